This is an optimization exercise on Yosys and OpenROAD, whose aim is small area and a short achievable clock period, not a production implementation. The RTL was checked by simulation tests, not by an equivalence proof against the original design. The runs stand in the order in which they began. Some may have run side by side, so a run need not build on the results above it, and the first need not be the original design. The series may have gaps, and a smaller design here may also do less where the tests do not look. No activity file was given, so power comes from the tool's default toggle rates.

==> flow/design.v <==
`timescale 1ns/1ns
module ceff #(
	parameter SIZE = 1
)
(
	input clk,
	input reset,
	input valid_i,
	input logic [SIZE-1:0] data_i,
	output logic [SIZE- 1:0] data_o,
	output logic valid_o
);
reg [SIZE-1:0] data;
logic valid;
assign data_o = data;
assign valid_o = valid;
always_ff @(posedge clk) begin
	if(reset) begin
		data <= 'b0;
		valid <= 'b0;
	end
	else begin
		if (valid_i) begin
			data <= data_i;
			valid <= 'b1;
		end
	end
end
endmodule
`timescale 1ns/1ns
module register_ #(
	parameter SIZE = 32
)
(
	input clk,
	input reset,
	input valid_i,
	input logic [SIZE - 1: 0] data_i,
	output logic [SIZE - 1: 0] data_o,
	output logic valid_o
);
ceff #(.SIZE(SIZE)) ff_inst(
	clk,
	reset,
	valid_i,
	data_i,
	data_o,
	valid_o
);
endmodule
`timescale 1ns/1ns
module decoder #(
	parameter SIZE = 5
)
(
	input logic [SIZE-1:0] inp_i,
	input logic valid_i,
	output logic [2**SIZE-1:0] out_o
);
always_comb begin
	if (~valid_i) begin
		out_o = 32'h0000_0000;
	end else begin
		out_o = 32'h0000_0000;
		case (inp_i)
			5'h00: out_o = 32'h0000_0001;
			5'h01: out_o = 32'h0000_0002;
			5'h02: out_o = 32'h0000_0004;
			5'h03: out_o = 32'h0000_0008;
			5'h04: out_o = 32'h0000_0010;
			5'h05: out_o = 32'h0000_0020;
			5'h06: out_o = 32'h0000_0040;
			5'h07: out_o = 32'h0000_0080;
			5'h08: out_o = 32'h0000_0100;
			5'h09: out_o = 32'h0000_0200;
			5'h0A: out_o = 32'h0000_0400;
			5'h0B: out_o = 32'h0000_0800;
			5'h0C: out_o = 32'h0000_1000;
			5'h0D: out_o = 32'h0000_2000;
			5'h0E: out_o = 32'h0000_4000;
			5'h0F: out_o = 32'h0000_8000;
			5'h10: out_o = 32'h0001_0000;
			5'h11: out_o = 32'h0002_0000;
			5'h12: out_o = 32'h0004_0000;
			5'h13: out_o = 32'h0008_0000;
			5'h14: out_o = 32'h0010_0000;
			5'h15: out_o = 32'h0020_0000;
			5'h16: out_o = 32'h0040_0000;
			5'h17: out_o = 32'h0080_0000;
			5'h18: out_o = 32'h0100_0000;
			5'h19: out_o = 32'h0200_0000;
			5'h1A: out_o = 32'h0400_0000;
			5'h1B: out_o = 32'h0800_0000;
			5'h1C: out_o = 32'h1000_0000;
			5'h1D: out_o = 32'h2000_0000;
			5'h1E: out_o = 32'h4000_0000;
			5'h1F: out_o = 32'h8000_0000;
		endcase
	end
end
endmodule
`timescale 1ns/1ns
module mux #(
	parameter SELECT_WIDTH = 5,
	parameter DATA_WIDTH = 5
)
(
	input logic [2**SELECT_WIDTH*2**DATA_WIDTH-1:0] inp_i,
	input [SELECT_WIDTH-1:0] selector_i,
	output [2**DATA_WIDTH-1:0] out_o
);
localparam W = 2**DATA_WIDTH;
logic [2**DATA_WIDTH-1:0] out;
assign out_o = out;
always_comb begin
	out = '0;
	case (selector_i)
		5'd00: out = inp_i[0*W +: W];
		5'd01: out = inp_i[1*W +: W];
		5'd02: out = inp_i[2*W +: W];
		5'd03: out = inp_i[3*W +: W];
		5'd04: out = inp_i[4*W +: W];
		5'd05: out = inp_i[5*W +: W];
		5'd06: out = inp_i[6*W +: W];
		5'd07: out = inp_i[7*W +: W];
		5'd08: out = inp_i[8*W +: W];
		5'd09: out = inp_i[9*W +: W];
		5'd10: out = inp_i[10*W +: W];
		5'd11: out = inp_i[11*W +: W];
		5'd12: out = inp_i[12*W +: W];
		5'd13: out = inp_i[13*W +: W];
		5'd14: out = inp_i[14*W +: W];
		5'd15: out = inp_i[15*W +: W];
		5'd16: out = inp_i[16*W +: W];
		5'd17: out = inp_i[17*W +: W];
		5'd18: out = inp_i[18*W +: W];
		5'd19: out = inp_i[19*W +: W];
		5'd20: out = inp_i[20*W +: W];
		5'd21: out = inp_i[21*W +: W];
		5'd22: out = inp_i[22*W +: W];
		5'd23: out = inp_i[23*W +: W];
		5'd24: out = inp_i[24*W +: W];
		5'd25: out = inp_i[25*W +: W];
		5'd26: out = inp_i[26*W +: W];
		5'd27: out = inp_i[27*W +: W];
		5'd28: out = inp_i[28*W +: W];
		5'd29: out = inp_i[29*W +: W];
		5'd30: out = inp_i[30*W +: W];
		5'd31: out = inp_i[31*W +: W];
	endcase
end
endmodule
`timescale 1ns/1ns
module equality_checker #(
	parameter DATA_WIDTH = 5,
	parameter NUM_COMP = 32
)
(
	input logic [NUM_COMP*2**DATA_WIDTH-1:0] inp_i,
	input logic [NUM_COMP-1:0] valid_i,
	input logic [2**DATA_WIDTH-1:0] data_i,
	output logic [NUM_COMP-1:0] out_o
);
logic [NUM_COMP-1:0] out;
assign out_o = out;
always_comb begin
	for (int iter = 0; iter < NUM_COMP; ++iter) begin
		out[iter] = ((inp_i[iter*2**DATA_WIDTH +: 2**DATA_WIDTH] == data_i) & valid_i[iter]);
	end
end
endmodule
`timescale 1ns/1ns
module priorityencoder #(parameter SIZE = 5) (
	input logic [2**SIZE-1:0] inp_i,
	output logic [SIZE-1:0] out_o,
	output logic valid_o
);
always_comb begin
	out_o = '0;
	for (int k = 0; k < 2**SIZE; ++k) begin
		if (inp_i[k]) begin
			out_o = k[SIZE-1:0];
		end
	end
	if (inp_i == 32'd0) begin
		valid_o = 1'b0;
	end
	else begin
		valid_o = 1'b1;
	end
end
endmodule
`timescale 1ns/1ns
module cam #(
  parameter ARRAY_WIDTH_LOG2 = 5,
  parameter ARRAY_SIZE_LOG2 = 5
)
(
  input logic clk,
  input logic reset,
  input logic read_i,
  input logic [ARRAY_WIDTH_LOG2 - 1:0] read_index_i,
  input logic write_i,
  input logic [ARRAY_WIDTH_LOG2 - 1:0] write_index_i,
  input logic [2**ARRAY_WIDTH_LOG2 - 1:0] write_data_i,
  input logic search_i,
  input logic [2**ARRAY_WIDTH_LOG2 - 1:0] search_data_i,
  output logic read_valid_o,
  output logic [2**ARRAY_WIDTH_LOG2 - 1:0] read_value_o,
  output logic search_valid_o,
  output logic [ARRAY_WIDTH_LOG2 - 1:0] search_index_o
);
localparam W = 2**ARRAY_WIDTH_LOG2;
localparam N = 2**ARRAY_SIZE_LOG2;
logic [2**ARRAY_WIDTH_LOG2 - 1:0] out_value;  
logic [ARRAY_WIDTH_LOG2 - 1:0] out_index;  
logic found;
logic written;
logic [N*W - 1:0] cam_i;
wire [N*W - 1:0] cam_o;
wire [N - 1:0] cam_v_o;
logic [2**ARRAY_SIZE_LOG2-1:0] cam_found;  
logic [N-1:0] write_reg_enable;
decoder write_dec(
  .inp_i(write_index_i),
  .valid_i(write_i),
  .out_o(write_reg_enable)
);
always_comb begin
  for (int iter = 0; iter < 2**ARRAY_SIZE_LOG2; ++iter) begin
    cam_i[iter*W +: W] = write_data_i;
  end
end
mux #(
  .SELECT_WIDTH(ARRAY_SIZE_LOG2),
  .DATA_WIDTH(ARRAY_WIDTH_LOG2)
) read_data_mux(
  .inp_i(cam_o),
  .selector_i(read_index_i),
  .out_o(out_value)
);
mux #(
  .SELECT_WIDTH(ARRAY_SIZE_LOG2),
  .DATA_WIDTH(0)
) read_valid_mux(
  .inp_i(cam_v_o),
  .selector_i(read_index_i),
  .out_o(written)
);
equality_checker #(
  .DATA_WIDTH(ARRAY_WIDTH_LOG2),
  .NUM_COMP(2**ARRAY_SIZE_LOG2)
) eq_check_search (
  .inp_i(cam_o),
  .valid_i(cam_v_o),
  .data_i(search_data_i),
  .out_o(cam_found)
);
priorityencoder #(
  .SIZE(ARRAY_WIDTH_LOG2)
) search_priorityenc (
  .inp_i(cam_found),
  .out_o(out_index),
  .valid_o(found)
);
assign read_valid_o = read_i && written && !reset;  
assign search_valid_o = search_i && found && !reset;  
assign read_value_o = out_value;  
assign search_index_o = out_index;  
generate
  for(genvar iter = 0; iter < 2**ARRAY_SIZE_LOG2; iter++) begin : g_entry
    register_ #(
      .SIZE(2**ARRAY_SIZE_LOG2)
    ) ar_inst(
      .clk(clk),
      .reset(reset),
      .data_i(cam_i[iter*W +: W]),
      .data_o(cam_o[iter*W +: W]),
      .valid_i(write_reg_enable[iter]),
      .valid_o(cam_v_o[iter])
    );
  end
endgenerate
endmodule
==> flow/run.sh <==
#!/bin/bash
# synth_recipe.tcl (not shown) runs the flow's synth.tcl, then flattens the netlist and writes it again
# the make line also repeats each setting of config.mk as NAME=value (left out here)
make -C /OpenROAD-flow-scripts/flow DESIGN_CONFIG=/design/flow/config.mk WORK_HOME=/design/flow/orfs CLKGATE_MAP_FILE= SYNTH_SCRIPT=/design/flow/synth_recipe.tcl finish
==> flow/config.mk <==
export PLATFORM = sky130hd
export DESIGN_NAME = cam
export DESIGN_NICKNAME = cam
export VERILOG_FILES = /design/flow/design.v
export SDC_FILE = /design/flow/constraint.sdc
export NUM_CORES = 4
export LEC_CHECK = 0
export CAP_MARGIN = 30
export CORE_MARGIN = 2
export CORE_UTILIZATION = 25
export SETUP_SLACK_MARGIN = 0.6
export SLEW_MARGIN = 40
==> flow/constraint.sdc <==
create_clock -name core_clock -period 7.0 [get_ports {clk}]
set_input_delay 1.4000 -clock core_clock [delete_from_list [all_inputs] [get_ports {clk}]]
set_output_delay 1.4000 -clock core_clock [all_outputs]
set_load 0.01 [all_outputs]
==> flow_metrics.env, run 1 <==
export IMPL_drt_pass1_iterations=8
export IMPL_ys_types=49
export IMPL_syn_num_nets=7161
export IMPL_ir_worst_vdd_mv=0.235
export IMPL_final_cell_mix="2088 x nand2_1, 1060 x a21oi_1, 1056 x dfxtp_1"
export IMPL_hp_start="g_entry[27].ar_inst.ff_inst.data[23]"
export IMPL_required_ns=5.60
export IMPL_core_rowCount=171
export IMPL_critPathKind="in -> out"
export IMPL_track_usage=0.491
export IMPL_final_net_count=7597
export IMPL_hpwl_um=428000
export IMPL_rsz0062_at_grt="yes"
export IMPL_syn_area_per_cell_um2=7.72
export IMPL_reg2reg_from="g_entry[20].ar_inst.ff_inst.data[29]"
export IMPL_die_height_um=472
export IMPL_synthesis_instances=7082
export IMPL_clk_pin_slew_worst_paths_ns=0.05
export IMPL_yosysSeqAreaShare=0.387
export IMPL_die_width_um=472
export IMPL_relSlewSlack=0.283
export IMPL_synth_edff_count=0
export IMPL_whs_ns=0.482
export IMPL_ys_warnings_count=7
export IMPL_async_reset_ff_frac=0
export IMPL_final_common_cell="nand2_1"
export IMPL_synthFlopType="dfxtp_1"
export IMPL_viasPerCell=6.21
export IMPL_timing_final_crit_share=0.937
export IMPL_grt_pass1_vias=57000
export IMPL_initial_core_util=0.252
export IMPL_place_congestion=1.10
export IMPL_ctsHoldBuffers=0
export IMPL_cp_end_kind="output pin"
export IMPL_cts_tree="built"
export IMPL_timing_final_ws_setup_ns=0.444
export IMPL_finClkSkew_ns=0
export IMPL_dieArea_mm2=0.222
export IMPL_htree_levels=4
export IMPL_fmax_mhz=153
export IMPL_finalWirelength_um=567000
export IMPL_first_iter_violations=12800
export IMPL_worstSkewPairLatency_ns=0.85
export IMPL_min_period_ns=6.56
export IMPL_detail_route_antenna_nets=0
export IMPL_root_buffer="clkbuf_16"
export IMPL_r2r_end="g_entry[20].ar_inst.ff_inst.data[29]"
export IMPL_finalHoldViolCount=0
export IMPL_grt_pass1_wl_um=696000
export IMPL_num_io_pins=118
export IMPL_clkSinkCount=1056
export IMPL_port_buffers=117
export IMPL_ys_seq_elements=1056
export IMPL_ff2ff_setup_slack_ns=5.37
export IMPL_syn_area_mm2=0.0547
export IMPL_tightestPinTransition_ns=1.08
export IMPL_gr_total_overflow=0
export IMPL_drc=0
export IMPL_setup_violations_final=0
export IMPL_cp_max_fo=8
export IMPL_place_inst=10200
export IMPL_clockBufferDepth=3
export IMPL_fill_cells=23200
export IMPL_vias=65300
export IMPL_hold_class="reg -> reg"
export IMPL_core_area_mm2=0.217
export IMPL_powerDensity_mw_per_mm2=231
export IMPL_stdcell_count=10500
export IMPL_crit_arrival_ns=5.16
export IMPL_p_leak_nw=23.1
export IMPL_cp_start_kind="input pin"
export IMPL_syn2layout_area_growth_pct=28.9
export IMPL_worst_hold_path_endpoint="g_entry[27].ar_inst.ff_inst.data[23]"
export IMPL_drv_cap=0
export IMPL_wl_per_cell_um=53.9
export IMPL_status="complete, no violations"
export IMPL_place_ws_ns=-0.226
export IMPL_maxSlewViolCount=0
export IMPL_drive_gt1_frac=0.173
export IMPL_hold_depth=2
export IMPL_grt_max_degree=164
export IMPL_antenna_found_initial=78
export IMPL_cts_inserted_buffers=143
export IMPL_r2r_cells=3
==> cell families after synthesis <==
kind of cell | share of synthesized area
simple gates | 0.211
compound gates | 0.182
xor+xnor | 0.164
buf+inv | 0.0566
flops | 0.387
==> state kept, by name, summed over array words and instances (netlist names) <==
name	flops
g_entry.ar_inst.ff_inst.valid	32
g_entry.ar_inst.ff_inst.data	1024
==> repair_timing <==
action,4_1_cts,5_1_grt
setup endpoints to repair,29,10
gates cloned,0,1
setup buffers,12,24
gates resized for setup,87,64
pin swaps,17,24
endpoints found under the hold margin,0,0
==> worst max-delay path, cell delays in order <==
cell and delay (ns):
buf_2 0.14, buf_12 0.16, xnor2_2 0.50, nand4_1 0.28, buf_4 0.26, nor4_2 0.23
buf_4 0.20, nand3_1 0.07, buf_4 0.16, o211ai_1 0.12, a311oi_2 0.14, or3_4 0.36
a31oi_1 0.23, o211ai_1 0.14, a31oi_1 0.24, o211ai_2 0.24, buf_4 0.22
==> final cells by class <==
type	instances	area, um2	area share
repair buffers	932	8700	0.124
inverters	7	26.3	0.000373
well taps	2854	3570	0.0507
diodes	33	82.6	0.00117
flip-flops and latches	1056	21100	0.300
multi-input cells	5378	32000	0.454
clock inverters	54	788	0.0112
clock buffers	207	4180	0.0594
==> routing by layer <==
metal,part of all wire,vias up,global-route usage
met1,0.39,33300,0.622
met3,0.11,1371,0.136
met2,0.40,5600,0.705
met4,0.094,20,0.369
met5,0.00022,-,0
li1,-,25000,-
==> stage by stage <==
| stage | instance area (um2) | utilization | setup TNS (ns) | total power, mW |
|---|---|---|---|---|
| 2_1_floorplan | 54700 | - | 0 | 6.97 |
| 3_3_place_gp | 63500 | 0.292 | -2.44 | 8.18 |
| 3_5_place_dp | 64100 | 0.295 | -0.428 | 8.18 |
| 4_1_cts | 69700 | 0.321 | 0 | 16.1 |
| 5_1_grt | 70400 | 0.324 | 0 | 16.4 |
| 6_report | 70500 | 0.324 | 0 | 16.3 |
==> synthesized netlist by cell type, types with 3 or more instances <==
master / count / area [um2]
buf_6: 73 / 822
o2111ai_1: 3 / 26.3
or4_4: 4 / 45.0
or4_1: 18 / 135
nand3b_1: 3 / 22.5
a221oi_1: 166 / 1450
xnor2_1: 845 / 7400
xor2_1: 174 / 1520
clkbuf_1: 505 / 1900
nor3_1: 20 / 100
nor2b_1: 5 / 31.3
a22o_1: 165 / 1450
nand2b_1: 8 / 50.1
nand2_1: 2096 / 7870
o21ai_0: 4 / 20.0
o21ai_1: 3 / 15.0
nand4_1: 276 / 1730
buf_2: 41 / 205
inv_1: 6 / 22.5
a21oi_1: 1061 / 5310
buf_1: 9 / 33.8
nand3_1: 87 / 435
buf_4: 11 / 82.6
nor2_1: 135 / 507
and3_1: 7 / 43.8
nor4_1: 74 / 463
a22oi_1: 165 / 1240
dfxtp_1: 1056 / 21100
xnor2_2: 4 / 65.1
o32a_1: 32 / 320
==> worst max path at each step <==
stage,from,end
final,search_data_i[27],search_index_o[1]
after global routing,search_data_i[0],search_index_o[1]
after CTS,search_data_i[14],search_index_o[0]
after detailed placement,search_data_i[18],search_index_o[0]
after global placement,search_data_i[15],search_index_o[0]
after floorplan,search_data_i[21],search_valid_o
==> power by group <==
part	internal [mW]	switching, mW	total [mW]
Sequential	6.06	0.109	6.16
Clock	4.63	3.42	8.05
Combinational	0.559	1.48	2.04
Total	11.2	5.01	16.3
==> inputs of run 2 (changes only) <==
==> flow/design.v (replaced) <==
`timescale 1ns/1ns
module cam_row #(parameter W = 32) (
  input  logic         clk,
  input  logic         we,
  input  logic         we_n,
  input  logic [W-1:0] wdata,
  input  logic [W-1:0] sdata,
  output logic [W-1:0] q,
  output logic         eq
);
  always_ff @(posedge clk) q <= (wdata & {W{we}}) | (q & {W{we_n}});
  assign eq = (q == sdata);
endmodule
module cam_read #(parameter N = 32, parameter W = 32) (
  input  logic [N-1:0]   sel,
  input  logic [N*W-1:0] d,
  output logic [W-1:0]   q
);
  always_comb begin
    q = '0;
    for (int k = 0; k < N; k++) q = q | (d[k*W +: W] & {W{sel[k]}});
  end
endmodule
module cam #(
  parameter ARRAY_WIDTH_LOG2 = 5,
  parameter ARRAY_SIZE_LOG2 = 5
)
(
  input logic clk,
  input logic reset,
  input logic read_i,
  input logic [ARRAY_WIDTH_LOG2 - 1:0] read_index_i,
  input logic write_i,
  input logic [ARRAY_WIDTH_LOG2 - 1:0] write_index_i,
  input logic [2**ARRAY_WIDTH_LOG2 - 1:0] write_data_i,
  input logic search_i,
  input logic [2**ARRAY_WIDTH_LOG2 - 1:0] search_data_i,
  output logic read_valid_o,
  output logic [2**ARRAY_WIDTH_LOG2 - 1:0] read_value_o,
  output logic search_valid_o,
  output logic [ARRAY_WIDTH_LOG2 - 1:0] search_index_o
);
localparam W = 2**ARRAY_WIDTH_LOG2;
localparam N = 2**ARRAY_SIZE_LOG2;
logic [N*W-1:0] data;
logic [N-1:0]   valid;
logic [N-1:0]   eq;
logic [N-1:0]   we;
logic [N-1:0]   rsel;
always_comb begin
  for (int k = 0; k < N; k++) begin
    we[k]   = write_i && !reset && (write_index_i == k[ARRAY_SIZE_LOG2-1:0]);
    rsel[k] = (read_index_i == k[ARRAY_SIZE_LOG2-1:0]);
  end
end
for (genvar k = 0; k < N; k++) begin : g_entry
  cam_row #(.W(W)) row (
    .clk(clk), .we(we[k]), .we_n(!we[k]),
    .wdata(write_data_i), .sdata(search_data_i),
    .q(data[k*W +: W]), .eq(eq[k])
  );
end
always_ff @(posedge clk) begin
  if (reset) valid <= '0;
  else valid <= valid | we;
end
cam_read #(.N(N), .W(W)) rd (.sel(rsel), .d(data), .q(read_value_o));
assign read_valid_o = read_i && !reset && (|(rsel & valid));
logic [N-1:0] match;
assign match = eq & valid;
always_comb begin
  search_index_o = '0;
  for (int k = 0; k < N; k++) if (match[k]) search_index_o = k[ARRAY_SIZE_LOG2-1:0];
end
assign search_valid_o = search_i && !reset && (|match);
endmodule
==> flow/config.mk (replaced) <==
export PLATFORM = sky130hd
export DESIGN_NAME = cam
export DESIGN_NICKNAME = cam
export VERILOG_FILES = /design/flow/design.v
export SDC_FILE = /design/flow/constraint.sdc
export NUM_CORES = 4
export LEC_CHECK = 0
export CAP_MARGIN = 20
export CORE_MARGIN = 2
export CORE_UTILIZATION = 55
export SETUP_SLACK_MARGIN = 2.0
export SLEW_MARGIN = 20
export SYNTH_HIERARCHICAL = 1
==> run 2 against run 1 <==
Still clean; flip-flop and latch count is the same; worst setup slack gained 1.0 ns; register-to-register slack gained 0.81 ns; wire length shrank 64%; utilization grew 35 points.
==> flow_metrics.env, run 2 <==
export IMPL_status="complete, no violations"
export IMPL_synth_commonest_cells="1056 x dfxtp_1, 1024 x xor2_1, 995 x a22o_1, 525 x a22oi_1, 256 x nor4_1"
export IMPL_wl_per_cell_um=32.8
export IMPL_antenna_found_initial=27
export IMPL_finClkSkew_ns=0
export IMPL_cts_inserted_buffers=114
export IMPL_synthesis_instances=4758
export IMPL_cts_tree="built"
export IMPL_min_period_ns=5.53
export IMPL_yosys_area_top_type="dfxtp_1"
export IMPL_port_buffers=117
export IMPL_num_io_pins=118
export IMPL_final_common_cell="dfxtp_1"
export IMPL_setup_tns_ns=0
export IMPL_busiest_layer="met2"
export IMPL_syn_area_mm2=0.0493
export IMPL_use_met3=0.107
export IMPL_worst_path_most_repeated_cell="nand2_1"
export IMPL_required_ns=5.60
export IMPL_grt_pass1_vias=41200
export IMPL_vias=44400
export IMPL_detail_route_antenna_nets=0
export IMPL_syn_num_nets=4837
export IMPL_ctsHoldBuffers=0
export IMPL_ff2ff_setup_slack_ns=6.18
export IMPL_syn_area_per_cell_um2=10.4
export IMPL_relSlewSlack=0.287
export IMPL_timing_final_crit_share=0.790
export IMPL_dieArea_mm2=0.0920
export IMPL_cp_max_fo=16
export IMPL_grt_pass1_wl_um=292000
export IMPL_regMostFlops="g_entry.row.q"
export IMPL_die_width_um=303
export IMPL_ys_warnings_count=9
export IMPL_p_leak_nw=25.4
export IMPL_cpMaxStageDelayCell="nand4_1"
export IMPL_clk_pin_slew_worst_paths_ns=0.06
export IMPL_final_net_count=5085
export IMPL_ir_worst_vdd_mv=0.268
export IMPL_largestRegisters="g_entry.row.q (1024), valid (32)"
export IMPL_fmax_mhz=181
export IMPL_async_reset_ff_frac=0
export IMPL_yosysMostFrequentCell="dfxtp_1"
export IMPL_yosys_area_top_type_share=0.429
export IMPL_yosys_top_cells_area="dfxtp_1 43%, xor2_1 18%, a22o_1 18%"
export IMPL_hpwl_um=140000
export IMPL_ys_types=50
export IMPL_track_usage=0.431
export IMPL_largest_reg_flops=1024
export IMPL_place_congestion=1.04
export IMPL_initial_core_util=0.557
export IMPL_powerDensity_mw_per_mm2=280
export IMPL_cp_start_kind="input pin"
export IMPL_core_area_mm2=0.0885
export IMPL_grt_met2_usage=0.622
export IMPL_critPathKind="in -> out"
export IMPL_cp_end_kind="output pin"
export IMPL_root_buffer="clkbuf_16"
export IMPL_finalWirelength_um=206000
export IMPL_slowest_delay_ns=0.40
export IMPL_clkSinkCount=1056
export IMPL_setup_violations_final=0
export IMPL_synthFlopType="dfxtp_1"
export IMPL_synth_edff_count=0
export IMPL_maxSlewViolCount=0
export IMPL_rsz0062_at_grt="yes"
export IMPL_tightestPinTransition_ns=1.07
export IMPL_die_height_um=303
export IMPL_syn2layout_area_growth_pct=20.5
export IMPL_hold_class="reg -> reg"
export IMPL_crit_chain="buf_4 > bufbuf_16 > xor2_1 > nor4_1 > nand4_1 > nor2_2 > nand2_1 > a32o_1 > nand2_1 > nand3_1 > o21ai_2 > buf_2"
export IMPL_gr_total_overflow=0
export IMPL_grt_max_degree=35
export IMPL_p_total_mw=16.6
export IMPL_first_iter_violations=5978
export IMPL_drv_cap=0
export IMPL_grt_met1_usage=0.597
export IMPL_yosysSeqAreaShare=0.429
export IMPL_htree_levels=3
export IMPL_finalHoldViolCount=0
export IMPL_core_rowCount=109
export IMPL_worstSkewPairLatency_ns=0.70
export IMPL_viasPerCell=7.07
export IMPL_clockBufferDepth=3
export IMPL_final_cell_mix="1056 x dfxtp_1, 1012 x xor2_1, 995 x a22o_1"
export IMPL_fill_cells=7006
export IMPL_ys_seq_elements=1056
export IMPL_drive_gt1_frac=0.187
export IMPL_crit_arrival_ns=4.13
export IMPL_drc=0
export IMPL_drt_pass1_iterations=6
run 2: worst paths after layout:
path,start,end,depth (start not counted)
worst min-delay path,g_entry[6].row.q[5],g_entry[6].row.q[5],1
worst min register to register,g_entry[6].row.q[5],g_entry[6].row.q[5],1
worst max-delay path,search_data_i[9],search_index_o[0],12
worst max register to register,g_entry[15].row.q[30],g_entry[15].row.q[30],1
run 2: kinds of logic after synthesis:
kind of cell / count (synthesis) / share of synthesized area
compound gates: 1597 / 0.270
flops: 1056 / 0.429
xor+xnor: 1024 / 0.182
simple gates: 729 / 0.0840
buf+inv: 346 / 0.0334
mux: 6 / 0.00122
run 2: area by class of cell:
type	instances	area, um2	share of cell area
multi-input combinational	3357	28200	0.475
tap	1165	1460	0.0246
clock buffer	169	3420	0.0577
clock inverter	41	477	0.00803
timing repair buffer	437	4470	0.0753
sequential	1056	21100	0.356
antenna	12	30.0	0.000506
inverter	40	150	0.00253
run 2: per-layer routing:
metal  share of wire  wire length [um]
met5         0.00089               183
met4           0.058             12000
met3            0.12             24600
met2            0.42             85900
met1            0.41             83500
run 2: timing repair:
| item | 4_1_cts | 5_1_grt |
|---|---|---|
| cloned | 13 | 6 |
| endpoints found under the setup margin | 39 | 38 |
| resized for setup | 532 | 97 |
| setup buffers | 67 | 17 |
| pin swaps | 171 | 90 |
run 2: worst max-delay path: cells and delay by family:
| family | cells | cell delay (ns) |
|---|---|---|
| AO/OA/AOI/OAI | 2 | 0.54 |
| XOR/XNOR | 1 | 0.15 |
| buffers and inverters | 3 | 0.68 |
| AND/OR/NAND/NOR | 6 | 1.33 |
run 2: metrics by stage:
stage          worst slack, ns  cell area, um2  utilization  std cells  hold WS, ns
6_report                  1.47           59400        0.671       6277        0.519
3_5_place_dp             0.459           52100        0.588       5951        0.498
5_1_grt                   1.46           59300        0.670       6266        0.530
2_1_floorplan             2.44           49300            -       4758        0.454
3_3_place_gp             0.409           52100        0.588       5950        0.496
4_1_cts                   1.58           58700        0.663       6241        0.518
run 2: where the power goes:
part | switching (mW) | leakage [nW] | internal [mW]
registers | 0.877 | 8.70 | 6.83
clock network | 2.57 | 1.93 | 3.73
logic | 1.31 | 14.8 | 1.29
total | 4.75 | 25.4 | 11.9
==> inputs of run 3 (changes only) <==
--- a/flow/config.mk
+++ b/flow/config.mk
@@ -7,7 +7,7 @@
 export LEC_CHECK = 0
 export CAP_MARGIN = 20
 export CORE_MARGIN = 2
-export CORE_UTILIZATION = 55
-export SETUP_SLACK_MARGIN = 2.0
+export CORE_UTILIZATION = 70
+export SETUP_SLACK_MARGIN = 3.0
 export SLEW_MARGIN = 20
 export SYNTH_HIERARCHICAL = 1
==> run 3 against run 2 <==
The run now fails in global routing (5_1_grt); synthesized cell count unchanged; synthesized area unchanged.
==> flow_metrics.env, run 3 <==
export IMPL_port_buffers=117
export IMPL_synth_commonest_cells="1056 x dfxtp_1, 1024 x xor2_1, 995 x a22o_1, 525 x a22oi_1, 256 x nor4_1"
export IMPL_die_width_um=269
export IMPL_grt_max_degree=35
export IMPL_status="stopped before the end"
export IMPL_synthFlopType="dfxtp_1"
export IMPL_syn_area_per_cell_um2=10.4
export IMPL_htree_levels=3
export IMPL_hpwl_um=129000
export IMPL_yosys_area_top_type="dfxtp_1"
export IMPL_core_rowCount=97
export IMPL_stop_stage="global routing (5_1_grt)"
export IMPL_yosys_top_cells_area="dfxtp_1 43%, xor2_1 18%, a22o_1 18%"
export IMPL_yosysSeqAreaShare=0.429
export IMPL_antenna_found_initial=30
export IMPL_place_ws_ns=0.538
export IMPL_num_io_pins=118
export IMPL_ys_warnings_count=9
export IMPL_worst_endpoint="search_index_o[2]"
export IMPL_syn_num_nets=4837
export IMPL_yosys_area_top_type_share=0.429
export IMPL_track_usage=0.801
export IMPL_synth_edff_count=0
export IMPL_ctsHoldBuffers=0
export IMPL_syn_area_mm2=0.0493
export IMPL_gr_total_overflow=23
export IMPL_ys_seq_elements=1056
export IMPL_cts_inserted_buffers=104
export IMPL_root_buffer="clkbuf_16"
export IMPL_place_congestion=1.05
export IMPL_ys_types=50
export IMPL_error="[ERROR GRT-0232] Routing congestion too high. Check the congestion heatmap in the GUI."
export IMPL_die_height_um=269
export IMPL_initial_core_util=0.705
export IMPL_clkSinkCount=1056
export IMPL_worst_path_end_type="output port"
export IMPL_yosysMostFrequentCell="dfxtp_1"
export IMPL_async_reset_ff_frac=0
export IMPL_synthesis_instances=4758
export IMPL_place_inst=5739
export IMPL_clockBufferDepth=3
[run 3: metal layers]
metal / GRT overflow / track usage
met2: 9 / 0.920
met1: 1 / 0.833
met3: 5 / 0.680
met4: 8 / 0.727
met5: 0 / 0.514
[run 3: power groups by stage]
stage / sequential, mW / combinational (mW) / clock (mW)
after floorplan: 7.54 / 1.51 / 0
after global placement: 7.72 / 2.20 / 0
after detailed placement: 7.75 / 2.29 / 0
after CTS: 7.67 / 2.57 / 6.05
[run 3: worst max-delay path by stage]
stage / endpoint / slack [ns] / cells past startpoint
3_3_place_gp: search_index_o[2] / 0.49 / 12
3_5_place_dp: search_index_o[1] / 0.54 / 12
4_1_cts: search_index_o[0] / 1.76 / 13
2_1_floorplan: read_value_o[30] / 2.71 / 9
[run 3: repair_timing]
item                       CTS
setup endpoints to repair   39
buffers inserted           107
pin swaps                  235
gates resized for setup    763
cloned                      20
[run 3: through the flow]
stage	hold WS [ns]	area, um2	total power [mW]	util
4_1_cts	0.517	59700	16.3	0.854
3_3_place_gp	0.487	52000	9.93	0.744
2_1_floorplan	0.454	49500	9.05	-
3_5_place_dp	0.489	52000	10.0	0.744
[run 3: kinds of logic after synthesis]
logic type                after synthesis  share of synthesized area
AOI/OAI and AO/OA                    1597                      0.270
xor gates and xnor gates             1024                      0.182
buffers and inverters                 346                     0.0334
DFF                                  1056                      0.429
muxes                                   6                    0.00122
and+or+nand+nor                       729                     0.0840
==> inputs of run 4 (changes only) <==
--- a/flow/config.mk
+++ b/flow/config.mk
@@ -7,7 +7,8 @@
 export LEC_CHECK = 0
 export CAP_MARGIN = 20
 export CORE_MARGIN = 2
-export CORE_UTILIZATION = 70
-export SETUP_SLACK_MARGIN = 3.0
+export CORE_UTILIZATION = 55
+export CTS_BUF_LIST = sky130_fd_sc_hd__clkbuf_8
+export SETUP_SLACK_MARGIN = 3.5
 export SLEW_MARGIN = 20
 export SYNTH_HIERARCHICAL = 1
==> run 4 against run 3 <==
Now clean on timing, DRC and antenna; synthesized cell count unchanged; synthesized area is the same.
==> flow_metrics.env, run 4 <==
export IMPL_status="complete, no violations"
export IMPL_r2r_end="g_entry[10].row.q[30]"
export IMPL_grt_max_degree=36
export IMPL_clk_pin_slew_worst_paths_ns=0.05
export IMPL_syn_area_per_cell_um2=10.4
export IMPL_reg2reg_from="g_entry[10].row.q[30]"
export IMPL_slowest_delay_ns=0.38
export IMPL_synthesis_instances=4758
export IMPL_finClkSkew_ns=0
export IMPL_num_io_pins=118
export IMPL_stdcell_count=6583
export IMPL_syn_area_mm2=0.0493
export IMPL_p_seq_frac=0.477
export IMPL_rsz0062_at_grt="yes"
export IMPL_hold_class="reg -> reg"
export IMPL_antenna_found_initial=20
export IMPL_wl_per_cell_um=36.8
export IMPL_relSlewSlack=0.153
export IMPL_grt_met1_usage=0.655
export IMPL_cp_start_kind="input pin"
export IMPL_die_width_um=303
export IMPL_drt_pass1_iterations=9
export IMPL_cpMaxStageDelayCell="nor4_2"
export IMPL_cts_tree="built"
export IMPL_largest_reg_flops=1024
export IMPL_worstSkewPairLatency_ns=0.87
export IMPL_final_cell_mix="1056 x dfxtp_1, 1022 x xor2_1, 995 x a22o_1"
export IMPL_critPathKind="in -> out"
export IMPL_syn2layout_area_growth_pct=26.1
export IMPL_vias=48000
export IMPL_cts_inserted_buffers=175
export IMPL_port_buffers=117
export IMPL_seq_area_mm2=0.0211
export IMPL_fill_cells=6784
export IMPL_async_reset_ff_frac=0
export IMPL_drc=0
export IMPL_ys_warnings_count=9
export IMPL_p_clk_frac=0.348
export IMPL_cp_max_fo=16
export IMPL_yosysSeqAreaShare=0.429
export IMPL_hpwl_um=156000
export IMPL_p_total_mw=16.3
export IMPL_p_sw_mw=5.06
export IMPL_core_rowCount=109
export IMPL_htree_levels=4
export IMPL_gr_total_overflow=0
export IMPL_ff2ff_setup_slack_ns=6.06
export IMPL_tightestPinTransition_ns=1.27
export IMPL_hold_depth=1
export IMPL_p_sw_frac=0.310
export IMPL_grt_pass1_wl_um=334000
export IMPL_first_iter_violations=7592
export IMPL_cp_end_kind="output pin"
export IMPL_initial_core_util=0.557
export IMPL_setup_violations_final=0
export IMPL_yosys_area_top_type="dfxtp_1"
export IMPL_grt_pass1_vias=44000
export IMPL_clkSinkCount=1056
export IMPL_yosys_top_cells_area="dfxtp_1 43%, xor2_1 18%, a22o_1 18%"
export IMPL_detail_route_antenna_nets=0
export IMPL_hp_start="g_entry[12].row.q[7]"
export IMPL_synth_commonest_cells="1056 x dfxtp_1, 1024 x xor2_1, 995 x a22o_1, 525 x a22oi_1, 256 x nor4_1"
export IMPL_worst_hold_path_endpoint="g_entry[12].row.q[7]"
export IMPL_synthFlopType="dfxtp_1"
export IMPL_yosysMostFrequentCell="dfxtp_1"
export IMPL_regMostFlops="g_entry.row.q"
export IMPL_die_height_um=303
export IMPL_dieArea_mm2=0.0920
export IMPL_use_met3=0.200
export IMPL_place_congestion=1.08
export IMPL_busiest_layer="met2"
export IMPL_syn_num_nets=4837
export IMPL_viasPerCell=7.29
export IMPL_multi_input_area_mm2=0.0287
export IMPL_drv_cap=0
export IMPL_maxSlewViolCount=0
export IMPL_core_area_mm2=0.0885
export IMPL_yosys_area_top_type_share=0.429
export IMPL_ys_types=50
export IMPL_drive_gt1_frac=0.247
export IMPL_ys_seq_elements=1056
export IMPL_setup_tns_ns=0
export IMPL_root_buffer="clkbuf_8"
export IMPL_largestRegisters="g_entry.row.q (1024), valid (32)"
export IMPL_place_area_mm2=0.0525
export IMPL_cp_buffers_inverters=5
export IMPL_fmax_mhz=180
export IMPL_ir_worst_vdd_mv=0.253
export IMPL_fin_area_mm2=0.0621
export IMPL_ctsHoldBuffers=0
export IMPL_r2r_cells=1
export IMPL_pwr_share_comb=0.175
export IMPL_path_delay_family="simple AND/OR/NAND/NOR gates"
export IMPL_final_net_count=5360
export IMPL_fin_util=0.702
export IMPL_track_usage=0.509
export IMPL_p_leak_nw=26.9
export IMPL_crit_arrival_ns=4.15
export IMPL_final_common_cell="dfxtp_1"
export IMPL_p_int_mw=11.3
export IMPL_finalWirelength_um=242000
export IMPL_min_period_ns=5.55
export IMPL_timing_final_crit_share=0.793
export IMPL_powerDensity_mw_per_mm2=263
export IMPL_finalHoldViolCount=0
export IMPL_crit_chain="buf_6 > buf_12 > xor2_1 > nor4_2 > nand4_1 > nor2_4 > buf_4 > a22o_1 > a31oi_1 > o211ai_1 > a31oi_1 > o21ai_1 > buf_4 > buf_6"
export IMPL_place_inst=5981
export IMPL_clockBufferDepth=3
export IMPL_required_ns=5.60
export IMPL_synth_edff_count=0
export IMPL_grt_met2_usage=0.682
==> run 4: cell counts after synthesis <==
Identical to the previous run, type by type.
==> run 4: worst max-delay path by stage <==
stage / from / endpoint / slack (ns) / depth (start not counted)
2_1_floorplan: read_index_i[2] / read_value_o[30] / 2.71 / 9
3_3_place_gp: read_index_i[2] / read_value_o[20] / 0.29 / 11
3_5_place_dp: read_index_i[2] / read_value_o[3] / 0.26 / 9
4_1_cts: search_data_i[2] / search_index_o[0] / 1.64 / 13
5_1_grt: search_data_i[28] / search_index_o[0] / 1.48 / 14
6_report: search_data_i[28] / search_index_o[0] / 1.45 / 14
==> run 4: layout make-up <==
cell class,count,share of cell area
clock inverters,79,0.00755
well taps,1165,0.0235
diodes,9,0.000363
inverters,40,0.00326
repair buffers,644,0.112
multi-input cells,3362,0.462
repair inverters,2,0.000242
flip-flops and latches,1056,0.340
clock buffers,226,0.0501
==> run 4: power groups by stage <==
stage                     logic, mW  clock network [mW]  registers [mW]
after CTS                      2.68                5.65            7.73
after detailed placement       2.40                   0            7.82
final                          2.85                5.69            7.80
after floorplan                1.51                   0            7.54
after global placement         2.34                   0            7.84
after global routing           2.98                5.91            7.86
==> run 4: through the flow <==
| stage | hold WS (ns) | worst slack [ns] |
|---|---|---|
| floorplan | 0.454 | 2.71 |
| global placement | 0.493 | 0.286 |
| detailed placement | 0.500 | 0.263 |
| CTS | 0.516 | 1.64 |
| global route | 0.535 | 1.48 |
| finish | 0.512 | 1.45 |
==> run 4: cells by family after synthesis <==
| kind of cell | after synthesis | synth area share |
|---|---|---|
| flip-flops | 1056 | 0.429 |
| multiplexers | 6 | 0.00122 |
| XOR/XNOR | 1024 | 0.182 |
| buffers and inverters | 346 | 0.0334 |
| AO/OA/AOI/OAI | 1597 | 0.270 |
| AND/OR/NAND/NOR | 729 | 0.0840 |
==> run 4: timing repair <==
action / in CTS / in global routing
resized for setup: 770 / 122
cloned: 28 / 4
pin swaps: 246 / 132
endpoints found under the setup margin: 186 / 582
setup buffers: 182 / 73
==> run 4: layer usage <==
layer,routed length (um),part of all wire,vias to the layer above
met4,21100,0.087,24
met2,94100,0.39,4038
met5,160,0.00066,-
met1,89700,0.37,23500
li1,-,-,19500
met3,37100,0.15,980
==> inputs of run 5 (changes only) <==
==> flow/design.v (replaced) <==
`timescale 1ns/1ns
module cg_xnor2 (input logic a, b, output logic y); assign y = ~(a ^ b); endmodule
module cg_nand4 (input logic a, b, c, d, output logic y); assign y = ~(a & b & c & d); endmodule
module cg_nand2 (input logic a, b, output logic y); assign y = ~(a & b); endmodule
module cg_nor2  (input logic a, b, output logic y); assign y = ~(a | b); endmodule
module cg_nor3  (input logic a, b, c, output logic y); assign y = ~(a | b | c); endmodule
module cg_a21oi (input logic a1, a2, b1, output logic y); assign y = ~((a1 & a2) | b1); endmodule
module cg_o21ai (input logic a1, a2, b1, output logic y); assign y = ~((a1 | a2) & b1); endmodule
module cg_inv   (input logic a, output logic y); assign y = ~a; endmodule
module cam_row #(parameter W = 32) (
  input  logic         clk,
  input  logic         we,
  input  logic         we_n,
  input  logic [W-1:0] wdata,
  output logic [W-1:0] q
);
  always_ff @(posedge clk) q <= (wdata & {W{we}}) | (q & {W{we_n}});
endmodule
module cam_match (
  input  logic [31:0] q,
  input  logic [31:0] s,
  input  logic        invalid,
  output logic        m
);
  logic [31:0] x;
  logic [7:0]  a_n;
  logic [3:0]  b;
  logic [1:0]  c_n;
  for (genvar i = 0; i < 32; i++) begin : g_x
    cg_xnor2 u (.a(q[i]), .b(s[i]), .y(x[i]));
  end
  for (genvar i = 0; i < 8; i++) begin : g_a
    cg_nand4 u (.a(x[4*i]), .b(x[4*i+1]), .c(x[4*i+2]), .d(x[4*i+3]), .y(a_n[i]));
  end
  for (genvar i = 0; i < 4; i++) begin : g_b
    cg_nor2 u (.a(a_n[2*i]), .b(a_n[2*i+1]), .y(b[i]));
  end
  for (genvar i = 0; i < 2; i++) begin : g_c
    cg_nand2 u (.a(b[2*i]), .b(b[2*i+1]), .y(c_n[i]));
  end
  cg_nor3 u_m (.a(c_n[0]), .b(c_n[1]), .c(invalid), .y(m));
endmodule
module cam_or8 (
  input  logic [7:0] sel,
  input  logic [7:0] d,
  output logic       y
);
  assign y = |(sel & d);
endmodule
module cam_rdec (
  input  logic [4:0]  a,
  output logic [31:0] y
);
  always_comb for (int k = 0; k < 32; k++) y[k] = (a == k[4:0]);
endmodule
module cam_read_bit (
  input  logic [31:0] sel,
  input  logic [31:0] d,
  output logic        y
);
  logic [3:0] o;
  logic [1:0] r_n;
  for (genvar i = 0; i < 4; i++) begin : g_o
    cam_or8 u (.sel(sel[8*i +: 8]), .d(d[8*i +: 8]), .y(o[i]));
  end
  for (genvar i = 0; i < 2; i++) begin : g_r
    cg_nor2 u (.a(o[2*i]), .b(o[2*i+1]), .y(r_n[i]));
  end
  cg_nand2 u_y (.a(r_n[0]), .b(r_n[1]), .y(y));
endmodule
module cam_prio (
  input  logic [31:0] m,       
  output logic [4:0]  idx,     
  output logic        any_n    
);
  logic [15:0] a1_n;
  for (genvar p = 0; p < 16; p++) begin : g_l1
    cg_nor2 u_a (.a(m[2*p+1]), .b(m[2*p]), .y(a1_n[p]));
  end
  logic [7:0] a2;
  logic [7:0] i2_0_n;
  for (genvar q = 0; q < 8; q++) begin : g_l2
    cg_nand2 u_a (.a(a1_n[2*q+1]), .b(a1_n[2*q]), .y(a2[q]));
    cg_a21oi u_0 (.a1(a1_n[2*q+1]), .a2(m[4*q+1]), .b1(m[4*q+3]), .y(i2_0_n[q]));
  end
  logic [3:0] a3_n;
  logic [3:0] i3_0, i3_1;
  for (genvar o = 0; o < 4; o++) begin : g_l3
    cg_nor2  u_a (.a(a2[2*o+1]), .b(a2[2*o]), .y(a3_n[o]));
    cg_o21ai u_0 (.a1(a2[2*o+1]), .a2(i2_0_n[2*o]), .b1(i2_0_n[2*o+1]), .y(i3_0[o]));
    cg_o21ai u_1 (.a1(a2[2*o+1]), .a2(a1_n[4*o+1]), .b1(a1_n[4*o+3]), .y(i3_1[o]));
  end
  logic [1:0] a4;
  logic [1:0] i4_0_n, i4_1_n, i4_2_n;
  for (genvar h = 0; h < 2; h++) begin : g_l4
    cg_nand2 u_a (.a(a3_n[2*h+1]), .b(a3_n[2*h]), .y(a4[h]));
    cg_a21oi u_0 (.a1(a3_n[2*h+1]), .a2(i3_0[2*h]), .b1(i3_0[2*h+1]), .y(i4_0_n[h]));
    cg_a21oi u_1 (.a1(a3_n[2*h+1]), .a2(i3_1[2*h]), .b1(i3_1[2*h+1]), .y(i4_1_n[h]));
    cg_a21oi u_2 (.a1(a3_n[2*h+1]), .a2(a2[4*h+1]), .b1(a2[4*h+3]), .y(i4_2_n[h]));
  end
  cg_nor2  u_a5 (.a(a4[1]), .b(a4[0]), .y(any_n));
  cg_o21ai u_i0 (.a1(a4[1]), .a2(i4_0_n[0]), .b1(i4_0_n[1]), .y(idx[0]));
  cg_o21ai u_i1 (.a1(a4[1]), .a2(i4_1_n[0]), .b1(i4_1_n[1]), .y(idx[1]));
  cg_o21ai u_i2 (.a1(a4[1]), .a2(i4_2_n[0]), .b1(i4_2_n[1]), .y(idx[2]));
  cg_o21ai u_i3 (.a1(a4[1]), .a2(a3_n[1]), .b1(a3_n[3]), .y(idx[3]));
  assign idx[4] = a4[1];
endmodule
module cam #(
  parameter ARRAY_WIDTH_LOG2 = 5,
  parameter ARRAY_SIZE_LOG2 = 5
)
(
  input logic clk,
  input logic reset,
  input logic read_i,
  input logic [ARRAY_WIDTH_LOG2 - 1:0] read_index_i,
  input logic write_i,
  input logic [ARRAY_WIDTH_LOG2 - 1:0] write_index_i,
  input logic [2**ARRAY_WIDTH_LOG2 - 1:0] write_data_i,
  input logic search_i,
  input logic [2**ARRAY_WIDTH_LOG2 - 1:0] search_data_i,
  output logic read_valid_o,
  output logic [2**ARRAY_WIDTH_LOG2 - 1:0] read_value_o,
  output logic search_valid_o,
  output logic [ARRAY_WIDTH_LOG2 - 1:0] search_index_o
);
localparam W = 2**ARRAY_WIDTH_LOG2;
localparam N = 2**ARRAY_SIZE_LOG2;
logic [W-1:0]   data [N];
logic [N-1:0]   valid;
logic [N-1:0]   match;
logic [N-1:0]   we;
always_comb begin
  for (int k = 0; k < N; k++) begin
    we[k]   = write_i && !reset && (write_index_i == k[ARRAY_SIZE_LOG2-1:0]);
  end
end
always_ff @(posedge clk) begin
  if (reset) valid <= '0;
  else valid <= valid | we;
end
for (genvar k = 0; k < N; k++) begin : g_entry
  cam_row #(.W(W)) row (
    .clk(clk), .we(we[k]), .we_n(!we[k]),
    .wdata(write_data_i), .q(data[k])
  );
  cam_match cmp (.q(data[k]), .s(search_data_i), .invalid(!valid[k]), .m(match[k]));
end
localparam RD = 3;
logic [N-1:0] rsel_c [RD];
for (genvar c = 0; c < RD; c++) begin : g_rdec
  cam_rdec u (.a(read_index_i), .y(rsel_c[c]));
end
logic [W:0] rd;
for (genvar b = 0; b <= W; b++) begin : g_read
  logic [N-1:0] col;
  for (genvar k = 0; k < N; k++) begin : g_col
    if (b < W) begin : g_d
      assign col[k] = data[k][b];
    end else begin : g_v
      assign col[k] = valid[k];
    end
  end
  cam_read_bit rb (.sel(rsel_c[b / 11]), .d(col), .y(rd[b]));
end
assign read_value_o = rd[W-1:0];
assign read_valid_o = read_i && !reset && rd[W];
logic none;
cam_prio prio (.m(match), .idx(search_index_o), .any_n(none));
assign search_valid_o = search_i && !reset && !none;
endmodule
--- a/flow/config.mk
+++ b/flow/config.mk
@@ -8,7 +8,6 @@
 export CAP_MARGIN = 20
 export CORE_MARGIN = 2
 export CORE_UTILIZATION = 55
-export CTS_BUF_LIST = sky130_fd_sc_hd__clkbuf_8
-export SETUP_SLACK_MARGIN = 3.5
+export SETUP_SLACK_MARGIN = 2.0
 export SLEW_MARGIN = 20
 export SYNTH_HIERARCHICAL = 1
==> run 5 against run 4 <==
Still clean on timing, DRC and antenna; register-to-register slack better by 0.24 ns; fmax is 9.6% higher; worst hold slack got worse by 0.0055 ns; synthesized cell count increased by 4.0%; critical endpoint is now read_value_o[28].
==> flow_metrics.env, run 5 <==
export IMPL_ys_seq_elements=1056
export IMPL_drv_cap=0
export IMPL_antenna_found_initial=3
export IMPL_ff2ff_setup_slack_ns=6.30
export IMPL_status="complete, no violations"
export IMPL_root_buffer="clkbuf_16"
export IMPL_largestRegisters="g_entry.row.q (1024), valid (32)"
export IMPL_cp_start_kind="input pin"
export IMPL_setup_violations_final=0
export IMPL_grt_pass1_vias=41200
export IMPL_place_congestion=0.921
export IMPL_final_cell_mix="1056 x dfxtp_1, 1018 x xnor2_1, 960 x a22o_1"
export IMPL_finClkSkew_ns=0
export IMPL_finalWirelength_um=185000
export IMPL_core_area_mm2=0.0929
export IMPL_synth_edff_count=0
export IMPL_largest_reg_flops=1024
export IMPL_crit_arrival_ns=3.66
export IMPL_drt_pass1_iterations=6
export IMPL_ys_warnings_count=11
export IMPL_gr_total_overflow=0
export IMPL_drive_gt1_frac=0.171
export IMPL_reg2reg_from="valid[20]"
export IMPL_cts_inserted_buffers=114
export IMPL_ir_worst_vdd_mv=0.216
export IMPL_whs_ns=0.507
export IMPL_yosys_area_top_type_share=0.412
export IMPL_initial_core_util=0.553
export IMPL_final_common_cell="dfxtp_1"
export IMPL_timing_final_crit_share=0.724
export IMPL_r2r_end="valid[20]"
export IMPL_grt_pass1_wl_um=272000
export IMPL_fin_util=0.640
export IMPL_relSlewSlack=0.358
export IMPL_min_period_ns=5.06
export IMPL_synth_commonest_cells="1056 x dfxtp_1, 1024 x xnor2_1, 960 x a22o_1, 528 x a22oi_1, 389 x nand4_1"
export IMPL_r2r_cells=2
export IMPL_yosys_top_cells_area="dfxtp_1 41%, xnor2_1 17%, a22o_1 16%"
export IMPL_async_reset_ff_frac=0
export IMPL_port_buffers=117
export IMPL_wl_per_cell_um=28.1
export IMPL_clockBufferDepth=3
export IMPL_setup_tns_ns=0
export IMPL_num_io_pins=118
export IMPL_yosysMostFrequentCell="dfxtp_1"
export IMPL_htree_levels=3
export IMPL_p_leak_nw=21.3
export IMPL_rsz0062_at_grt="yes"
export IMPL_first_iter_violations=4676
export IMPL_worstSkewPairLatency_ns=0.70
export IMPL_die_height_um=310
export IMPL_die_width_um=310
export IMPL_tightestPinTransition_ns=0.960
export IMPL_startpoint="read_index_i[0]"
export IMPL_cp_max_fo=17
export IMPL_syn2layout_area_growth_pct=15.9
export IMPL_grt_max_degree=33
export IMPL_track_usage=0.374
export IMPL_required_ns=5.60
export IMPL_viasPerCell=6.57
export IMPL_cts_tree="built"
export IMPL_critPathKind="in -> out"
export IMPL_hold_class="reg -> reg"
export IMPL_detail_route_antenna_nets=0
export IMPL_powerDensity_mw_per_mm2=277
export IMPL_synthesis_instances=4947
export IMPL_crit_end="read_value_o[28]"
export IMPL_hpwl_um=127000
export IMPL_yosys_area_top_type="dfxtp_1"
export IMPL_core_rowCount=112
export IMPL_ys_types=39
export IMPL_synthFlopType="dfxtp_1"
export IMPL_cp_end_kind="output pin"
export IMPL_syn_area_mm2=0.0514
export IMPL_clkSinkCount=1056
export IMPL_finalHoldViolCount=0
export IMPL_vias=43200
export IMPL_clk_pin_slew_worst_paths_ns=0.06
export IMPL_ctsHoldBuffers=0
export IMPL_fmax_mhz=197
export IMPL_drc=0
export IMPL_syn_num_nets=5026
export IMPL_final_net_count=5311
export IMPL_regMostFlops="g_entry.row.q"
export IMPL_syn_area_per_cell_um2=10.4
export IMPL_maxSlewViolCount=0
export IMPL_yosysSeqAreaShare=0.412
export IMPL_dieArea_mm2=0.0958
-- run 5: logic make-up after synthesis --
logic type,after synthesis,synth area share
AOI/OAI and AO/OA,1610,0.261
DFF,1056,0.412
xor gates and xnor gates,1024,0.175
and+or+nand+nor,969,0.101
buffers and inverters,288,0.0521
-- run 5: power by group --
part / switching [mW] / internal (mW)
registers: 0.848 / 6.83
clock network: 2.56 / 3.62
logic: 1.16 / 1.48
total: 4.57 / 11.9
-- run 5: worst min path at each step --
stage / cells after the start / to / from
floorplan: 2 / valid[28] / valid[28]
global placement: 2 / valid[28] / valid[28]
detailed placement: 2 / valid[28] / valid[28]
CTS: 2 / valid[28] / valid[28]
global route: 1 / g_entry[6].row.q[15] / g_entry[6].row.q[15]
finish: 2 / valid[28] / valid[28]
-- run 5: repair_timing --
item	in CTS	in global routing
gates resized for setup	397	98
setup buffers	49	9
pin swaps	61	52
gates cloned	13	3
endpoints found under the setup margin	39	32
-- run 5: critical path, stage by stage --
cell and delay [ns]:
buf_6 0.17, nand3b_1 0.30, nor2_1 0.09, buf_4 0.19, a22oi_1 0.31, nand4_1 0.26
nor2_1 0.30, nand2_1 0.12, clkdlybuf4s50_1 0.50
-- run 5: layout make-up --
type	instances	area [um2]
repair buffers	421	4130
clock inverters	41	457
fillers	7672	33400
inverters	32	120
flip-flops and latches	1056	21100
multi-input cells	3607	28700
diodes	1	2.50
well taps	1254	1570
clock buffers	166	3340
-- run 5: routing by layer --
| layer | wire length (um) | vias to the layer above | track usage |
|---|---|---|---|
| met5 | 17 | - | 0 |
| met2 | 81600 | 2012 | 0.577 |
| li1 | - | 19500 | - |
| met1 | 78100 | 21300 | 0.508 |
| met4 | 11600 | 4 | 0.209 |
| met3 | 13300 | 448 | 0.0459 |
-- run 5: Yosys stat by module, one instance, submodules excluded, excerpt --
| module | cell area (um2) | times used |
|---|---|---|
| cam | 1900 | 1 |
| cam_rdec | 221 | 3 |
| cg_xnor2 | 8.76 | 1024 |
| cam_prio | 7.51 | 1 |
| cg_o21ai | 5.00 | 12 |
| cg_nor2 | 3.75 | 215 |
-- run 5: through the flow --
stage	std cells	power [mW]	setup WS [ns]	cell area [um2]
after floorplan	4947	9.33	2.73	51400
final	6578	16.5	1.94	59500
after detailed placement	6295	10.2	0.694	53300
after global placement	6295	10.2	0.725	53300
after CTS	6564	16.5	1.92	59000
after global routing	6577	17.1	1.95	59500
==> inputs of run 6 (changes only) <==
--- a/flow/design.v
+++ b/flow/design.v
@@ -3,7 +3,7 @@
 module cg_nand4 (input logic a, b, c, d, output logic y); assign y = ~(a & b & c & d); endmodule
 module cg_nand2 (input logic a, b, output logic y); assign y = ~(a & b); endmodule
 module cg_nor2  (input logic a, b, output logic y); assign y = ~(a | b); endmodule
-module cg_nor3  (input logic a, b, c, output logic y); assign y = ~(a | b | c); endmodule
+module cg_nand3 (input logic a, b, c, output logic y); assign y = ~(a & b & c); endmodule
 module cg_a21oi (input logic a1, a2, b1, output logic y); assign y = ~((a1 & a2) | b1); endmodule
 module cg_o21ai (input logic a1, a2, b1, output logic y); assign y = ~((a1 | a2) & b1); endmodule
 module cg_inv   (input logic a, output logic y); assign y = ~a; endmodule
@@ -19,7 +19,7 @@
 module cam_match (
   input  logic [31:0] q,
   input  logic [31:0] s,
-  input  logic        invalid,
+  input  logic        valid,
   output logic        m
 );
   logic [31:0] x;
@@ -35,10 +35,9 @@
   for (genvar i = 0; i < 4; i++) begin : g_b
     cg_nor2 u (.a(a_n[2*i]), .b(a_n[2*i+1]), .y(b[i]));
   end
-  for (genvar i = 0; i < 2; i++) begin : g_c
-    cg_nand2 u (.a(b[2*i]), .b(b[2*i+1]), .y(c_n[i]));
-  end
-  cg_nor3 u_m (.a(c_n[0]), .b(c_n[1]), .c(invalid), .y(m));
+  cg_nand3 u_c0 (.a(b[0]), .b(b[1]), .c(valid), .y(c_n[0]));
+  cg_nand2 u_c1 (.a(b[2]), .b(b[3]), .y(c_n[1]));
+  cg_nor2 u_m (.a(c_n[0]), .b(c_n[1]), .y(m));
 endmodule
 module cam_or8 (
   input  logic [7:0] sel,
@@ -144,7 +143,7 @@
     .clk(clk), .we(we[k]), .we_n(!we[k]),
     .wdata(write_data_i), .q(data[k])
   );
-  cam_match cmp (.q(data[k]), .s(search_data_i), .invalid(!valid[k]), .m(match[k]));
+  cam_match cmp (.q(data[k]), .s(search_data_i), .valid(valid[k]), .m(match[k]));
 end
 localparam RD = 3;
 logic [N-1:0] rsel_c [RD];
==> flow/flow/run.sh (new file) <==
#!/bin/bash
# Layout flow: the standard flow (standard.sh, unchanged synthesis and
# steps), with two settings passed to ORFS through the environment:
#  - ports are buffered with buf_4 instead of the resizer's default choice
#    (a slow clkdlybuf4s50 delay cell);
#  - clock tree synthesis runs without dummy loads and builds the tree from
#    clkbuf_8 cells.
# The full output of the flow goes to flow.log in the work folder; ORFS's
# per-step logs stay under orfs/logs/.
set -o pipefail
export BUFFER_PORTS_ARGS="-buffer_cell sky130_fd_sc_hd__buf_4"
export CTS_ARGS="-sink_clustering_enable -repair_clock_nets -dont_use_dummy_load -buf_list sky130_fd_sc_hd__clkbuf_8"
bash standard.sh > flow.log 2>&1
==> flow/standard.sh (new file) <==
#!/bin/bash
# synth_recipe.tcl (not shown) runs the flow's synth.tcl, then flattens the netlist and writes it again
# the make line also repeats each setting of config.mk as NAME=value (left out here)
make -C /OpenROAD-flow-scripts/flow DESIGN_CONFIG=/design/flow/config.mk WORK_HOME=/design/flow/orfs CLKGATE_MAP_FILE= SYNTH_SCRIPT=/design/flow/synth_recipe.tcl "${@:-finish}"
removed: flow/run.sh
==> run 6 against run 5 <==
Still clean; combinational power is 6% lower; design area is 7.4% lower; clock-buffer cell count is 12 higher; worst setup slack worse by 0.0099 ns; worst hold slack worse by 0.020 ns; global-route usage is 1.4 points lower; total power is 11% lower; clock power is 27% lower; synthesized area is 0.30% lower; sequential share of layout area is 2.9 points higher.
==> flow_metrics.env, run 6 <==
export IMPL_status="complete, no violations"
export IMPL_final_net_count=5143
export IMPL_htree_levels=4
export IMPL_vias=42200
export IMPL_die_width_um=309
export IMPL_clk_pin_slew_worst_paths_ns=0.06
export IMPL_yosys_top_cells_area="dfxtp_1 41%, xnor2_1 18%, a22o_1 16%"
export IMPL_syn2layout_area_growth_pct=7.59
export IMPL_finalWirelength_um=176000
export IMPL_port_buffers=117
export IMPL_viasPerCell=6.69
export IMPL_syn_num_nets=5025
export IMPL_antenna_found_initial=1
export IMPL_initial_core_util=0.557
export IMPL_syn_area_mm2=0.0512
export IMPL_largest_reg_flops=1024
export IMPL_gr_total_overflow=0
export IMPL_tightestPinTransition_ns=0.998
export IMPL_fin_area_mm2=0.0551
export IMPL_crit_chain="buf_4 > nand3b_1 > nor2_2 > a22oi_1 > nand4_1 > nor2_1 > nand2_1 > buf_4"
export IMPL_regMostFlops="g_entry.row.q"
export IMPL_ys_types=38
export IMPL_ys_seq_elements=1056
export IMPL_synth_commonest_cells="1056 x dfxtp_1, 1024 x xnor2_1, 960 x a22o_1, 528 x a22oi_1, 390 x nand4_1"
export IMPL_hpwl_um=123000
export IMPL_finClkSkew_ns=0
export IMPL_place_congestion=0.963
export IMPL_clkSinkCount=1056
export IMPL_num_io_pins=118
export IMPL_cp_start_kind="input pin"
export IMPL_syn_area_per_cell_um2=10.4
export IMPL_final_common_cell="dfxtp_1"
export IMPL_ir_worst_vdd_mv=0.203
export IMPL_root_buffer="clkbuf_8"
export IMPL_grt_pass1_vias=40200
export IMPL_grt_max_degree=42
export IMPL_ys_warnings_count=11
export IMPL_drc=0
export IMPL_wl_per_cell_um=27.9
export IMPL_cts_inserted_buffers=178
export IMPL_cts_tree="built"
export IMPL_path_delay_family="simple AND/OR/NAND/NOR gates"
export IMPL_yosys_area_top_type="dfxtp_1"
export IMPL_dieArea_mm2=0.0955
export IMPL_async_reset_ff_frac=0
export IMPL_p_leak_nw=19.0
export IMPL_synth_edff_count=0
export IMPL_core_rowCount=111
export IMPL_synthFlopType="dfxtp_1"
export IMPL_core_area_mm2=0.0919
export IMPL_drive_gt1_frac=0.127
export IMPL_cp_max_fo=24
export IMPL_track_usage=0.360
export IMPL_cpMaxStageDelayCell="nor2_2"
export IMPL_slowest_delay_ns=0.66
export IMPL_cp_end_kind="output pin"
export IMPL_powerDensity_mw_per_mm2=266
export IMPL_largestRegisters="g_entry.row.q (1024), valid (32)"
export IMPL_detail_route_antenna_nets=0
export IMPL_relSlewSlack=0.334
export IMPL_fmax_mhz=197
export IMPL_die_height_um=309
export IMPL_worstSkewPairLatency_ns=0.84
export IMPL_yosys_area_top_type_share=0.413
export IMPL_finalHoldViolCount=0
export IMPL_rsz0062_at_grt="yes"
export IMPL_setup_violations_final=0
export IMPL_critPathKind="in -> out"
export IMPL_worst_path_most_repeated_cell="buf_4"
export IMPL_setup_tns_ns=0
export IMPL_yosysSeqAreaShare=0.413
export IMPL_drv_cap=0
export IMPL_drt_pass1_iterations=8
export IMPL_ctsHoldBuffers=0
export IMPL_timing_final_crit_share=0.725
export IMPL_place_area_mm2=0.0517
export IMPL_first_iter_violations=4508
export IMPL_required_ns=5.60
export IMPL_synthesis_instances=4946
export IMPL_clockBufferDepth=3
export IMPL_hold_class="reg -> reg"
export IMPL_grt_pass1_wl_um=261000
export IMPL_cp_buffers_inverters=2
export IMPL_maxSlewViolCount=0
export IMPL_crit_arrival_ns=3.67
export IMPL_yosysMostFrequentCell="dfxtp_1"
export IMPL_min_period_ns=5.07
export IMPL_final_cell_mix="1056 x dfxtp_1, 1024 x xnor2_1, 960 x a22o_1"
[run 6: cell types whose count changed in the layout (fill, tap and decap cells not counted), sizes merged, moves of 4 or more]
| cell | delta |
|---|---|
| dlymetal6s2s | -7 |
| nor3 | -33 |
| nand2 | -32 |
| clkinvlp | -6 |
| dlygate4sd2 | -13 |
| clkbuf | +7 |
| nor2 | +28 |
| clkdlybuf4s50 | -56 |
| inv | -4 |
| bufinv | -9 |
| clkinv | -24 |
| buf | -144 |
| nand3 | +32 |
[run 6: path summary, 6_finish.rpt]
path / from / to / slack [ns] / cells after the start
max: read_index_i[1] / read_value_o[9] / 1.93 / 8
min: valid[1] / valid[1] / 0.49 / 2
max reg2reg: valid[3] / valid[3] / 6.28 / 2
min reg2reg: valid[1] / valid[1] / 0.49 / 2
[run 6: layout make-up]
class | count | area, um2
timing repair buffer | 195 | 1860
tap | 1243 | 1560
antenna | 2 | 5.00
inverter | 30 | 113
multi-input combinational | 3603 | 28000
clock buffer | 178 | 2450
sequential | 1056 | 21100
fill | 8161 | 36900
[run 6: layer usage]
metal  share of wire  GRT usage  wire length (um)
met3           0.087     0.0681             15400
met2            0.43      0.538             76100
met5               0          0                 0
met4           0.039      0.150              6890
met1            0.44      0.507             77700
[run 6: logic make-up after synthesis]
logic type / share of synthesized area
xor+xnor: 0.175
simple gates: 0.0979
buf+inv: 0.0523
flops: 0.413
compound gates: 0.262
[run 6: through the flow]
stage	power, mW	hold WS [ns]	instances	util	setup WS (ns)
6_report	14.7	0.487	6307	0.599	1.93
5_1_grt	15.3	0.504	6306	0.599	1.96
4_1_cts	14.7	0.483	6293	0.594	1.98
3_5_place_dp	10.1	0.473	6115	0.562	1.16
3_3_place_gp	10.1	0.470	6115	0.562	1.19
2_1_floorplan	9.33	0.450	4946	-	2.78
[run 6: report_power, final]
group	switching [mW]	internal (mW)	leakage, nW	total (mW)
registers	0.821	6.84	8.70	7.66
clock network	2.31	2.23	1.28	4.54
logic	1.10	1.37	8.97	2.47
[run 6: tightest hold or removal path, delay by kind of cell, from the launching register on]
kind	cells	cell delay, ns
compound gates	1	0.06
buf+inv	1	0.05
flops	1	0.32
[run 6: timing repair]
action                     in CTS  in global routing
pin swaps                       0                  1
setup endpoints to repair      37                 28
gates resized for setup       147                100
setup buffers                   0                 11
gates cloned                    0                  0
[run 6: modules after synthesis (local to each module, per instance), a selection]
module	cells	copies in the design	cell area, um2	flip-flops and latches
cg_a21oi	1	14	8.76	0
cg_nand2	1	75	3.75	0
cg_nor2	1	247	3.75	0
cg_nand4	1	256	6.26	0
cam_rdec	47	3	221	0
cam	244	1	1910	32
cam_or8	5	132	36.3	0
cam_prio	1	1	7.51	0
cg_o21ai	1	12	5.00	0
cg_xnor2	1	1024	8.76	0
cg_nand3	1	32	5.00	0
==> inputs of run 7 (changes only) <==
--- a/flow/design.v
+++ b/flow/design.v
@@ -145,7 +145,7 @@
   );
   cam_match cmp (.q(data[k]), .s(search_data_i), .valid(valid[k]), .m(match[k]));
 end
-localparam RD = 3;
+localparam RD = 4;
 logic [N-1:0] rsel_c [RD];
 for (genvar c = 0; c < RD; c++) begin : g_rdec
   cam_rdec u (.a(read_index_i), .y(rsel_c[c]));
@@ -160,7 +160,7 @@
       assign col[k] = valid[k];
     end
   end
-  cam_read_bit rb (.sel(rsel_c[b / 11]), .d(col), .y(rd[b]));
+  cam_read_bit rb (.sel(rsel_c[b / 9]), .d(col), .y(rd[b]));
 end
 assign read_value_o = rd[W-1:0];
 assign read_valid_o = read_i && !reset && rd[W];
==> flow/flow/run.sh (replaced) <==
#!/bin/bash
# Layout flow: the standard flow (standard.sh, unchanged synthesis and
# steps), with two settings passed to ORFS through the environment:
#  - ports are buffered with buf_4 instead of the resizer's default choice
#    (a slow clkdlybuf4s50 delay cell);
#  - clock tree synthesis runs without dummy loads and builds the tree from
#    clkbuf_16 cells, each driving a cluster of up to 24 flip-flops.
# The full output of the flow goes to flow.log in the work folder; ORFS's
# per-step logs stay under orfs/logs/.
set -o pipefail
export BUFFER_PORTS_ARGS="-buffer_cell sky130_fd_sc_hd__buf_4"
export CTS_ARGS="-sink_clustering_enable -repair_clock_nets -dont_use_dummy_load -buf_list sky130_fd_sc_hd__clkbuf_16 -sink_clustering_size 24 -sink_clustering_max_diameter 80"
bash standard.sh > flow.log 2>&1
==> run 7 against run 6 <==
Still clean; design area is 1.4% lower; synthesized area is 0.43% higher; clock power is 24% lower; via count is 0.61% lower; die area is 0.43% higher; synthesized cell count is 0.95% higher; utilization is 1.6 points lower; sequential share of layout area is 0.55 points higher; cell count is 1.0% lower; total power is 7.2% lower; critical path type unchanged.
==> flow_metrics.env, run 7 <==
export IMPL_status="complete, no violations"
export IMPL_ys_types=38
export IMPL_yosys_area_top_type="dfxtp_1"
export IMPL_clkSinkCount=1056
export IMPL_worst_path_most_repeated_cell="buf_4"
export IMPL_synth_edff_count=0
export IMPL_fmax_mhz=197
export IMPL_cts_tree="built"
export IMPL_largestRegisters="g_entry.row.q (1024), valid (32)"
export IMPL_drc=0
export IMPL_cp_max_fo=32
export IMPL_fin_area_mm2=0.0543
export IMPL_yosys_top_cells_area="dfxtp_1 41%, xnor2_1 17%, a22o_1 16%"
export IMPL_initial_core_util=0.553
export IMPL_ys_warnings_count=11
export IMPL_cpMaxStageDelayCell="nand3_1"
export IMPL_root_buffer="clkbuf_16"
export IMPL_finalWirelength_um=180000
export IMPL_die_width_um=310
export IMPL_syn_area_mm2=0.0514
export IMPL_cts_inserted_buffers=55
export IMPL_grt_pass1_wl_um=262000
export IMPL_rsz0062_at_grt="yes"
export IMPL_setup_tns_ns=0
export IMPL_syn_num_nets=5072
export IMPL_num_io_pins=118
export IMPL_final_common_cell="dfxtp_1"
export IMPL_wl_per_cell_um=28.8
export IMPL_min_period_ns=5.08
export IMPL_grt_pass1_vias=39200
export IMPL_port_buffers=117
export IMPL_dieArea_mm2=0.0960
export IMPL_timing_final_crit_share=0.725
export IMPL_ys_seq_elements=1056
export IMPL_critPathKind="in -> out"
export IMPL_required_ns=5.60
export IMPL_syn_area_per_cell_um2=10.3
export IMPL_p_total_mw=13.6
export IMPL_cp_start_kind="input pin"
export IMPL_core_area_mm2=0.0930
export IMPL_track_usage=0.362
export IMPL_p_int_mw=9.60
export IMPL_pwr_share_comb=0.186
export IMPL_p_seq_frac=0.562
export IMPL_yosysMostFrequentCell="dfxtp_1"
export IMPL_htree_levels=2
export IMPL_first_iter_violations=4848
export IMPL_fill_cells=8318
export IMPL_synthFlopType="dfxtp_1"
export IMPL_cp_end_kind="output pin"
export IMPL_drt_pass1_iterations=6
export IMPL_viasPerCell=6.72
export IMPL_clockBufferDepth=3
export IMPL_worstSkewPairLatency_ns=0.67
export IMPL_hold_class="reg -> reg"
export IMPL_p_clk_frac=0.252
export IMPL_final_cell_mix="1056 x dfxtp_1, 1024 x xnor2_1, 960 x a22o_1"
export IMPL_synth_commonest_cells="1056 x dfxtp_1, 1024 x xnor2_1, 960 x a22o_1, 528 x a22oi_1, 401 x nor2_1"
export IMPL_place_area_mm2=0.0518
export IMPL_p_sw_mw=4.01
export IMPL_detail_route_antenna_nets=0
export IMPL_setup_violations_final=0
export IMPL_drv_cap=0
export IMPL_die_height_um=310
export IMPL_clk_pin_slew_worst_paths_ns=0.10
export IMPL_synthesis_instances=4993
export IMPL_largest_reg_flops=1024
export IMPL_finalHoldViolCount=0
export IMPL_drive_gt1_frac=0.109
export IMPL_powerDensity_mw_per_mm2=251
export IMPL_maxSlewViolCount=0
export IMPL_vias=42000
export IMPL_crit_chain="buf_4 > nand3_1 > nor2_4 > a22oi_1 > nand4_1 > nor2_2 > nand2_1 > buf_4"
export IMPL_async_reset_ff_frac=0
export IMPL_timing_final_ws_setup_ns=1.92
export IMPL_tightestPinTransition_ns=1.02
export IMPL_crit_arrival_ns=3.68
export IMPL_regMostFlops="g_entry.row.q"
export IMPL_grt_max_degree=42
export IMPL_antenna_found_initial=0
export IMPL_slowest_delay_ns=0.57
export IMPL_finClkSkew_ns=0
export IMPL_yosysSeqAreaShare=0.411
export IMPL_gr_total_overflow=0
export IMPL_p_leak_nw=18.4
export IMPL_p_sw_frac=0.295
export IMPL_ir_worst_vdd_mv=0.217
export IMPL_yosys_area_top_type_share=0.411
export IMPL_syn2layout_area_growth_pct=5.60
export IMPL_place_congestion=0.957
export IMPL_final_net_count=5067
export IMPL_core_rowCount=112
export IMPL_relSlewSlack=0.321
export IMPL_place_ws_ns=1.24
export IMPL_hpwl_um=130000
-- run 7: cell count changes in the layout (fill, tap and decap cells not counted), sizes merged --
| cell | delta |
|---|---|
| nand3b | +3 |
| nand2 | +1 |
| buf | +2 |
| nor2 | +32 |
| nand2b | +2 |
| clkbuf | -122 |
| nand3 | +1 |
| or3b | +3 |
| or2 | +1 |
| or3 | +1 |
-- run 7: worst max-delay path, delay by kind of cell --
kind	cells	cell delay (ns)
and+or+nand+nor	5	1.63
buffers and inverters	2	0.39
AOI/OAI and AO/OA	1	0.22
-- run 7: cells by family (layout without fill, tap and decap cells) --
| group | after synthesis | after routing | synth area share |
|---|---|---|---|
| AO/OA/AOI/OAI | 1610 | 1610 | 0.261 |
| XOR/XNOR | 1024 | 1024 | 0.174 |
| AND/OR/NAND/NOR | 1013 | 1013 | 0.102 |
| other | 0 | 2 | 0 |
| flip-flops | 1056 | 1056 | 0.411 |
| buffers and inverters | 290 | 283 | 0.0523 |
-- run 7: final cells by class --
class	instances	area (um2)	share of cell area
Clock buffer	55	1380	0.0253
Inverter	30	113	0.00207
Tap cell	1254	1570	0.0289
Multi-Input combinational cell	3647	28200	0.519
Antenna cell	2	5.00	0.0000922
Timing Repair Buffer	198	1910	0.0352
Sequential cell	1056	21100	0.389
-- run 7: final timing paths --
kind / from / to / slack (ns) / cells after the start
worst max-delay path: read_index_i[1] / read_value_o[17] / 1.92 / 8
worst min-delay path: valid[22] / valid[22] / 0.49 / 2
worst max register to register: valid[26] / valid[26] / 6.26 / 2
worst min register to register: valid[22] / valid[22] / 0.49 / 2
-- run 7: timing repair --
| action | in CTS | in global routing |
|---|---|---|
| hold buffers | 0 | 0 |
| buffers inserted | 1 | 24 |
| pin swaps | 1 | 2 |
| endpoints found under the setup margin | 36 | 34 |
| gates resized for setup | 146 | 121 |
-- run 7: per-stage QoR --
stage	std cells	utilization	hold slack, ns
2_1_floorplan	4993	-	0.450
3_3_place_gp	6158	0.557	0.469
3_5_place_dp	6158	0.557	0.476
4_1_cts	6214	0.577	0.491
5_1_grt	6240	0.584	0.509
6_report	6242	0.584	0.492
-- run 7: Yosys stat by module, one instance, submodules excluded, a selection --
module | flops+latches | copies in the design | cells | area (um2)
cam | 32 | 1 | 244 | 1910
cam_or8 | 0 | 132 | 5 | 36.3
cam_prio | 0 | 1 | 1 | 7.51
cg_a21oi | 0 | 14 | 1 | 8.76
cg_nand2 | 0 | 75 | 1 | 3.75
cg_nand3 | 0 | 32 | 1 | 5.00
cg_nand4 | 0 | 256 | 1 | 6.26
cg_nor2 | 0 | 247 | 1 | 3.75
cg_o21ai | 0 | 12 | 1 | 5.00
-- run 7: power by group through the flow --
stage / Combinational, mW / Clock, mW / Sequential (mW)
after floorplan: 1.79 / 0 / 7.55
after global placement: 2.38 / 0 / 7.78
after detailed placement: 2.43 / 0 / 7.77
after CTS: 2.47 / 3.47 / 7.64
after global routing: 2.72 / 3.67 / 7.76
final: 2.53 / 3.43 / 7.66
-- run 7: layer usage --
metal	global-route usage	share of wire	vias to the layer above
met5	0	0	-
met4	0.121	0.033	0
met3	0.0674	0.091	306
met2	0.559	0.44	1975
met1	0.506	0.43	20800
li1	-	-	18900
==> inputs of run 8 (changes only) <==
--- a/flow/config.mk
+++ b/flow/config.mk
@@ -7,7 +7,7 @@
 export LEC_CHECK = 0
 export CAP_MARGIN = 20
 export CORE_MARGIN = 2
-export CORE_UTILIZATION = 55
+export CORE_UTILIZATION = 66
 export SETUP_SLACK_MARGIN = 2.0
 export SLEW_MARGIN = 20
 export SYNTH_HIERARCHICAL = 1
==> run 8 against run 7 <==
Sequential share of layout area grew 0.37 points; total power down 1.1%; worst hold slack got worse by 0.0056 ns; via count up 2.8%; first-iteration DRC count grew 16%; fmax up 0.69%; design area is 0.95% lower; non-clock buffer count down 21; synthesized cell count did not move; synthesized area stayed put; largest power group unchanged; highest routed layer unchanged.
==> flow_metrics.env, run 8 <==
export IMPL_clkSinkCount=1056
export IMPL_drive_gt1_frac=0.0981
export IMPL_startpoint="read_index_i[2]"
export IMPL_min_period_ns=5.04
export IMPL_clockBufferDepth=3
export IMPL_detail_route_antenna_nets=0
export IMPL_r2r_end="valid[15]"
export IMPL_die_width_um=283
export IMPL_syn_area_mm2=0.0514
export IMPL_num_io_pins=118
export IMPL_grt_max_degree=42
export IMPL_hold_depth=2
export IMPL_initial_core_util=0.665
export IMPL_cp_buffers_inverters=2
export IMPL_finalWirelength_um=174000
export IMPL_powerDensity_mw_per_mm2=250
export IMPL_relSlewSlack=0.375
export IMPL_seq_area_mm2=0.0211
export IMPL_die_height_um=283
export IMPL_cts_inserted_buffers=52
export IMPL_largest_reg_flops=1024
export IMPL_ir_worst_vdd_mv=0.230
export IMPL_synth_edff_count=0
export IMPL_place_ws_ns=1.45
export IMPL_cp_max_fo=16
export IMPL_setup_tns_ns=0
export IMPL_track_usage=0.409
export IMPL_reg2reg_from="valid[15]"
export IMPL_syn2layout_area_growth_pct=4.60
export IMPL_syn_area_per_cell_um2=10.3
export IMPL_timing_final_ws_setup_ns=1.96
export IMPL_core_rowCount=102
export IMPL_synthFlopType="dfxtp_1"
export IMPL_yosysMostFrequentCell="dfxtp_1"
export IMPL_final_common_cell="dfxtp_1"
export IMPL_viasPerCell=7.18
export IMPL_timing_final_crit_share=0.720
export IMPL_drt_pass1_iterations=7
export IMPL_multi_input_area_mm2=0.0281
export IMPL_vias=43100
export IMPL_port_buffers=117
export IMPL_stdcell_count=6004
export IMPL_grt_pass1_vias=40400
export IMPL_fill_cells=6214
export IMPL_ctsHoldBuffers=0
export IMPL_r2r_cells=2
export IMPL_yosys_top_cells_area="dfxtp_1 41%, xnor2_1 17%, a22o_1 16%"
export IMPL_rsz0062_at_grt="yes"
export IMPL_tightestPinTransition_ns=0.938
export IMPL_maxSlewViolCount=0
export IMPL_htree_levels=2
export IMPL_crit_arrival_ns=3.64
export IMPL_final_cell_mix="1056 x dfxtp_1, 1022 x xnor2_1, 960 x a22o_1"
export IMPL_worstSkewPairLatency_ns=0.66
export IMPL_async_reset_ff_frac=0
export IMPL_antenna_found_initial=1
export IMPL_synth_commonest_cells="1056 x dfxtp_1, 1024 x xnor2_1, 960 x a22o_1, 528 x a22oi_1, 401 x nor2_1"
export IMPL_crit_end="read_value_o[19]"
export IMPL_p_total_mw=13.5
export IMPL_finalHoldViolCount=0
export IMPL_slowest_delay_ns=0.43
export IMPL_ff2ff_setup_slack_ns=6.28
export IMPL_fmax_mhz=198
export IMPL_drc=0
export IMPL_place_inst=5939
export IMPL_crit_chain="buf_4 > nand2_1 > nor2_2 > a22oi_1 > nand4_1 > nor2_2 > nand2_1 > buf_4"
export IMPL_cts_tree="built"
export IMPL_final_net_count=5043
export IMPL_gr_total_overflow=0
export IMPL_yosys_area_top_type="dfxtp_1"
export IMPL_cp_start_kind="input pin"
export IMPL_ys_types=38
export IMPL_hpwl_um=122000
export IMPL_cp_end_kind="output pin"
export IMPL_largestRegisters="g_entry.row.q (1024), valid (32)"
export IMPL_root_buffer="clkbuf_16"
export IMPL_finClkSkew_ns=0
export IMPL_path_depth=8
export IMPL_status="complete, no violations"
export IMPL_syn_num_nets=5072
export IMPL_fin_util=0.695
export IMPL_ys_seq_elements=1056
export IMPL_clk_pin_slew_worst_paths_ns=0.10
export IMPL_cpMaxStageDelayCell="nor2_2"
export IMPL_first_iter_violations=5634
export IMPL_required_ns=5.60
export IMPL_critPathKind="in -> out"
export IMPL_dieArea_mm2=0.0802
export IMPL_place_congestion=1.02
export IMPL_synthesis_instances=4993
export IMPL_drv_cap=0
export IMPL_path_delay_family="simple AND/OR/NAND/NOR gates"
export IMPL_hold_class="reg -> reg"
export IMPL_yosysSeqAreaShare=0.411
export IMPL_core_area_mm2=0.0773
export IMPL_setup_violations_final=0
export IMPL_yosys_area_top_type_share=0.411
export IMPL_ys_warnings_count=11
export IMPL_wl_per_cell_um=28.9
export IMPL_p_leak_nw=18.3
export IMPL_regMostFlops="g_entry.row.q"
export IMPL_grt_pass1_wl_um=256000
run 8: cell count changes in the layout (fill, tap and decap cells not counted), sizes merged:
cell,delta
clkbuf,+1
buf,-25
run 8: cell type report:
cell class | count | share of cell area
clock buffer | 52 | 0.0242
sequential | 1056 | 0.393
inverter | 30 | 0.00209
multi-input combinational | 3647 | 0.522
antenna | 2 | 0.0000930
tap | 1040 | 0.0242
timing repair buffer | 177 | 0.0339
run 8: logic make-up (layout without fill, tap and decap cells):
| group | count (synthesis) | count (layout) | share of synthesized area |
|---|---|---|---|
| simple gates | 1013 | 1013 | 0.102 |
| flops | 1056 | 1056 | 0.411 |
| compound gates | 1610 | 1610 | 0.261 |
| xor+xnor | 1024 | 1024 | 0.174 |
| other cells | 0 | 2 | 0 |
| buf+inv | 290 | 259 | 0.0523 |
run 8: how the worst min path moves through the flow:
| stage | from | to | slack, ns |
|---|---|---|---|
| 2_1_floorplan | valid[12] | valid[12] | 0.45 |
| 3_3_place_gp | valid[11] | valid[11] | 0.47 |
| 3_5_place_dp | valid[11] | valid[11] | 0.47 |
| 4_1_cts | valid[11] | valid[11] | 0.49 |
| 5_1_grt | valid[3] | valid[3] | 0.52 |
| 6_report | valid[11] | valid[11] | 0.49 |
run 8: report_power, final:
part | total, mW | internal [mW] | switching (mW) | leakage, nW
registers | 7.66 | 6.82 | 0.833 | 8.70
logic | 2.54 | 1.38 | 1.15 | 8.98
clock network | 3.27 | 1.33 | 1.94 | 0.641
run 8: modules after synthesis, one instance, submodules excluded, a selection:
module | cells inside | copies in the design
cam | 244 | 1
cam_prio | 1 | 1
cg_o21ai | 1 | 12
cg_xnor2 | 1 | 1024
cg_a21oi | 1 | 14
cam_rdec | 47 | 4
cg_nand4 | 1 | 256
cam_or8 | 5 | 132
cg_nand2 | 1 | 75
cg_nor2 | 1 | 247
cg_nand3 | 1 | 32
run 8: repair_timing:
| action | CTS | global route |
|---|---|---|
| pin swaps | 0 | 4 |
| hold endpoints to repair | 0 | 0 |
| setup buffers | 0 | 6 |
| gates resized for setup | 123 | 114 |
| endpoints found under the setup margin | 27 | 33 |
| gates cloned | 0 | 4 |
run 8: worst reg2reg max path, cell delays in order, from the launching register on:
cell and delay, ns:
dfxtp_1 0.44, inv_1 0.06, o22ai_1 0.13
run 8: metrics by stage:
stage | area [um2] | hold slack, ns
6_report | 53800 | 0.487
5_1_grt | 53800 | 0.519
4_1_cts | 53200 | 0.488
3_5_place_dp | 51500 | 0.474
3_3_place_gp | 51500 | 0.473
2_1_floorplan | 51400 | 0.450
run 8: layer usage:
layer | vias to the layer above | track usage | share of wire
li1 | 18900 | - | -
met1 | 21100 | 0.559 | 0.40
met2 | 2683 | 0.628 | 0.44
met3 | 416 | 0.0820 | 0.11
met4 | 0 | 0.180 | 0.047
met5 | - | 0 | 0
==> inputs of run 9 (changes only) <==
--- a/flow/config.mk
+++ b/flow/config.mk
@@ -7,7 +7,7 @@
 export LEC_CHECK = 0
 export CAP_MARGIN = 20
 export CORE_MARGIN = 2
-export CORE_UTILIZATION = 66
-export SETUP_SLACK_MARGIN = 2.0
+export CORE_UTILIZATION = 70
+export SETUP_SLACK_MARGIN = 2.2
 export SLEW_MARGIN = 20
 export SYNTH_HIERARCHICAL = 1
==> run 9 against run 8 <==
Still clean; worst hold slack gained 0.0084 ns; clock power is essentially flat; global-route usage grew 1.8 points; non-clock buffer count grew 14; sequential power is essentially flat; clock-buffer cell count shrank 1; critical path type unchanged.
==> flow_metrics.env, run 9 <==
export IMPL_status="complete, no violations"
export IMPL_path_delay_family="simple AND/OR/NAND/NOR gates"
export IMPL_yosys_top_cells_area="dfxtp_1 41%, xnor2_1 17%, a22o_1 16%"
export IMPL_track_usage=0.427
export IMPL_worst_path_most_repeated_cell="nor2_1"
export IMPL_cp_max_fo=32
export IMPL_cpMaxStageDelayCell="nor2_1"
export IMPL_clk_pin_slew_worst_paths_ns=0.10
export IMPL_root_buffer="clkbuf_16"
export IMPL_largest_reg_flops=1024
export IMPL_finClkSkew_ns=0
export IMPL_p_leak_nw=18.7
export IMPL_relSlewSlack=0.350
export IMPL_port_buffers=117
export IMPL_startpoint="search_data_i[16]"
export IMPL_maxSlewViolCount=0
export IMPL_grt_max_degree=42
export IMPL_ir_worst_vdd_mv=0.313
export IMPL_ys_types=38
export IMPL_yosysSeqAreaShare=0.411
export IMPL_syn2layout_area_growth_pct=6.45
export IMPL_ys_warnings_count=11
export IMPL_yosys_area_top_type_share=0.411
export IMPL_synthesis_instances=4993
export IMPL_num_io_pins=118
export IMPL_viasPerCell=7.33
export IMPL_gr_total_overflow=0
export IMPL_finalHoldViolCount=0
export IMPL_fill_cells=5317
export IMPL_wl_per_cell_um=28.9
export IMPL_slowest_delay_ns=0.25
export IMPL_cp_end_kind="output pin"
export IMPL_async_reset_ff_frac=0
export IMPL_rsz0062_at_grt="yes"
export IMPL_cp_start_kind="input pin"
export IMPL_yosysMostFrequentCell="dfxtp_1"
export IMPL_initial_core_util=0.706
export IMPL_finalWirelength_um=171000
export IMPL_tightestPinTransition_ns=0.975
export IMPL_cts_inserted_buffers=51
export IMPL_ctsHoldBuffers=0
export IMPL_yosys_area_top_type="dfxtp_1"
export IMPL_vias=43500
export IMPL_synth_edff_count=0
export IMPL_ys_seq_elements=1056
export IMPL_timing_final_crit_share=0.705
export IMPL_drc=0
export IMPL_final_net_count=5056
export IMPL_syn_area_mm2=0.0514
export IMPL_dieArea_mm2=0.0756
export IMPL_hpwl_um=119000
export IMPL_die_height_um=275
export IMPL_first_iter_violations=6744
export IMPL_place_congestion=0.997
export IMPL_fmax_mhz=203
export IMPL_required_ns=5.60
export IMPL_clockBufferDepth=3
export IMPL_drt_pass1_iterations=7
export IMPL_syn_area_per_cell_um2=10.3
export IMPL_drive_gt1_frac=0.120
export IMPL_regMostFlops="g_entry.row.q"
export IMPL_hp_start="valid[19]"
export IMPL_grt_pass1_vias=40000
export IMPL_setup_violations_final=0
export IMPL_crit_arrival_ns=3.53
export IMPL_cp_buffers_inverters=2
export IMPL_powerDensity_mw_per_mm2=246
export IMPL_critPathKind="in -> out"
export IMPL_drv_cap=0
export IMPL_hold_class="reg -> reg"
export IMPL_crit_chain="buf_12 > xnor2_1 > nand4_1 > nor2_1 > nand2_1 > nor2_1 > nor2_1 > nand2_1 > nor2_1 > nand2_1 > nor2_4 > nor3b_2 > buf_4"
export IMPL_antenna_found_initial=2
export IMPL_setup_tns_ns=0
export IMPL_clkSinkCount=1056
export IMPL_grt_pass1_wl_um=249000
export IMPL_syn_num_nets=5072
export IMPL_die_width_um=275
export IMPL_fin_util=0.752
export IMPL_synthFlopType="dfxtp_1"
export IMPL_core_rowCount=99
export IMPL_detail_route_antenna_nets=0
export IMPL_largestRegisters="g_entry.row.q (1024), valid (32)"
export IMPL_cts_tree="built"
export IMPL_core_area_mm2=0.0728
export IMPL_final_common_cell="dfxtp_1"
export IMPL_htree_levels=2
export IMPL_reg2reg_from="valid[6]"
export IMPL_final_cell_mix="1056 x dfxtp_1, 1006 x xnor2_1, 960 x a22o_1"
export IMPL_synth_commonest_cells="1056 x dfxtp_1, 1024 x xnor2_1, 960 x a22o_1, 528 x a22oi_1, 401 x nor2_1"
export IMPL_worstSkewPairLatency_ns=0.64
export IMPL_min_period_ns=4.93
[run 9: cell counts after synthesis]
No cell type changed its count.
[run 9: worst paths after layout]
kind	end	cells after the start	slack, ns
hold / removal	valid[19]	2	0.49
hold reg to reg	valid[19]	2	0.49
setup / recovery	search_valid_o	13	2.07
setup reg to reg	valid[6]	2	6.24
[run 9: timing repair]
item	in CTS	in global routing
setup endpoints to repair	37	38
pin swaps	4	38
cloned	3	9
buffers inserted	4	16
resized for setup	247	157
[run 9: final cells by class]
cell class              count  area (um2)  area share
diodes                      2        5.00   0.0000914
flip-flops and latches   1056       21100       0.386
clock buffers              51        1280      0.0233
multi-input cells        3647       28800       0.526
repair buffers            191        2240      0.0408
inverters                  30         113     0.00206
well taps                 959        1200      0.0219
[run 9: stage by stage]
| stage | std cells | power [mW] | worst slack (ns) | hold WS (ns) | instance area (um2) |
|---|---|---|---|---|---|
| 2_1_floorplan | 4993 | 9.34 | 2.80 | 0.450 | 51400 |
| 3_3_place_gp | 5849 | 10.1 | 1.61 | 0.474 | 51300 |
| 3_5_place_dp | 5849 | 10.1 | 1.52 | 0.477 | 51300 |
| 4_1_cts | 5907 | 13.3 | 2.16 | 0.490 | 53600 |
| 5_1_grt | 5935 | 14.0 | 2.09 | 0.499 | 54700 |
| 6_report | 5936 | 13.5 | 2.07 | 0.495 | 54700 |
[run 9: modules after synthesis, one instance, submodules excluded, excerpt]
module	cell area, um2	flops+latches	cells inside
cg_nand2	3.75	0	1
cg_nand4	6.26	0	1
cam_rdec	221	0	47
cg_nand3	5.00	0	1
cam	1910	32	244
cg_nor2	3.75	0	1
cg_xnor2	8.76	0	1
cam_or8	36.3	0	5
cg_a21oi	8.76	0	1
cam_prio	7.51	0	1
[run 9: worst min-delay path, cell delays in order (launching register included)]
cell and delay [ns]:
dfxtp_1 0.34, inv_1 0.05, o22ai_1 0.06
[run 9: cells by family (layout without fill, tap and decap cells)]
| group | after synthesis | after routing | synth area share |
|---|---|---|---|
| buffers and inverters | 290 | 272 | 0.0523 |
| XOR/XNOR | 1024 | 1024 | 0.174 |
| AO/OA/AOI/OAI | 1610 | 1610 | 0.261 |
| AND/OR/NAND/NOR | 1013 | 1013 | 0.102 |
| other | 0 | 2 | 0 |
| flip-flops | 1056 | 1056 | 0.411 |
[run 9: where the power goes]
group          leakage [nW]  switching, mW  total, mW  internal [mW]
Clock                 0.628           1.94       3.24           1.30
Combinational          9.32           1.16       2.58           1.42
Sequential             8.70          0.839       7.66           6.82
Total                  18.7           3.94       13.5           9.54
[run 9: routing by layer]
metal | GRT usage | routed length [um] | vias up
li1 | - | - | 18900
met1 | 0.590 | 68000 | 21200
met2 | 0.648 | 74400 | 2942
met3 | 0.0846 | 21100 | 430
met4 | 0.185 | 7750 | 2
met5 | 0 | 9 | -
==> inputs of run 10 (changes only) <==
--- a/flow/design.v
+++ b/flow/design.v
@@ -6,7 +6,7 @@
 module cg_nand3 (input logic a, b, c, output logic y); assign y = ~(a & b & c); endmodule
 module cg_a21oi (input logic a1, a2, b1, output logic y); assign y = ~((a1 & a2) | b1); endmodule
 module cg_o21ai (input logic a1, a2, b1, output logic y); assign y = ~((a1 | a2) & b1); endmodule
-module cg_inv   (input logic a, output logic y); assign y = ~a; endmodule
+module cg_a41oi (input logic a1, a2, a3, a4, b1, output logic y); assign y = ~((a1 & a2 & a3 & a4) | b1); endmodule
 module cam_row #(parameter W = 32) (
   input  logic         clk,
   input  logic         we,
@@ -69,8 +69,9 @@
 endmodule
 module cam_prio (
   input  logic [31:0] m,       
+  input  logic        en_n,    
   output logic [4:0]  idx,     
-  output logic        any_n    
+  output logic        found    
 );
   logic [15:0] a1_n;
   for (genvar p = 0; p < 16; p++) begin : g_l1
@@ -97,7 +98,7 @@
     cg_a21oi u_1 (.a1(a3_n[2*h+1]), .a2(i3_1[2*h]), .b1(i3_1[2*h+1]), .y(i4_1_n[h]));
     cg_a21oi u_2 (.a1(a3_n[2*h+1]), .a2(a2[4*h+1]), .b1(a2[4*h+3]), .y(i4_2_n[h]));
   end
-  cg_nor2  u_a5 (.a(a4[1]), .b(a4[0]), .y(any_n));
+  cg_a41oi u_f (.a1(a3_n[0]), .a2(a3_n[1]), .a3(a3_n[2]), .a4(a3_n[3]), .b1(en_n), .y(found));
   cg_o21ai u_i0 (.a1(a4[1]), .a2(i4_0_n[0]), .b1(i4_0_n[1]), .y(idx[0]));
   cg_o21ai u_i1 (.a1(a4[1]), .a2(i4_1_n[0]), .b1(i4_1_n[1]), .y(idx[1]));
   cg_o21ai u_i2 (.a1(a4[1]), .a2(i4_2_n[0]), .b1(i4_2_n[1]), .y(idx[2]));
@@ -164,7 +165,7 @@
 end
 assign read_value_o = rd[W-1:0];
 assign read_valid_o = read_i && !reset && rd[W];
-logic none;
-cam_prio prio (.m(match), .idx(search_index_o), .any_n(none));
-assign search_valid_o = search_i && !reset && !none;
+logic search_off;
+assign search_off = !search_i || reset;
+cam_prio prio (.m(match), .en_n(search_off), .idx(search_index_o), .found(search_valid_o));
 endmodule
==> run 10 against run 9 <==
Still clean on timing, DRC and antenna; combinational power about the same; cell count up 0.12%; highest routed layer unchanged; sequential share of layout area about the same; fmax down 0.72%; clock power about the same; design area about the same; worst hold slack worse by 0.0060 ns; wire length up 1.7%; die area unchanged; synthesized cell count about the same; global-route usage up 0.90 points.
==> flow_metrics.env, run 10 <==
export IMPL_cts_inserted_buffers=52
export IMPL_timing_final_crit_share=0.710
export IMPL_finalWirelength_um=174000
export IMPL_regMostFlops="g_entry.row.q"
export IMPL_place_inst=5848
export IMPL_wl_per_cell_um=29.3
export IMPL_die_width_um=275
export IMPL_syn_area_per_cell_um2=10.3
export IMPL_status="complete, no violations"
export IMPL_timing_final_ws_setup_ns=2.03
export IMPL_fin_area_mm2=0.0547
export IMPL_synthMuxAreaShare=0
export IMPL_cp_max_fo=32
export IMPL_maxSlewViolCount=0
export IMPL_drt_pass1_iterations=8
export IMPL_place_ws_ns=1.36
export IMPL_synth_edff_count=0
export IMPL_gr_total_overflow=0
export IMPL_finalHoldViolCount=0
export IMPL_first_iter_violations=6360
export IMPL_multi_input_area_mm2=0.0288
export IMPL_required_ns=5.60
export IMPL_crit_arrival_ns=3.57
export IMPL_root_buffer="clkbuf_16"
export IMPL_fill_cells=5343
export IMPL_async_reset_ff_frac=0
export IMPL_antenna_found_initial=3
export IMPL_rsz0062_at_grt="yes"
export IMPL_synth_compound_area_frac=0.261
export IMPL_setup_violations_final=0
export IMPL_ctsHoldBuffers=0
export IMPL_seq_area_mm2=0.0211
export IMPL_yosysMostFrequentCell="dfxtp_1"
export IMPL_clk_pin_slew_worst_paths_ns=0.10
export IMPL_viasPerCell=7.44
export IMPL_synthAdderAreaFrac=0
export IMPL_port_buffers=117
export IMPL_hold_class="reg -> reg"
export IMPL_post_synth_and_or_nand_nor_area_fraction=0.101
export IMPL_stdcell_count=5943
export IMPL_syn_num_nets=5070
export IMPL_synth_commonest_cells="1056 x dfxtp_1, 1024 x xnor2_1, 960 x a22o_1, 528 x a22oi_1, 400 x nor2_1"
export IMPL_final_common_cell="dfxtp_1"
export IMPL_grt_pass1_wl_um=253000
export IMPL_num_io_pins=118
export IMPL_die_height_um=275
export IMPL_vias=44200
export IMPL_cp_end_kind="output pin"
export IMPL_drv_cap=0
export IMPL_place_congestion=1.02
export IMPL_yosys_area_top_type_share=0.411
export IMPL_fmax_mhz=201
export IMPL_relSlewSlack=0.354
export IMPL_initial_core_util=0.706
export IMPL_largest_reg_flops=1024
export IMPL_cp_start_kind="input pin"
export IMPL_critPathKind="in -> out"
export IMPL_fin_util=0.751
export IMPL_synth_top_family_by_area="compound AO/OA/AOI/OAI gates"
export IMPL_worstSkewPairLatency_ns=0.63
export IMPL_p_total_mw=13.5
export IMPL_whs_ns=0.489
export IMPL_powerDensity_mw_per_mm2=247
export IMPL_syn2layout_area_growth_pct=6.37
export IMPL_ir_worst_vdd_mv=0.311
export IMPL_place_area_mm2=0.0513
export IMPL_syn_area_mm2=0.0514
export IMPL_final_net_count=5063
export IMPL_detail_route_antenna_nets=0
export IMPL_yosys_area_top_type="dfxtp_1"
export IMPL_yosysSeqAreaShare=0.411
export IMPL_ys_warnings_count=11
export IMPL_hpwl_um=119000
export IMPL_track_usage=0.436
export IMPL_ys_types=39
export IMPL_synthFlopType="dfxtp_1"
export IMPL_core_area_mm2=0.0728
export IMPL_core_rowCount=99
export IMPL_drc=0
export IMPL_cts_tree="built"
export IMPL_dieArea_mm2=0.0756
export IMPL_p_leak_nw=18.6
export IMPL_htree_levels=2
export IMPL_tightestPinTransition_ns=0.970
export IMPL_finClkSkew_ns=0
export IMPL_drive_gt1_frac=0.128
export IMPL_grt_pass1_vias=40900
export IMPL_clockBufferDepth=3
export IMPL_yosys_top_cells_area="dfxtp_1 41%, xnor2_1 17%, a22o_1 16%"
export IMPL_largestRegisters="g_entry.row.q (1024), valid (32)"
export IMPL_synthesis_instances=4991
export IMPL_min_period_ns=4.97
export IMPL_ys_seq_elements=1056
export IMPL_synth_xor_area_frac=0.174
export IMPL_setup_tns_ns=0
export IMPL_final_cell_mix="1056 x dfxtp_1, 1016 x xnor2_1, 960 x a22o_1"
export IMPL_grt_max_degree=42
export IMPL_clkSinkCount=1056
[run 10: area by class of cell]
class	instances	area share
Multi-Input combinational cell	3646	0.526
Timing Repair Buffer	198	0.0391
Antenna cell	2	0.0000915
Tap cell	959	0.0219
Inverter	30	0.00206
Sequential cell	1056	0.387
Clock buffer	52	0.0238
[run 10: path summary, 6_finish.rpt]
check	to	start	cells after the start	slack (ns)
max	read_value_o[14]	read_index_i[1]	8	2.03
min	valid[20]	valid[20]	2	0.49
max reg2reg	valid[3]	valid[3]	2	6.24
min reg2reg	valid[20]	valid[20]	2	0.49
[run 10: worst max-delay path, stage by stage]
cell and delay (ns):
buf_4 0.30, or3b_4 0.53, nor2_2 0.46, a22oi_1 0.18, nand4_1 0.22, nor2_2 0.12, nand2_1 0.18, buf_4 0.15
[run 10: logic make-up after synthesis]
family | Yosys count
AO/OA/AOI/OAI | 1611
XOR/XNOR | 1024
buffers and inverters | 289
flip-flops | 1056
AND/OR/NAND/NOR | 1011
[run 10: per-module statistics from Yosys (local to each module, per instance), excerpt]
module / flip-flops and latches / times used / area, um2
cg_nand2: 0 / 74 / 3.75
cg_nor2: 0 / 246 / 3.75
cg_a21oi: 0 / 14 / 8.76
cg_nand4: 0 / 256 / 6.26
cg_o21ai: 0 / 12 / 5.00
cam: 32 / 1 / 1910
cam_or8: 0 / 132 / 36.3
cam_rdec: 0 / 4 / 221
[run 10: what timing repair did]
action                                  in CTS  in global routing
setup buffers                                4                 29
gates resized for setup                    223                196
endpoints found under the setup margin      39                 39
cloned                                       4                  4
pin swaps                                    3                 26
[run 10: power by group]
part	switching, mW	internal [mW]	leakage (nW)	total (mW)
Sequential	0.842	6.82	8.70	7.66
Combinational	1.19	1.41	9.23	2.60
Clock	1.94	1.33	0.641	3.26
[run 10: routing by layer]
layer	track usage	part of all wire	vias up
met3	0.0965	0.12	551
met4	0.215	0.054	5
met2	0.659	0.44	2981
li1	-	-	18900
met1	0.587	0.39	21700
met5	0.0107	0.00070	-

==> re-timing with driven ports <==
The results above use ideal ports. As a check the final layouts listed here were re-extracted and re-timed, cells and wires unchanged. Step 1 assumes that a clkbuf_16 drives the clock port and a buf_2 every other input. Step 2 moves the port delays by t, midway between the first and last clock arrival at a register: inputs arrive t later, outputs are due t later. That takes back most of the time a late clock gives input paths. a / b / c = no drivers / after step 1 / after step 2; a / b = the first two.
run	t, ns	setup slack, ns	worst hold slack (ns)	pins driven straight from the clock port
run 1	0.926	0.444 / 0.409 / 0.409	0.482 / 0.482 / 0.482	1
run 2	0.766	1.468 / 1.287 / 1.287	0.519 / 0.519 / 0.519	1
run 4	0.950	1.450 / 1.408 / 1.408	0.512 / 0.512 / 0.512	1
run 5	0.771	1.935 / 1.898 / 1.898	0.507 / 0.507 / 0.507	1
run 6	0.904	1.925 / 1.902 / 1.902	0.487 / 0.487 / 0.487	1
run 7	0.770	1.922 / 1.874 / 1.874	0.492 / 0.492 / 0.492	1
run 8	0.719	1.957 / 1.764 / 1.764	0.487 / 0.487 / 0.487	1
run 9	0.718	2.067 / 1.879 / 1.879	0.495 / 0.495 / 0.495	1
run 10	0.718	2.032 / 1.958 / 1.958	0.489 / 0.489 / 0.489	1
After both steps setup and hold are still met in every run listed. The setup slack of run 8, which loses most, moves by -0.193 ns with the drivers and by -0.193 ns with both steps.
